What follows belongs to an exercise in optimizing a design on an open flow for a short achievable clock period and few clock cycles; a production flow would make more cautious choices. Where RTL was checked, it was by simulation tests only, not by an equivalence proof against the original. Runs are listed by start time; runs that overlapped did not see each other's results, and the first one shown may already differ from the original design. Some runs may be left out. An edit can pass the tests and still lose a function that they never use. Only the layout flow was run in runs 1 and 2; the RTL was not checked for function there.

[flow/config.mk]
export PLATFORM = sky130hd
export DESIGN_NAME = mips
export DESIGN_NICKNAME = mips
export VERILOG_FILES = /design/flow/design.v
export SDC_FILE = /design/flow/constraint.sdc
export NUM_CORES = 4
export LEC_CHECK = 0
export CAP_MARGIN = 20
export CORE_MARGIN = 2
export CORE_UTILIZATION = 40
export PLACE_DENSITY = 0.6
export SLEW_MARGIN = 20
[flow/design.v]
`timescale 1ns / 1ps
module ALU(
    input [31:0] A,        
    input [31:0] B,        
    input [3:0] ALUOp,
    output [31:0] ALUOut
    );
	 wire signed [31:0]C = A;
	 wire signed [31:0]D = B;
	 assign ALUOut = (ALUOp == 4'b0000) ? A + B :
						  (ALUOp == 4'b0001) ? A - B :
						  (ALUOp == 4'b0010 ) ? A | B : 
						  (ALUOp == 4'b0011) ? A & B :
						  (ALUOp == 4'b0100) ? A ^ B : 
						  (ALUOp == 4'b0101) ? (~(A | B)): 
						  (ALUOp == 4'b0110) ? ((C < D) ? 32'h0000_0001 : 32'b0) :
						  (ALUOp == 4'b0111)? ((A < B) ? 32'h0000_0001 : 32'b0) : 
						  (ALUOp == 4'b1000) ? A <<B :
						  (ALUOp == 4'b1001) ? A >>B :
						  (ALUOp == 4'b1010) ? $signed($signed(A)>>>B) : 32'b0;
endmodule
`timescale 1ns / 1ps
module CMP(
    input signed [31:0] A,
    input signed [31:0] B,
    output equal,
    output great,
    output less
    );
	 assign equal = (A == B) ? 1 : 0;
	 assign great = (A >  B) ? 1 : 0;
	 assign less  = (A <  B) ? 1 : 0;
endmodule
`timescale 1ns / 1ps
module CONTROL(
    input [31:0] instr,
    output RegDst,
    output RegWrite,
    output ALUSrc,
    output MemWrite,
    output MemToReg,
    output [1:0] EXTOp,
    output [3:0] ALUOp,
	 output [2:0] DMEXTOp,
    output if_beq,
	 output if_bgez,
	 output if_bgtz,
	 output if_blez,
	 output if_bltz,
	 output if_bne,
    output if_jal,
    output if_jr,
	 output if_j,
	 output if_jalr,
	 output if_sw,
	 output if_sh,
	 output if_sb,
	 output shift_i,
	 output shift_v,
	 output start,
	 output mthi,
	 output mtlo,
	 output mfhi,
	 output mflo,
	 output mdop,
	 output [1:0] MDOp
    );
	 wire [5:0] OpCode,Func;
	 wire add,addu,And,Nor,Or,sub,subu,Xor;
	 wire addi,addiu,andi,lui,ori,xori;
	 wire beq,blez,bltz,bgez,bgtz,bne;
	 wire jal,jr,j,jalr;
	 wire slt,sltu,slti,sltiu;
	 wire sll,sllv,sra,srav,srl,srlv;
	 wire lw,lh,lhu,lb,lbu;
	 wire sw,sh,sb;
	 wire multu,mult,divu,div;
	 assign OpCode = instr[31:26];
	 assign Func2  = instr[20:16];
	 assign Func   = instr[5:0];
    assign add  = ((OpCode == 6'b0) & (Func == 6'b100000)); 
	 assign addu = ((OpCode == 6'b0) & (Func == 6'b100001));
	 assign And  = ((OpCode == 6'b0) & (Func == 6'b100100));
	 assign Nor  = ((OpCode == 6'b0) & (Func == 6'b100111));
	 assign Or   = ((OpCode == 6'b0) & (Func == 6'b100101));
	 assign sub  = ((OpCode == 6'b0) & (Func == 6'b100010));
	 assign subu = ((OpCode == 6'b0) & (Func == 6'b100011));
	 assign Xor  = ((OpCode == 6'b0) & (Func == 6'b100110));
	 assign addi = (OpCode == 6'b001000);
	 assign addiu= (OpCode == 6'b001001);
	 assign andi = (OpCode == 6'b001100);
	 assign lui  = (OpCode == 6'b001111);
	 assign ori  = (OpCode == 6'b001101);
	 assign xori = (OpCode == 6'b001110);
	 assign beq  =  (OpCode == 6'b000100);
	 assign bgez = ((OpCode == 6'b000001) & (Func2 == 5'b00001));
	 assign bgtz =  (OpCode == 6'b000111);
	 assign blez =  (OpCode == 6'b000110);
	 assign bltz = ((OpCode == 6'b000001) & (Func2 == 5'b00000));
	 assign bne  =  (OpCode == 6'b000101);
	 assign j   = (OpCode == 6'b000010);
	 assign jal = (OpCode == 6'b000011);
	 assign jr  = ((OpCode == 6'b0) & (Func == 6'b001000));
	 assign jalr= ((OpCode == 6'b0) & (Func == 6'b001001));
	 assign slt  = ((OpCode == 6'b0) & (Func == 6'b101010));
	 assign sltu = ((OpCode == 6'b0) & (Func == 6'b101011));
	 assign slti = (OpCode == 6'b001010);
	 assign sltiu= (OpCode == 6'b001011);
	 assign sll  = ((OpCode == 6'b0) & (Func == 6'b000000));
	 assign sllv = ((OpCode == 6'b0) & (Func == 6'b000100));
	 assign sra  = ((OpCode == 6'b0) & (Func == 6'b000011));
	 assign srav = ((OpCode == 6'b0) & (Func == 6'b000111));
	 assign srl  = ((OpCode == 6'b0) & (Func == 6'b000010));
	 assign srlv = ((OpCode == 6'b0) & (Func == 6'b000110));
	 assign lw  = (OpCode == 6'b100011);
	 assign lh  = (OpCode == 6'b100001);
	 assign lhu = (OpCode == 6'b100101);
	 assign lb  = (OpCode == 6'b100000);
	 assign lbu = (OpCode == 6'b100100);
	 assign sw  = (OpCode == 6'b101011);
	 assign sh  = (OpCode == 6'b101001);
	 assign sb  = (OpCode == 6'b101000);
	 assign multu = ((OpCode == 6'b0) & (Func == 6'b011001));
	 assign mult  = ((OpCode == 6'b0) & (Func == 6'b011000));
	 assign divu  = ((OpCode == 6'b0) & (Func == 6'b011011));
	 assign div   = ((OpCode == 6'b0) & (Func == 6'b011010));
	 assign mfhi  = ((OpCode == 6'b0) & (Func == 6'b010000));
	 assign mflo  = ((OpCode == 6'b0) & (Func == 6'b010010));
	 assign mthi  = ((OpCode == 6'b0) & (Func == 6'b010001));
	 assign mtlo  = ((OpCode == 6'b0) & (Func == 6'b010011));
	 assign RegDst   = add  | addu | And | Nor  | Or  | sub | subu | Xor | jalr 
						  | slt  | sltu | sll |sllv  |sra  | srl | srav |srlv | mfhi | mflo;
	 assign RegWrite = add  | addu | And | Nor  | Or  | sub | subu | Xor 
						  | addi | addiu| andi| lui  | ori | xori 
						  | jal  | jalr | slt | sltu | slti| sltiu
						  | sll  | sllv | sra | srav | srl | srlv
						  | lw   | lh   | lhu | lb   | lbu | mfhi | mflo;
	 assign ALUSrc   = addi | addiu|andi | lui  | ori | xori 
						  | lw   | lh   | lhu | lb   | lbu 
						  | sw   | sh   | sb  |slti  | sltiu;
	 assign MemWrite = sw   | sh   | sb;
	 assign MemToReg = lw   | lh   | lhu | lb   | lbu;
	 assign EXTOp[1] = lui;
	 assign EXTOp[0] = addi| addiu 
						  | beq | bgez | bgtz| blez | bltz | bne
					     | sw  | sh   | sb  | slti | sltiu
						  | lw  | lh   | lhu | lb   | lbu;
	 assign ALUOp[3] = sll | sllv | sra | srav | srl  | srlv;
	 assign ALUOp[2] = Nor | Xor  | xori| slt  | slti | sltiu | sltu;
	 assign ALUOp[1] = And | Or   | andi| ori  | slt  | slti  | sltiu | sltu | sra | srav;
	 assign ALUOp[0] = And | Nor  | sub | subu | andi | sltiu | sltu  | srl  | srlv;
	 assign DMEXTOp[2] = lh;
	 assign DMEXTOp[1] = lhu | lb;
	 assign DMEXTOp[0] = lhu | lbu;
	 assign if_beq   = beq;
	 assign if_bgez  = bgez;
	 assign if_bgtz  = bgtz;
	 assign if_blez  = blez;
	 assign if_bltz  = bltz;
	 assign if_bne   = bne;
	 assign if_jal   = jal;
	 assign if_jr    = jr;
	 assign if_j     = j;
	 assign if_jalr  = jalr;
	 assign if_sw    = sw;
	 assign if_sh    = sh;
	 assign if_sb    = sb;
	 assign shift_i  = sll  | srl  | sra;
	 assign shift_v  = sllv | srlv | srav;
	 assign start    = multu| mult | divu | div;
	 assign mdop     = multu| mult | divu | div | mtlo | mthi | mflo | mfhi;
	 assign MDOp[1]  = divu | div;
	 assign MDOp[0]  = mult | div;
endmodule
`timescale 1ns / 1ps
module DMEXT(
    input [1:0] A,
    input [31:0] Din,
    input [2:0] Op,
    output [31:0] DOut
    );
	 assign DOut = (Op == 3'b000) ? Din :
						(Op == 3'b001) ? ((A == 2'b00) ? {24'b0,Din[7:0] } :
													(A == 2'b01) ? {24'b0,Din[15:8] }:
													(A == 2'b10) ? {24'b0,Din[23:16]}:
													(A == 2'b11) ? {24'b0,Din[31:24]}: 0) :
						(Op == 3'b010) ? ((A == 2'b00) ? ((Din[7]  == 1) ? {24'hffffff,Din[7:0]  } : {24'b0,Din[7:0]  }):
													(A == 2'b01) ? ((Din[15] == 1) ? {24'hffffff,Din[15:8] }	: {24'b0,Din[15:8] }):
													(A == 2'b10) ? ((Din[23] == 1) ? {24'hffffff,Din[23:16]}	: {24'b0,Din[23:16]}):
													(A == 2'b11) ? ((Din[31] == 1) ? {24'hffffff,Din[31:24]}	: {24'b0,Din[31:24]}): 0) :
						(Op == 3'b011) ? ((A[1] == 0) ? {16'b0,Din[15:0]} : {16'b0,Din[31:16]}) :
						(Op == 3'b100) ? ((A[1] == 0) ? ((Din[15] == 1) ? {16'hffff,Din[15:0]} : {16'b0,Din[15:0]}) :
																	  ((Din[31] == 1) ? {16'hffff,Din[31:16]}: {16'b0,Din[31:16]})) : 0;
endmodule
`timescale 1ns / 1ps
module EXT(
    input [15:0] imm16,
    input [1:0] EXTOp,     
    output [31:0] ext32
    );
	 assign ext32 = (EXTOp == 2'b00) ? {16'b0,imm16} :
						 (EXTOp == 2'b01) ? ((imm16[15] == 1) ? {16'hffff,imm16} : {16'b0,imm16}) :
						 (EXTOp == 2'b10 ) ? {imm16,16'b0} : 0;
endmodule
`timescale 1ns / 1ps
module GPR(
    input clk,
    input reset,
	 input WE,
    input [4:0] RA,           
    input [4:0] RB,           
    input [4:0] RW,           
    input [31:0] WD,      	   
	 input [31:0] pc,
    output [31:0] BusA,       
    output [31:0] BusB        
    );
	 reg [31:0] gpr [31:0];
	 assign BusA = gpr[RA];     
	 assign BusB = gpr[RB];
	 integer i;
	 always @(posedge clk) begin
		if (reset) begin
			for(i = 0 ; i < 32 ; i = i + 1) begin
				gpr[i] <= 0;
			end
		end
		else begin
			if (WE) begin
				if (RW != 5'b0) begin
					gpr[RW] <= WD;
				end
			end
		end
	 end
endmodule
`timescale 1ns / 1ps
module HAZARD(
    input [4:0] D_Rs,
    input [4:0] D_Rt,
	 input       D_ALUSrc,
    input 		 D_branch,
    input		 D_jump,
    input [4:0] E_Rs,
    input [4:0] E_Rt,
    input 		 E_WriteEnable,
	 input 		 E_MemToReg,
    input [4:0] E_WriteReg,
    input [4:0] M_Rs,
    input [4:0] M_Rt,
    input 		 M_WriteEnable,
    input [4:0] M_WriteReg,
    input 		 M_MemToReg,
    input 		 W_WriteEnable,
    input [4:0] W_WriteReg,
	 input       busy,
	 input       start,
	 input       D_mdop,
	 output [1:0] ForwardAD,
    output [1:0] ForwardBD,
    output [1:0] ForwardAE,
    output [1:0] ForwardBE,
	 output ForwardBM,
    output Stall
    );
	 assign ForwardAD = (M_WriteEnable & (D_Rs != 0) & (M_WriteReg == D_Rs)) ? 2 :
							  (W_WriteEnable & (D_Rs != 0) & (W_WriteReg == D_Rs)) ? 1 : 0;
	 assign ForwardBD = (M_WriteEnable & (D_Rt != 0) & (M_WriteReg == D_Rt)) ? 2 :
							  (W_WriteEnable & (D_Rt != 0) & (W_WriteReg == D_Rt)) ? 1 : 0;
	 assign ForwardAE = (M_WriteEnable & (E_Rs != 0) & (M_WriteReg == E_Rs)) ? 2 :
							  (W_WriteEnable & (E_Rs != 0) & (W_WriteReg == E_Rs)) ? 1 : 0;
	 assign ForwardBE = (M_WriteEnable & (E_Rt != 0) & (M_WriteReg == E_Rt)) ? 2 :
							  (W_WriteEnable & (E_Rt != 0) & (W_WriteReg == E_Rt)) ? 1 : 0; 
	 assign ForwardBM = (W_WriteEnable & (M_Rt != 0) & (W_WriteReg == M_Rt)) ? 1 : 0;
	 wire Stall_load,Stall_branch,Stall_jump,Stall_md;            
	 assign Stall_load = (E_MemToReg & ((E_Rt == D_Rs) | (E_Rt == D_Rt & !D_ALUSrc)));    
	 assign Stall_branch  = (D_branch & E_WriteEnable & (E_WriteReg != 0) & (E_WriteReg == D_Rs | E_WriteReg == D_Rt)) |
									(D_branch & M_MemToReg & (M_WriteReg != 0) & (M_WriteReg == D_Rs | M_WriteReg == D_Rt));
	 assign Stall_jump    = (D_jump  & E_WriteEnable & (E_WriteReg != 0) & (E_WriteReg == D_Rs)) |
								   (D_jump  & M_MemToReg & (M_WriteReg != 0) & (M_WriteReg == D_Rs));
	 assign Stall_md      = (busy|start & D_mdop) ;
	 assign Stall = Stall_load | Stall_branch | Stall_jump | Stall_md;
endmodule
`timescale 1ns / 1ps
module MD(
    input [31:0] A,
    input [31:0] B,
	 input [31:0] WD,
	 input mthi,
	 input mtlo,
    input clk,
    input reset,
    input start,
    input [1:0] MDOp,
    output reg busy,
    output reg [31:0] hi,
	 output reg [31:0] lo
    );
	 integer cnt;
	 reg [63:0] prod;
	 reg [31:0] hi_n,lo_n;
	 reg busy_n;
	 reg [31:0] dv_quo,dv_den,dv_rem;
	 reg [32:0] dv_tmp;
	 reg dv_negq,dv_negr,dv_run;
	 always @(posedge clk) begin
		hi_n = hi;
		lo_n = lo;
		busy_n = busy;
		if(reset) begin
			hi_n = 0;
			lo_n = 0;
			cnt = 0;
    		busy_n = 0;
			dv_run = 0;
		end
		else if(dv_run) begin
			dv_tmp = {dv_rem,dv_quo[31]} - {1'b0,dv_den};
			if (!dv_tmp[32]) dv_rem = dv_tmp[31:0];
			else             dv_rem = {dv_rem[30:0],dv_quo[31]};
			dv_quo = {dv_quo[30:0],!dv_tmp[32]};
			if (cnt == 0) begin
				dv_run = 0;
				hi_n = dv_negr ? (~dv_rem + 1) : dv_rem;
				lo_n = dv_negq ? (~dv_quo + 1) : dv_quo;
			end
		end
		else if(start) begin
			case (MDOp)
				2'b00:
					begin
						cnt = 4;
						prod= A * B;
						hi_n  = prod[63:32];
						lo_n  = prod[31:0] ;
					end
				2'b01:
					begin
						cnt = 4;
						prod= $signed(A) * $signed(B);
						hi_n  = prod[63:32];
						lo_n  = prod[31:0] ;
					end
				2'b10,2'b11:
					begin
						cnt = 32;
						dv_negq = MDOp[0] & (A[31] ^ B[31]);
						dv_negr = MDOp[0] & A[31];
						dv_quo = (MDOp[0] & A[31]) ? (~A + 1) : A;
						dv_den = (MDOp[0] & B[31]) ? (~B + 1) : B;
						dv_rem = 0;
						dv_run = 1;
					end
				 default:
					begin
						hi_n = 0;
						lo_n = 0;
						cnt = 0;
						busy_n = 0;
					end
			endcase
			busy_n = 1;
		end
		else if(mthi) begin
			hi_n = WD;
		end
		else if(mtlo) begin
			lo_n = WD;
		end
	   if(cnt > 0) begin
			cnt = cnt - 1;	
		end
		else begin
			busy_n = 0;
		end
		hi   <= hi_n;
		lo   <= lo_n;
		busy <= busy_n;
	 end
endmodule
`timescale 1ns / 1ps
module MUX32_2(
    input [31:0] in0,
    input [31:0] in1,
    input sel,
    output [31:0] out
    );
	 assign out = (sel) ? in1 : in0;
endmodule
module MUX32_3(
	 input [31:0] in0,
	 input [31:0] in1,
	 input [31:0] in2,
	 input [1:0]  sel,
	 output [31:0] out
	 );
	 assign out = (sel == 0) ? in0 :
					  (sel == 1) ? in1 :
					  (sel == 2) ? in2 : 0;
endmodule
`timescale 1ns / 1ps
module NPC(
    input [31:0] pc4,
    output [31:0] npc,
    input if_beq,              
	 input if_bgez,
	 input if_bgtz,
	 input if_blez,
	 input if_bltz,
	 input if_bne,
    input if_jal,
    input if_jr,
	 input if_j,
	 input if_jalr,
	 input zero,                 
	 input great,
	 input less,
    input [31:0] jr_pc,         
	 input [31:0] offset,        
	 input [31:0] instr
    );
	 wire [31:0] b_pc,j_pc;   
	 assign b_pc = pc4 + (offset << 2);
	 assign j_pc = {pc4[31:28],instr[25:0],2'b0};
	 assign npc = (  (if_beq && zero) | (if_bgez && (zero || great)) 
					  |  (if_bgtz&& great)| (if_blez && (zero || less ))
					  |  (if_bltz&& less) | (if_bne  && !zero)         ) ? b_pc :
					  (if_jal | if_j) ? j_pc :
					  (if_jr  | if_jalr) ? jr_pc : pc4;
endmodule
`timescale 1ns / 1ps
module PC(
    input [31:0] in_pc,
    input clk,
	 input en,
    input reset,
    output reg [31:0] pc
    );
	 always  @(posedge clk) begin
		if (reset) begin
			pc <= 32'h0000_3000;
		end
		else begin
			if (en) begin
				pc <= in_pc;
			end
		end
	 end
endmodule
`timescale 1ns / 1ps
module PREG(
	 input [31:0] in,
	 input clk,
	 input reset,
	 input en,
	 output reg [31:0] out
    );
	 always @(posedge clk) begin
		if (reset) begin
			out <= 0;
		end
		else begin
			if(en) begin
				out <= in;
			end
		end
	 end
endmodule
`timescale 1ns / 1ps
module mips(
    input clk,
    input reset,
    output [31:0] i_addr,
    input  [31:0] i_data,
    output [31:0] d_addr,
    output        d_we,
    output [3:0]  d_be,
    output [31:0] d_wdata,
    input  [31:0] d_rdata,
    output        wb_en,
    output [4:0]  wb_reg,
    output [31:0] wb_data,
    output [31:0] wb_pc
    );
	 wire [31:0] in_pcF,pcF,npc,pc4F,pc4D,jr_pcD,pc8D,pc8E,pc8M,pc8W,pcM,pcW;
	 wire [31:0] instrF,instrD,instrE,instrM,instrW;
	 wire [31:0] ext32D,ext32E;
	 wire [31:0] BusAD,BusBD,BusAE,BusBE;
	 wire [31:0] srcW,WriteDataW;                     
	 wire [31:0] ALUOutE,EXOutE,EXOutM,EXOutW;
	 wire [31:0] DMOutM,DMOutW,DOutW;
	 wire [31:0] WriteMemoryM;
	 wire [31:0] ForwardValue1,ForwardValue2;    
	 wire [31:0] hiE,loE;
	 wire RegDstD,RegDstE,RegDstM,RegDstW;
	 wire RegWriteD,RegWriteE,RegWriteM,RegWriteW;                   
	 wire ALUSrcD,ALUSrcE;
	 wire MemWriteD,MemWriteE,MemWriteM,MemWriteW;
	 wire MemToRegD,MemToRegE,MemToRegM,MemToRegW;
	 wire [1:0] EXTOpD,MDOpE;
	 wire [3:0] ALUOpE;
	 wire [2:0] DMEXTOpW;
	 wire if_beqD,if_bgezD,if_bgtzD,if_blezD,if_bltzD,if_bneD,if_branchD;
	 wire if_jrD,if_jD,if_jalrD,if_jumpD;
	 wire if_jalD,if_jalE,if_jalM,if_jalW,if_jalrM,if_jalrW;
	 wire shift_iE,shift_vE;
	 wire swM,shM,sbM;
	 wire mdopD;
	 wire startE,mthiE,mtloE,mfhiE,mfloE;
	 wire PCSrcD;
	 wire zeroD,greatD,lessD;                
	 wire [4:0] RsD,RsE,RsM;
	 wire [4:0] RtD,RtE,RtM;
	 wire [4:0] WriteRegE,WriteRegM,WriteRegW;
	 wire [31:0] MFAD,MFBD,MFAE,ALUAE,MFBE,ALUBE,SRCE,MFBM;
	 wire [31:0] cmpA,cmpB;
	 wire [1:0] ForwardAD,ForwardBD;
	 wire [1:0] ForwardAE,ForwardBE;
	 wire       ForwardBM;
	 wire stall;
	 wire busyE;
	 wire const0=0,const1=1;
	 assign pc4F = pcF + 4;
	 MUX32_2 F_mpcin (.in0(pc4F),.in1(npc),.sel(PCSrcD),.out(in_pcF));
	 PC F_pc (.clk(clk),.en(!stall),.reset(reset),.in_pc(in_pcF),.pc(pcF));
	 assign i_addr = pcF;
	 assign instrF = i_data;
	 PREG F_D_IR (.clk(clk),.reset(reset),.en(!stall),.in(instrF),.out(instrD));   
	 PREG F_D_PC (.clk(clk),.reset(reset),.en(!stall),.in(pc4F),.out(pc4D));
    assign PCSrcD = (if_beqD && zeroD) | (if_bgezD && (zeroD || greatD)) 
						| (if_bgtzD&& greatD) | (if_blezD && (zeroD || lessD))
						| (if_bltzD&& lessD) | (if_bneD && !zeroD)
						| if_jalD | if_jrD | if_jD | if_jalrD;
	 assign pc8D = pc4D + 4;
	 assign RsD = instrD[25:21];
	 assign RtD = instrD[20:16];
	 assign jr_pcD = MFAD;      
	 assign cmpA = MFAD;
	 assign if_branchD = if_beqD | if_bgezD | if_bgtzD | if_blezD | if_bltzD | if_bneD;
	 assign if_jumpD = if_jrD | if_jalrD;
	 GPR D_gpr (.clk(clk),.reset(reset),.WE(RegWriteW),.RA(instrD[25:21]),.RB(instrD[20:16]),
				   .RW(WriteRegW),.WD(WriteDataW),.pc(pcW),.BusA(BusAD),.BusB(BusBD));        
	 EXT D_ext (.imm16(instrD[15:0]),.EXTOp(EXTOpD),.ext32(ext32D));
	 MUX32_3 D_mf_cmp_a (.in0(BusAD),.in1(ForwardValue1),.in2(ForwardValue2),.sel(ForwardAD),.out(MFAD));    
	 MUX32_3 D_mf_cmp_b (.in0(BusBD),.in1(ForwardValue1),.in2(ForwardValue2),.sel(ForwardBD),.out(MFBD));     
	 MUX32_2 D_ms_cmp_b (.in0(MFBD),.in1(0),.sel(if_bgezD | if_blezD),.out(cmpB));
	 CMP D_cmp (.A(cmpA),.B(cmpB),.equal(zeroD),.great(greatD),.less(lessD));
	 CONTROL D_controller (.instr(instrD),.RegDst(RegDstD),.RegWrite(RegWriteD),.ALUSrc(ALUSrcD),
								  .MemWrite(MemWriteD),.MemToReg(MemToRegD),.EXTOp(EXTOpD),
								  .if_beq(if_beqD),.if_bgez(if_bgezD),.if_bgtz(if_bgtzD),
								  .if_blez(if_blezD),.if_bltz(if_bltzD),.if_bne(if_bneD),
								  .if_jal(if_jalD),.if_jr(if_jrD),.if_j(if_jD),.if_jalr(if_jalrD),
								  .mdop(mdopD));
	 NPC D_npc (.pc4(pc4D),.npc(npc),
				  .if_beq(if_beqD),.if_bgez(if_bgezD),.if_bgtz(if_bgtzD),
				  .if_blez(if_blezD),.if_bltz(if_bltzD),.if_bne(if_bneD),
				  .if_jal(if_jalD),.if_jr(if_jrD),.if_j(if_jD),.if_jalr(if_jalrD),
				  .zero(zeroD),.great(greatD),.less(lessD),
				  .jr_pc(jr_pcD),.offset(ext32D),.instr(instrD));
	 PREG D_E_IR (.clk(clk),.reset(stall|reset),.en(const1),.in(instrD),.out(instrE));
	 PREG D_E_PC (.clk(clk),.reset(stall|reset),.en(const1),.in(pc8D),.out(pc8E));
	 PREG D_E_BusA (.clk(clk),.reset(stall|reset),.en(const1),.in(MFAD),.out(BusAE));
	 PREG D_E_BusB (.clk(clk),.reset(stall|reset),.en(const1),.in(MFBD),.out(BusBE));
	 PREG D_E_Ext  (.clk(clk),.reset(stall|reset),.en(const1),.in(ext32D),.out(ext32E));
	 assign RsE = instrE[25:21];
	 assign RtE = instrE[20:16];
	 assign WriteRegE = (if_jalE) ? 5'b11111 : 
							  (RegDstE) ? instrE[15:11] : instrE[20:16];
	 MUX32_3 E_mf_alu_a (.in0(BusAE),.in1(ForwardValue1),.in2(ForwardValue2),.sel(ForwardAE),.out(MFAE));      
	 MUX32_2 E_ms_alu_a (.in0(MFAE),.in1(MFBE),.sel(shift_iE | shift_vE),.out(ALUAE));
	 MUX32_3 E_mf_alu_b (.in0(BusBE),.in1(ForwardValue1),.in2(ForwardValue2),.sel(ForwardBE),.out(MFBE));
	 MUX32_2 E_ms1_alu_b(.in0(MFBE),.in1(ext32E),.sel(ALUSrcE),.out(SRCE));
	 assign ALUBE = (shift_iE) ? {27'b0,instrE[10:6]} : 
						 (shift_vE) ? {27'b0,MFAE[4:0]} : SRCE;
	 ALU E_alu (.A(ALUAE),.B(ALUBE),.ALUOp(ALUOpE),.ALUOut(ALUOutE));
	 MD  E_md  (.clk(clk),.reset(reset),.A(MFAE),.B(MFBE),.WD(MFAE),
				   .mthi(mthiE),.mtlo(mtloE),.start(startE),.MDOp(MDOpE),
					.busy(busyE),.hi(hiE),.lo(loE));
	 assign EXOutE = (mfhiE) ? hiE :                              
						  (mfloE) ? loE : ALUOutE;
	 CONTROL E_controller (.instr(instrE),.RegDst(RegDstE),.RegWrite(RegWriteE),.ALUSrc(ALUSrcE),
								  .MemWrite(MemWriteE),.MemToReg(MemToRegE),.ALUOp(ALUOpE),
								  .shift_i(shift_iE),.shift_v(shift_vE),.if_jal(if_jalE),
								  .start(startE),.mthi(mthiE),.mtlo(mtloE),.mfhi(mfhiE),.mflo(mfloE),.MDOp(MDOpE));
	 PREG E_M_IR (.clk(clk),.reset(reset),.en(const1),.in(instrE),.out(instrM));
	 PREG E_M_PC (.clk(clk),.reset(reset),.en(const1),.in(pc8E),.out(pc8M));
	 PREG E_M_EO (.clk(clk),.reset(reset),.en(const1),.in(EXOutE),.out(EXOutM));
	 PREG E_M_WM (.clk(clk),.reset(reset),.en(const1),.in(MFBE),.out(WriteMemoryM));
	 assign pcM = pc8M - 8;
	 assign RsM = instrM[25:21];
	 assign RtM = instrM[20:16];
	 assign WriteRegM = (if_jalM) ? 5'b11111:
							  (RegDstM) ? instrM[15:11] : instrM[20:16];
	 assign ForwardValue2 = (if_jalM | if_jalrM) ? pc8M : EXOutM;
	 MUX32_2 M_mf_dm_wd (.in0(WriteMemoryM),.in1(ForwardValue1),.sel(ForwardBM),.out(MFBM));
	 assign d_addr  = EXOutM;
	 assign d_we    = MemWriteM;
	 assign d_be    = swM ? 4'b1111 :
	                  shM ? (EXOutM[1] ? 4'b1100 : 4'b0011) :
	                  (4'b0001 << EXOutM[1:0]);
	 assign d_wdata = swM ? MFBM :
	                  shM ? {MFBM[15:0],MFBM[15:0]} : {4{MFBM[7:0]}};
	 assign DMOutM  = d_rdata;
	 CONTROL M_controller (.instr(instrM),.RegDst(RegDstM),.RegWrite(RegWriteM),
								  .MemWrite(MemWriteM),.MemToReg(MemToRegM),.if_jal(if_jalM),
								  .if_jalr(if_jalrM),.if_sw(swM),.if_sh(shM),.if_sb(sbM));
	 PREG M_W_IR (.clk(clk),.reset(reset),.en(const1),.in(instrM),.out(instrW));
	 PREG M_W_PC (.clk(clk),.reset(reset),.en(const1),.in(pc8M),.out(pc8W));
	 PREG M_W_DO (.clk(clk),.reset(reset),.en(const1),.in(DMOutM),.out(DMOutW));
	 PREG M_W_AO (.clk(clk),.reset(reset),.en(const1),.in(EXOutM),.out(EXOutW));
	 assign pcW = pc8W - 8;
	 assign WriteRegW = (if_jalW) ? 5'b11111 :
							  (RegDstW) ? instrW[15:11] : instrW[20:16];
	 assign ForwardValue1 = WriteDataW;
	 DMEXT W_dmext(.A(EXOutW[1:0]),.Din(DMOutW),.Op(DMEXTOpW),.DOut(DOutW));
    MUX32_2 W_ms_pc (.in0(EXOutW),.in1(pc8W),.sel(if_jalW | if_jalrW),.out(srcW));
	 MUX32_2 W_ms_wb (.in0(srcW),.in1(DOutW),.sel(MemToRegW),.out(WriteDataW));	
	 CONTROL W_controller (.instr(instrW),.RegWrite(RegWriteW),.RegDst(RegDstW),
								  .MemWrite(MemWriteW),.MemToReg(MemToRegW),.DMEXTOp(DMEXTOpW),
								  .if_jal(if_jalW),.if_jalr(if_jalrW));
	 assign wb_en   = RegWriteW & (WriteRegW != 5'b0);
	 assign wb_reg  = WriteRegW;
	 assign wb_data = WriteDataW;
	 assign wb_pc   = pcW;
	 HAZARD hazard (.D_Rs(RsD),.D_Rt(RtD),.D_ALUSrc(ALUSrcD),.D_branch(if_branchD),.D_jump(if_jumpD),.D_mdop(mdopD),
				       .E_Rs(RsE),.E_Rt(RtE),.E_WriteEnable(RegWriteE),.E_MemToReg(MemToRegE),.E_WriteReg(WriteRegE),
						 .M_Rs(RsM),.M_Rt(RtM),.M_WriteEnable(RegWriteM),.M_MemToReg(MemToRegM),.M_WriteReg(WriteRegM),
						 .W_WriteEnable(RegWriteW),.W_WriteReg(WriteRegW),.ForwardBM(ForwardBM),
						 .ForwardAD(ForwardAD),.ForwardBD(ForwardBD),.ForwardAE(ForwardAE),.ForwardBE(ForwardBE),
						 .Stall(stall),.busy(busyE),.start(startE));
endmodule
[flow/constraint.sdc]
create_clock -name core_clock -period 20.0 [get_ports {clk}]
set_input_delay 4.0000 -clock core_clock [delete_from_list [all_inputs] [get_ports {clk}]]
set_output_delay 4.0000 -clock core_clock [all_outputs]
set_load 0.01 [all_outputs]
[flow/run.sh]
#!/bin/bash
# synth_recipe.tcl (not shown) runs the flow's synth.tcl, then flattens the netlist and writes it again
# the make line also repeats each setting of config.mk as NAME=value (left out here)
make -C /OpenROAD-flow-scripts/flow DESIGN_CONFIG=/design/flow/config.mk WORK_HOME=/design/flow/orfs CLKGATE_MAP_FILE= SYNTH_SCRIPT=/design/flow/synth_recipe.tcl finish
==> results.cfg, run 1 <==
[drt]
dr_total_vias = 126500
drt_iter0_markers = 18070
routedWlPerCell_um = 33.98
drc = 0
dr.pass1.iters = 6
viasPerCell = 6.249
drt-total-wl_mm = 687.6
ant_nets = 0

[setup_path]
crit_top_cell = fa_1
start_kind = flop
reg2regPathDepth = 38
crit_fanout = 35
arrival_ns = 15.80
required_ns = 20.71
slowest_delay_ns = 1.16
critPathSlowestCell = mux2_2
path_class = reg2reg
end_kind = flop

[flow_run]
maxCapViolCount = 0

[synth]
synth_adder_area_share_pct = 24.21
synth_cell_types = 113
synth-seq-area-share_pct = 29.99
synth-async-reset-ratio_pct = 0
syn_area_per_cell_um2 = 10.05
synthSimpleGateAreaFrac_pct = 13.25
syn_inst = 15160
synth_compound_area_share_pct = 9.315
synth-xor-area-share_pct = 2.437
synth_mux_area_share_pct = 13.64
ys_warn_count = 5
ys_seq_elements = 1722
synth_ff_type = edfxtp_1
synth_area_um2 = 152400
yosys.area.top_type = edfxtp_1
synth_top_family_by_area = adder cells
synth_top_area_share_pct = 22.11
synth-edff-count = 1122
synth.area.top_cells = edfxtp_1 22%, fa_1 19%, mux4_2 9.6%

[global_routing]
grt_util_all_layers_pct = 34.85
grt_max_degree = 127
grt_overflow = 0
grt_first_pass_wirelength_mm = 951.3
antenna_found_initial = 47
grt_pass1_vias = 122900

[place]
gp_congestion = 1.060
portBuffers = 236
dp_hpwl_mm = 487.3

[clock_network]
cts_buffers = 182
postCtsResizedCells = 0
cts_sinks = 1722
hold_buffers = 0
path_clk_slew_ns = 0.09
clock_latency_ns = 0.92
cts_max_path_buffers = 4
cts_root_buf = clkbuf_16
cts_tree = yes
htree_num_levels = 4
post_cts_buffers = 0

[floorplan]
num_rows = 226
die_area_um2 = 385900
io_pins = 237
die_y_um = 621.2
coreArea_um2 = 379200
die_x_um = 621.2
initial_core_util_pct = 40.19

[layout]
layout_common_cells = 2252 x nor2_1, 1819 x inv_1, 1476 x fa_1
final_layout_size_suffix_gt1_share_pct = 11.65
multi_input_comb_area_um2 = 97060
register_area_um2 = 45740
layout_commonest_cell = nor2_1
fillers = 36130
nets = 17160
area_growth_pct = 10.10

[sta]
fin_crit_sh_pct = 75.45
setup_viol = 0
drv_slew = 0
worstMarginPinSlew_ns = 1.316
rsz0062_at_grt = no
skew_ns = 0.1048
hold_viol_final = 0
fin_crit_ns = 15.09
slew_headroom_pct = 11.70
fmax_mhz = 66.27
tns_ns = 0

[worst_hold_path]
min_path_type = reg2reg
hold_depth = 1

[status]
status = no timing/DRC/antenna violations
layer usage:
metal	vias up	wire length (um)	track usage (%)
met5	-	144	0
met4	16	61050	25.19
met3	2386	85740	9.753
met2	9245	295900	51.91
met1	63410	244800	43.44
li1	51410	-	-
final timing paths:
| kind | startpoint | to | slack, ns |
|---|---|---|---|
| max reg2reg | E_M_IR.out[0] | E_md.hi[28] | 4.91 |
| max | E_M_IR.out[0] | E_md.hi[28] | 4.91 |
| min | E_M_PC.out[21] | M_W_PC.out[21] | 0.43 |
| min reg2reg | E_M_PC.out[21] | M_W_PC.out[21] | 0.43 |
state kept, by name, indices dropped and copies added (netlist names), 22 cells and up, named ones only:
| signal | flops |
|---|---|
| E_M_EO.out | 32 |
| D_E_BusB.out | 32 |
| M_W_PC.out | 32 |
| D_E_IR.out | 32 |
| E_md.dv_quo | 32 |
| E_md.cnt | 32 |
| E_md.lo | 32 |
| D_E_Ext.out | 32 |
| D_E_BusA.out | 32 |
| M_W_IR.out | 22 |
| M_W_AO.out | 32 |
| E_md.hi | 32 |
| E_md.dv_den | 32 |
| E_M_PC.out | 32 |
| D_gpr.gpr | 1024 |
| M_W_DO.out | 32 |
| F_D_IR.out | 32 |
| E_M_WM.out | 32 |
| E_M_IR.out | 22 |
| D_E_PC.out | 32 |
| F_D_PC.out | 32 |
| F_pc.pc | 32 |
| E_md.dv_rem | 32 |
worst max-delay path, delay by kind of cell (launching register included):
family / cells / cell delay (ns)
AOI/OAI and AO/OA: 11 / 4.52
adders and majority gates: 9 / 4.45
and+or+nand+nor: 9 / 2.40
muxes: 2 / 2.01
buffers and inverters: 5 / 0.79
xor gates and xnor gates: 2 / 0.36
DFF: 1 / 0.33
cells by family (layout without fill, tap and decap cells):
| group | count (synthesis) | in the layout |
|---|---|---|
| AND/OR/NAND/NOR | 4675 | 4675 |
| buffers and inverters | 2860 | 2847 |
| AO/OA/AOI/OAI | 2182 | 2182 |
| adder cells (fa/ha/maj) | 2063 | 2063 |
| flip-flops | 1722 | 1722 |
| multiplexers | 1231 | 1231 |
| XOR/XNOR | 424 | 424 |
| other | 1 | 77 |
synthesized netlist by cell type (all sizes together) (53+ instances only):
library cell / instances
a211oi: 138
a21o: 139
a21oi: 526
a221oi: 53
a31oi: 69
and3: 188
buf: 208
clkbuf: 806
dfxtp: 600
edfxtp: 1122
fa: 1476
ha: 587
inv: 1842
mux2: 97
mux2i: 485
mux4: 649
nand2: 1264
nand2b: 77
nand3: 155
nand4: 66
nor2: 2267
nor2b: 198
nor3: 189
nor4: 59
o211ai: 147
o21ai: 550
or3: 64
xnor2: 302
xor2: 122
area by class of cell:
| class | count | area share [%] |
|---|---|---|
| flip-flops and latches | 1722 | 27.26 |
| clock inverters | 88 | 0.5600 |
| inverters | 1846 | 4.133 |
| multi-input cells | 10610 | 57.85 |
| well taps | 5016 | 3.741 |
| diodes | 45 | 0.06712 |
| clock buffers | 237 | 2.967 |
| repair buffers | 676 | 3.421 |
through the flow:
stage	hold slack [ns]	utilization [%]	setup WS [ns]	cells	cell area (um^2)
2_1_floorplan	0.4138	-	7.238	15190	152500
3_3_place_gp	0.4157	42.63	5.379	19860	161700
3_5_place_dp	0.4212	42.64	5.375	19870	161700
4_1_cts	0.4360	44.20	5.265	20190	167600
5_1_grt	0.4508	44.22	4.550	20190	167700
6_report	0.4260	44.25	4.909	20240	167800
Power of run 1 is not shown: the default activity estimate is doubtful for this run.
==> run 2: changes to the inputs <==
==> flow/design.v (replaced) <==
`timescale 1ns / 1ps
module mips(
    input clk,
    input reset,
    output [31:0] i_addr,
    input  [31:0] i_data,
    output [31:0] d_addr,
    output        d_we,
    output [3:0]  d_be,
    output [31:0] d_wdata,
    input  [31:0] d_rdata,
    output        wb_en,
    output [4:0]  wb_reg,
    output [31:0] wb_data,
    output [31:0] wb_pc
    );
    reg  [31:0] pcF;
    reg  [31:0] instrD, pcD, pc4D;
    reg  [31:0] gpr [1:31];
    reg  [31:0] hi, lo;
    reg  [31:0] pcE, aE_r, bE_r, immE, linkE;
    reg  [4:0]  shE, rdE;
    reg         wrE, loadE, storeE;
    reg         fAM, fAW, fBM, fBW;
    reg         e_add, e_subm, e_sum, e_and, e_or, e_xor, e_nor, e_slt, e_sltu;
    reg         e_sll, e_srl, e_sra, e_shv, e_lui, e_link, e_mfhi, e_mflo, e_bimm;
    reg         e_lb, e_lh, e_lw, e_lbu, e_lhu, e_sb, e_sh, e_sw;
    reg         e_mult, e_div, e_msgn, e_mthi, e_mtlo;
    reg  [31:0] resM, addrM, wdataM, pcM;
    reg  [3:0]  beM;
    reg  [4:0]  rdM;
    reg         wrM, loadM, weM;
    reg         m_lb, m_lh, m_lw, m_lbu, m_lhu;
    reg  [31:0] wdW, pcW;
    reg  [4:0]  rdW;
    reg         wrW;
    wire [31:0] pc4F = pcF + 32'd4;
    assign i_addr = pcF;
    wire [5:0]  op  = instrD[31:26];
    wire [5:0]  fn  = instrD[5:0];
    wire [4:0]  rsD = instrD[25:21];
    wire [4:0]  rtD = instrD[20:16];
    wire [4:0]  rdD = instrD[15:11];
    wire [15:0] immD = instrD[15:0];
    wire        isR = (op == 6'd0);
    wire d_sll   = isR & (fn == 6'h00);
    wire d_srl   = isR & (fn == 6'h02);
    wire d_sra   = isR & (fn == 6'h03);
    wire d_sllv  = isR & (fn == 6'h04);
    wire d_srlv  = isR & (fn == 6'h06);
    wire d_srav  = isR & (fn == 6'h07);
    wire d_jr    = isR & (fn == 6'h08);
    wire d_jalr  = isR & (fn == 6'h09);
    wire d_mfhi  = isR & (fn == 6'h10);
    wire d_mthi  = isR & (fn == 6'h11);
    wire d_mflo  = isR & (fn == 6'h12);
    wire d_mtlo  = isR & (fn == 6'h13);
    wire d_mult  = isR & (fn == 6'h18);
    wire d_multu = isR & (fn == 6'h19);
    wire d_div   = isR & (fn == 6'h1a);
    wire d_divu  = isR & (fn == 6'h1b);
    wire d_add   = isR & ((fn == 6'h20) | (fn == 6'h21));
    wire d_sub   = isR & ((fn == 6'h22) | (fn == 6'h23));
    wire d_and   = isR & (fn == 6'h24);
    wire d_or    = isR & (fn == 6'h25);
    wire d_xor   = isR & (fn == 6'h26);
    wire d_nor   = isR & (fn == 6'h27);
    wire d_slt   = isR & (fn == 6'h2a);
    wire d_sltu  = isR & (fn == 6'h2b);
    wire d_bltz  = (op == 6'h01) & ~rtD[0];
    wire d_bgez  = (op == 6'h01) &  rtD[0];
    wire d_j     = (op == 6'h02);
    wire d_jal   = (op == 6'h03);
    wire d_beq   = (op == 6'h04);
    wire d_bne   = (op == 6'h05);
    wire d_blez  = (op == 6'h06);
    wire d_bgtz  = (op == 6'h07);
    wire d_addi  = (op == 6'h08) | (op == 6'h09);
    wire d_slti  = (op == 6'h0a);
    wire d_sltiu = (op == 6'h0b);
    wire d_andi  = (op == 6'h0c);
    wire d_ori   = (op == 6'h0d);
    wire d_xori  = (op == 6'h0e);
    wire d_lui   = (op == 6'h0f);
    wire d_lb    = (op == 6'h20);
    wire d_lh    = (op == 6'h21);
    wire d_lw    = (op == 6'h23);
    wire d_lbu   = (op == 6'h24);
    wire d_lhu   = (op == 6'h25);
    wire d_sb    = (op == 6'h28);
    wire d_sh    = (op == 6'h29);
    wire d_sw    = (op == 6'h2b);
    wire d_load   = d_lb | d_lh | d_lw | d_lbu | d_lhu;
    wire d_store  = d_sb | d_sh | d_sw;
    wire d_shimm  = d_sll | d_srl | d_sra;
    wire d_shv    = d_sllv | d_srlv | d_srav;
    wire d_ralu   = d_add | d_sub | d_and | d_or | d_xor | d_nor | d_slt | d_sltu | d_shimm | d_shv;
    wire d_ialu   = d_addi | d_slti | d_sltiu | d_andi | d_ori | d_xori | d_lui;
    wire d_branch = d_beq | d_bne | d_blez | d_bgtz | d_bltz | d_bgez;
    wire d_mdstart = d_mult | d_multu | d_div | d_divu;
    wire d_mdop   = d_mdstart | d_mfhi | d_mflo | d_mthi | d_mtlo;
    wire use_rs = (d_ralu & ~d_shimm) | d_jr | d_jalr | d_mdstart | d_mthi | d_mtlo |
                  (d_ialu & ~d_lui) | d_load | d_store | d_branch;
    wire use_rt = d_ralu | d_mdstart | d_store | d_beq | d_bne;
    wire [4:0] dstD = d_jal ? 5'd31 :
                      (d_ralu | d_jalr | d_mfhi | d_mflo) ? rdD :
                      (d_ialu | d_load) ? rtD : 5'd0;
    wire wrD = (dstD != 5'd0);
    wire [31:0] rfA = (rsD == 5'd0) ? 32'd0 : gpr[rsD];
    wire [31:0] rfB = (rtD == 5'd0) ? 32'd0 : gpr[rtD];
    wire aM = wrM & ~loadM & (rdM == rsD);
    wire bM = wrM & ~loadM & (rdM == rtD);
    wire aW = wrW & (rdW == rsD);
    wire bW = wrW & (rdW == rtD);
    wire [31:0] aD = aM ? resM : aW ? wdW : rfA;
    wire [31:0] bD = bM ? resM : bW ? wdW : rfB;
    wire hitEa = wrE & (rdE == rsD);
    wire hitEb = wrE & (rdE == rtD);
    wire hitE  = (use_rs & hitEa) | (use_rt & hitEb);
    wire hitML = wrM & loadM & ((use_rs & (rdM == rsD)) | (use_rt & (rdM == rtD)));
    reg         m1v;             
    reg  [1:0]  dvst;            
    wire md_block = e_mult | e_div | m1v | (dvst == 2'd1) | (dvst == 2'd2);
    wire needD   = d_branch | d_jr | d_jalr;
    wire stall   = (loadE & hitE) | (needD & (hitE | hitML)) | (d_mdop & md_block);
    wire a_eq_b = (aD == bD);
    wire a_zero = (aD == 32'd0);
    wire taken  = (d_beq & a_eq_b) | (d_bne & ~a_eq_b) |
                  (d_blez & (aD[31] | a_zero)) | (d_bgtz & ~aD[31] & ~a_zero) |
                  (d_bltz & aD[31]) | (d_bgez & ~aD[31]);
    wire [31:0] btarget = pc4D + {{14{immD[15]}}, immD, 2'b00};
    wire [31:0] jtarget = {pc4D[31:28], instrD[25:0], 2'b00};
    wire [31:0] npc = taken ? btarget :
                      (d_j | d_jal) ? jtarget :
                      (d_jr | d_jalr) ? aD : pc4F;
    wire [31:0] immExt = d_lui ? {immD, 16'd0} :
                         (d_andi | d_ori | d_xori) ? {16'd0, immD} :
                         {{16{immD[15]}}, immD};
    always @(posedge clk) begin
        if (reset) begin
            pcF    <= 32'h0000_3000;
            instrD <= 32'd0;
        end else if (!stall) begin
            pcF    <= npc;
            instrD <= i_data;
            pcD    <= pcF;
            pc4D   <= pc4F;
        end
    end
    always @(posedge clk) begin
        pcE   <= pcD;
        aE_r  <= aD;
        bE_r  <= bD;
        immE  <= immExt;
        linkE <= pc4D + 32'd4;
        shE   <= instrD[10:6];
        rdE   <= dstD;
        fAM   <= hitEa;
        fBM   <= hitEb;
        fAW   <= ~hitEa & wrM & loadM & (rdM == rsD);
        fBW   <= ~hitEb & wrM & loadM & (rdM == rtD);
        e_subm <= d_sub | d_slt | d_sltu | d_slti | d_sltiu;
        e_sum  <= d_add | d_addi | d_sub;
        e_and  <= d_and | d_andi;
        e_or   <= d_or | d_ori;
        e_xor  <= d_xor | d_xori;
        e_nor  <= d_nor;
        e_slt  <= d_slt | d_slti;
        e_sltu <= d_sltu | d_sltiu;
        e_sll  <= d_sll | d_sllv;
        e_srl  <= d_srl | d_srlv;
        e_sra  <= d_sra | d_srav;
        e_shv  <= d_shv;
        e_lui  <= d_lui;
        e_link <= d_jal | d_jalr;
        e_mfhi <= d_mfhi;
        e_mflo <= d_mflo;
        e_bimm <= d_ialu | d_load | d_store;
        e_lb   <= d_lb;
        e_lh   <= d_lh;
        e_lw   <= d_lw;
        e_lbu  <= d_lbu;
        e_lhu  <= d_lhu;
        e_sb   <= d_sb;
        e_sh   <= d_sh;
        e_sw   <= d_sw;
        e_msgn <= d_mult | d_div;
        if (reset | stall) begin
            wrE    <= 1'b0;
            loadE  <= 1'b0;
            storeE <= 1'b0;
            e_mult <= 1'b0;
            e_div  <= 1'b0;
            e_mthi <= 1'b0;
            e_mtlo <= 1'b0;
        end else begin
            wrE    <= wrD;
            loadE  <= d_load;
            storeE <= d_store;
            e_mult <= d_mult | d_multu;
            e_div  <= d_div | d_divu;
            e_mthi <= d_mthi;
            e_mtlo <= d_mtlo;
        end
    end
    wire [31:0] aE = fAM ? resM : fAW ? wdW : aE_r;
    wire [31:0] bE = fBM ? resM : fBW ? wdW : bE_r;
    wire [31:0] opB = e_bimm ? immE : bE;
    wire [32:0] addsub = {1'b0, aE} + {1'b0, opB ^ {32{e_subm}}} + {32'd0, e_subm};
    wire        slt_r  = (aE[31] ^ opB[31]) ? aE[31] : addsub[31];
    wire        sltu_r = ~addsub[32];
    wire [4:0]  sa     = e_shv ? aE[4:0] : shE;
    wire [31:0] sll_r  = bE << sa;
    wire [32:0] sr_in  = {e_sra & bE[31], bE};
    wire [32:0] sr_o   = $signed(sr_in) >>> sa;
    wire [31:0] resE = ({32{e_sum}}  & addsub[31:0]) |
                       ({32{e_and}}  & (aE & opB)) |
                       ({32{e_or}}   & (aE | opB)) |
                       ({32{e_xor}}  & (aE ^ opB)) |
                       ({32{e_nor}}  & ~(aE | opB)) |
                       {31'd0, (e_slt & slt_r) | (e_sltu & sltu_r)} |
                       ({32{e_sll}}  & sll_r) |
                       ({32{e_srl | e_sra}} & sr_o[31:0]) |
                       ({32{e_lui}}  & immE) |
                       ({32{e_link}} & linkE) |
                       ({32{e_mfhi}} & hi) |
                       ({32{e_mflo}} & lo);
    wire [31:0] addrE = aE + immE;
    wire [3:0]  beE   = e_sw ? 4'b1111 :
                        e_sh ? (addrE[1] ? 4'b1100 : 4'b0011) :
                        (4'b0001 << addrE[1:0]);
    wire [31:0] wdE   = e_sw ? bE : e_sh ? {2{bE[15:0]}} : {4{bE[7:0]}};
    always @(posedge clk) begin
        resM   <= resE;
        addrM  <= addrE;
        wdataM <= wdE;
        beM    <= beE;
        pcM    <= pcE;
        rdM    <= rdE;
        m_lb   <= e_lb;
        m_lh   <= e_lh;
        m_lw   <= e_lw;
        m_lbu  <= e_lbu;
        m_lhu  <= e_lhu;
        if (reset) begin
            wrM   <= 1'b0;
            loadM <= 1'b0;
            weM   <= 1'b0;
        end else begin
            wrM   <= wrE;
            loadM <= loadE;
            weM   <= storeE;
        end
    end
    assign d_addr  = addrM;
    assign d_we    = weM;
    assign d_be    = beM;
    assign d_wdata = wdataM;
    wire [15:0] ld_h = addrM[1] ? d_rdata[31:16] : d_rdata[15:0];
    wire [7:0]  ld_b = addrM[0] ? ld_h[15:8] : ld_h[7:0];
    wire [31:0] ldv  = m_lw ? d_rdata :
                       (m_lh | m_lhu) ? {{16{m_lh & ld_h[15]}}, ld_h} :
                       {{24{m_lb & ld_b[7]}}, ld_b};
    always @(posedge clk) begin
        wdW <= loadM ? ldv : resM;
        pcW <= pcM;
        rdW <= rdM;
        if (reset) wrW <= 1'b0;
        else       wrW <= wrM;
    end
    assign wb_en   = wrW;
    assign wb_reg  = rdW;
    assign wb_data = wdW;
    assign wb_pc   = pcW;
    integer i;
    always @(posedge clk) begin
        if (reset) begin
            for (i = 1; i < 32; i = i + 1) gpr[i] <= 32'd0;
        end else if (wrW) begin
            gpr[rdW] <= wdW;
        end
    end
    reg  [31:0] mA, mB;
    reg         mS, m2v;
    reg  [31:0] pLL;
    reg  [33:0] pLH, pHL, pHH;
    wire signed [16:0] mAh = {mS & mA[31], mA[31:16]};
    wire signed [16:0] mBh = {mS & mB[31], mB[31:16]};
    wire signed [16:0] mAl = {1'b0, mA[15:0]};
    wire signed [16:0] mBl = {1'b0, mB[15:0]};
    wire [63:0] prod = {32'd0, pLL} +
                       {{14{pLH[33]}}, pLH, 16'd0} +
                       {{14{pHL[33]}}, pHL, 16'd0} +
                       {pHH[31:0], 32'd0};
    always @(posedge clk) begin
        if (e_mult) begin
            mA <= aE;
            mB <= bE;
            mS <= e_msgn;
        end
        pLL <= mA[15:0] * mB[15:0];
        pLH <= mAl * mBh;
        pHL <= mAh * mBl;
        pHH <= mAh * mBh;
        if (reset) begin
            m1v <= 1'b0;
            m2v <= 1'b0;
        end else begin
            m1v <= e_mult;
            m2v <= m1v;
        end
    end
    function [5:0] clz32(input [31:0] x);
        reg [31:0] v;
        reg [4:0]  n;
        begin
            v = x;
            n = 5'd0;
            if (v[31:16] == 16'd0) begin n[4] = 1'b1; v = {v[15:0], 16'd0}; end
            if (v[31:24] == 8'd0)  begin n[3] = 1'b1; v = {v[23:0], 8'd0};  end
            if (v[31:28] == 4'd0)  begin n[2] = 1'b1; v = {v[27:0], 4'd0};  end
            if (v[31:30] == 2'd0)  begin n[1] = 1'b1; v = {v[29:0], 2'd0};  end
            n[0] = ~v[31];
            clz32 = (x == 32'd0) ? 6'd32 : {1'b0, n};
        end
    endfunction
    reg  [31:0] dvA, dvB;        
    reg         dvNq, dvNr;      
    reg  [31:0] dvR, dvQ, dvD;
    reg  [5:0]  dvCnt;           
    wire        aNeg = e_msgn & aE[31];
    wire        bNeg = e_msgn & bE[31];
    wire [5:0]  clzA = clz32(dvA);
    wire [5:0]  clzB = clz32(dvB);
    wire [5:0]  dvS  = clzB - clzA;
    wire [32:0] dt1 = {1'b0, dvR} - {1'b0, dvD};
    wire        g1  = ~dt1[32];
    wire [31:0] r1  = g1 ? dt1[31:0] : dvR;
    wire [31:0] d1  = {1'b0, dvD[31:1]};
    wire [32:0] dt2 = {1'b0, r1} - {1'b0, d1};
    wire        g2  = ~dt2[32];
    wire [31:0] r2  = g2 ? dt2[31:0] : r1;
    always @(posedge clk) begin
        if (e_div) begin
            dvA  <= aNeg ? (~aE + 32'd1) : aE;
            dvB  <= bNeg ? (~bE + 32'd1) : bE;
            dvNq <= aNeg ^ bNeg;
            dvNr <= aNeg;
        end
        if (reset) begin
            dvst <= 2'd0;
        end else begin
            case (dvst)
                2'd0: if (e_div) dvst <= 2'd1;
                2'd1: begin
                    dvR <= dvA;
                    dvQ <= 32'd0;
                    dvD <= dvB << dvS[4:0];
                    dvCnt <= dvS + 6'd1;
                    if (clzB < clzA) dvst <= 2'd3;
                    else             dvst <= 2'd2;
                end
                2'd2: begin
                    if (dvCnt == 6'd1) begin
                        dvR   <= r1;
                        dvQ   <= {dvQ[30:0], g1};
                        dvst  <= 2'd3;
                    end else begin
                        dvR   <= r2;
                        dvQ   <= {dvQ[29:0], g1, g2};
                        dvD   <= {2'b00, dvD[31:2]};
                        dvCnt <= dvCnt - 6'd2;
                        if (dvCnt == 6'd2) dvst <= 2'd3;
                    end
                end
                2'd3: dvst <= 2'd0;
            endcase
        end
    end
    always @(posedge clk) begin
        if (reset) begin
            hi <= 32'd0;
            lo <= 32'd0;
        end else if (m2v) begin
            hi <= prod[63:32];
            lo <= prod[31:0];
        end else if (dvst == 2'd3) begin
            hi <= dvNr ? (~dvR + 32'd1) : dvR;
            lo <= dvNq ? (~dvQ + 32'd1) : dvQ;
        end else if (e_mthi) begin
            hi <= aE;
        end else if (e_mtlo) begin
            lo <= aE;
        end
    end
endmodule
--- a/flow/config.mk
+++ b/flow/config.mk
@@ -5,6 +5,7 @@
 export SDC_FILE = /design/flow/constraint.sdc
 export NUM_CORES = 4
 export LEC_CHECK = 0
+export ABC_CLOCK_PERIOD_IN_PS = 3000
 export CAP_MARGIN = 20
 export CORE_MARGIN = 2
 export CORE_UTILIZATION = 40
==> run 2 against run 1 <==
Against the previous run: register-to-register slack improved by 6.1 ns; core utilization increased by 0.24 points; maximum frequency increased by 69%; still clean; wire length decreased by 21%; die area decreased by 2.0%; final cell count decreased by 5.4%; critical path depth decreased by 5; first-iteration DRC count decreased by 36%; critical path type unchanged; non-clock buffer count decreased by 99.
==> results.cfg, run 2 <==
[layout]
largest-register = gpr
final_layout_size_suffix_gt1_share_pct = 11.08
nets = 15730
fillers = 34860
area_growth_pct = 10.81
layout_common_cells = 1413 x and2_1, 1326 x inv_1, 1319 x edfxtp_1
layout_commonest_cell = and2_1
largestRegisters = gpr (1024), pHL (34), pLH (34)
largest_register_ffs = 1024

[worst_hold_path]
min_path_type = reg2reg

[drt]
ant_nets = 0
dr_total_vias = 111300
routedWlPerCell_um = 28.51
viasPerCell = 5.812
drt_iter0_markers = 11560
dr.pass1.iters = 6
drt-total-wl_mm = 545.7
drc = 0

[synth]
synth_most_common_cell = and2_1
synth_ff_type = edfxtp_1
synth_adder_area_share_pct = 19.29
netlist_top_cells_count = 1413 x and2_1, 1329 x inv_1, 1319 x edfxtp_1
synth-seq-area-share_pct = 35.79
synth_cell_types = 90
synth-xor-area-share_pct = 3.367
synth_top_area_share_pct = 26.53
synth_mux_area_share_pct = 11.29
syn_area_per_cell_um2 = 10.59
yosys.area.top_type = edfxtp_1
synth_top_family_by_area = adder cells
ys_warn_count = 1
synth_area_um2 = 149300
syn_inst = 14100
synth.area.top_cells = edfxtp_1 27%, fa_1 13%, dfxtp_1 9.3%
synthSimpleGateAreaFrac_pct = 14.16
synth_compound_area_share_pct = 10.16
ys_seq_elements = 2010
synth-async-reset-ratio_pct = 0
synth-edff-count = 1319

[sta]
worstMarginPinSlew_ns = 1.250
setup_viol = 0
skew_ns = 0.1372
tns_ns = 0
fin_crit_sh_pct = 44.71
slew_headroom_pct = 16.53
fmax_mhz = 111.8
hold_viol_final = 0
fin_crit_ns = 8.943
rsz0062_at_grt = no
drv_slew = 0

[setup_path]
path_class = reg2reg
crit_fanout = 33
crit_top_cell = a21oi_1
end_kind = flop
start_kind = flop
arrival_ns = 9.56
critPathSlowestCell = buf_4
slowest_delay_ns = 0.49
required_ns = 20.62
reg2reg_slack_ns = 11.06

[clock_network]
cts_max_path_buffers = 4
path_clk_slew_ns = 0.06
cts_sinks = 2010
cts_root_buf = clkbuf_16
cts_buffers = 230
postCtsResizedCells = 0
post_cts_buffers = 0
cts_tree = yes
clock_latency_ns = 1.00
htree_num_levels = 4
hold_buffers = 0

[global_routing]
grt_overflow = 0
grt_max_degree = 95
grt_first_pass_wirelength_mm = 788.0
grt_util_all_layers_pct = 28.43
grt_pass1_vias = 110200
antenna_found_initial = 49

[status]
status = no timing/DRC/antenna violations

[floorplan]
io_pins = 237
coreArea_um2 = 371900
die_y_um = 615.0
die_x_um = 615.0
num_rows = 224
initial_core_util_pct = 40.15
die_area_um2 = 378200

[place]
portBuffers = 236
gp_congestion = 1.012
dp_hpwl_mm = 390.1

[flow_run]
maxCapViolCount = 0
run 2: cells by family (layout without fill, tap and decap cells):
kind of cell	after synthesis	in the layout
mux	966	966
other cells	0	21
xor+xnor	574	574
flops	2010	2010
fa+ha+maj	1709	1709
simple gates	4225	4225
buf+inv	2284	2338
compound gates	2328	2328
run 2: metal layers:
metal / up-vias / wire length, um / GRT usage [%]
li1: 48650 / - / -
met1: 56140 / 207100 / 35.35
met2: 5129 / 256500 / 46.68
met3: 1308 / 46300 / 5.184
met4: 30 / 35680 / 15.88
met5: - / 172 / 0
run 2: cell type report:
class | instances | area, um^2 | area share, %
diodes | 21 | 52.55 | 0.03176
inverters | 1331 | 4999 | 3.021
repair buffers | 577 | 5047 | 3.051
well taps | 4972 | 6221 | 3.760
flip-flops and latches | 2010 | 53490 | 32.33
clock inverters | 152 | 1642 | 0.9922
multi-input cells | 9802 | 87850 | 53.10
clock buffers | 278 | 6147 | 3.715
run 2: path summary, 6_finish.rpt:
path / startpoint / endpoint / cells past startpoint
max: dvR[0] / dvR[12] / 33
min reg2reg: e_lb / m_lb / 0
min: e_lb / m_lb / 0
max reg2reg: dvR[0] / dvR[12] / 33
run 2: stage by stage:
step	instances	utilization [%]	setup WS, ns	hold slack (ns)	instance area [um^2]
after CTS	19120	44.47	11.07	0.2723	165400
after floorplan	14100	-	12.18	0.3096	149300
after global placement	18690	42.33	11.13	0.3106	157400
final	19140	44.49	11.06	0.3094	165500
after global routing	19130	44.48	10.59	0.2926	165400
after detailed placement	18690	42.38	11.15	0.3121	157600
run 2: worst max-delay path: cells and delay by family, from the launching register on:
family | cells | cell delay, ns
AOI/OAI and AO/OA | 19 | 4.64
buffers and inverters | 5 | 1.04
adders and majority gates | 4 | 1.02
muxes | 3 | 1.00
DFF | 1 | 0.43
and+or+nand+nor | 2 | 0.43
Power of run 2 is not shown: the default activity estimate is doubtful for this run.
==> run 3: changes to the inputs <==
--- a/flow/design.v
+++ b/flow/design.v
@@ -14,8 +14,11 @@
     output [31:0] wb_data,
     output [31:0] wb_pc
     );
-    reg  [31:0] pcF;
+    reg  [31:0] pcF;             
+    reg  [31:0] pcFn;            
+    reg         rst_q;           
     reg  [31:0] instrD, pcD, pc4D;
+    reg  [31:0] rsOH, rtOH;      
     reg  [31:0] gpr [1:31];
     reg  [31:0] hi, lo;
     reg  [31:0] pcE, aE_r, bE_r, immE, linkE;
@@ -26,15 +29,19 @@
     reg         e_sll, e_srl, e_sra, e_shv, e_lui, e_link, e_mfhi, e_mflo, e_bimm;
     reg         e_lb, e_lh, e_lw, e_lbu, e_lhu, e_sb, e_sh, e_sw;
     reg         e_mult, e_div, e_msgn, e_mthi, e_mtlo;
+    reg         e_lbr, e_beq, e_bne, e_blez, e_bgtz, e_bltz, e_bgez;
     reg  [31:0] resM, addrM, wdataM, pcM;
+    reg  [1:0]  lnM;             
     reg  [3:0]  beM;
     reg  [4:0]  rdM;
     reg         wrM, loadM, weM;
     reg         m_lb, m_lh, m_lw, m_lbu, m_lhu;
-    reg  [31:0] wdW, pcW;
-    reg  [4:0]  rdW;
-    reg         wrW;
-    wire [31:0] pc4F = pcF + 32'd4;
+    reg  [31:0] wdW, pcW, wbD;
+    reg  [4:0]  rdW, wbR;
+    reg         nwrW, wbE;       
+    wire        wrW = ~nwrW;
+    wire [31:0] pcFi = ~pcFn;
+    wire [31:0] pc4F = pcFi + 32'd4;
     assign i_addr = pcF;
     wire [5:0]  op  = instrD[31:26];
     wire [5:0]  fn  = instrD[5:0];
@@ -106,8 +113,16 @@
                       (d_ralu | d_jalr | d_mfhi | d_mflo) ? rdD :
                       (d_ialu | d_load) ? rtD : 5'd0;
     wire wrD = (dstD != 5'd0);
-    wire [31:0] rfA = (rsD == 5'd0) ? 32'd0 : gpr[rsD];
-    wire [31:0] rfB = (rtD == 5'd0) ? 32'd0 : gpr[rtD];
+    reg  [31:0] rfA, rfB;
+    integer r;
+    always @* begin
+        rfA = 32'd0;
+        rfB = 32'd0;
+        for (r = 1; r < 32; r = r + 1) begin
+            rfA = rfA | ({32{rsOH[r]}} & gpr[r]);
+            rfB = rfB | ({32{rtOH[r]}} & gpr[r]);
+        end
+    end
     wire aM = wrM & ~loadM & (rdM == rsD);
     wire bM = wrM & ~loadM & (rdM == rtD);
     wire aW = wrW & (rdW == rsD);
@@ -119,10 +134,11 @@
     wire hitE  = (use_rs & hitEa) | (use_rt & hitEb);
     wire hitML = wrM & loadM & ((use_rs & (rdM == rsD)) | (use_rt & (rdM == rtD)));
     reg         m1v;             
-    reg  [1:0]  dvst;            
-    wire md_block = e_mult | e_div | m1v | (dvst == 2'd1) | (dvst == 2'd2);
-    wire needD   = d_branch | d_jr | d_jalr;
-    wire stall   = (loadE & hitE) | (needD & (hitE | hitML)) | (d_mdop & md_block);
+    reg  [2:0]  dvst;            
+    wire md_block = e_mult | e_div | m1v | m2v | (dvst == 3'd1) | (dvst == 3'd2) | (dvst == 3'd3);
+    wire needJ   = d_jr | d_jalr;
+    wire stall   = (loadE & hitE) | (needJ & (hitE | hitML)) | (d_mdop & md_block);
+    wire lateD   = d_branch & (hitE | hitML);
     wire a_eq_b = (aD == bD);
     wire a_zero = (aD == 32'd0);
     wire taken  = (d_beq & a_eq_b) | (d_bne & ~a_eq_b) |
@@ -130,21 +146,35 @@
                   (d_bltz & aD[31]) | (d_bgez & ~aD[31]);
     wire [31:0] btarget = pc4D + {{14{immD[15]}}, immD, 2'b00};
     wire [31:0] jtarget = {pc4D[31:28], instrD[25:0], 2'b00};
-    wire [31:0] npc = taken ? btarget :
+    wire [31:0] npc = (taken | lateD) ? btarget :
                       (d_j | d_jal) ? jtarget :
                       (d_jr | d_jalr) ? aD : pc4F;
     wire [31:0] immExt = d_lui ? {immD, 16'd0} :
                          (d_andi | d_ori | d_xori) ? {16'd0, immD} :
                          {{16{immD[15]}}, immD};
     always @(posedge clk) begin
+        rst_q <= reset;
         if (reset) begin
             pcF    <= 32'h0000_3000;
+            pcFn   <= ~32'h0000_3000;
             instrD <= 32'd0;
-        end else if (!stall) begin
-            pcF    <= npc;
-            instrD <= i_data;
-            pcD    <= pcF;
-            pc4D   <= pc4F;
+            rsOH   <= 32'd1;
+            rtOH   <= 32'd1;
+        end else begin
+            if (mispE) begin
+                pcF    <= linkE;
+                pcFn   <= ~linkE;
+            end else if (!stall) begin
+                pcF    <= npc;
+                pcFn   <= ~npc;
+            end
+            if (!stall) begin
+                rsOH   <= mispE ? 32'd1 : (32'd1 << i_data[25:21]);
+                rtOH   <= mispE ? 32'd1 : (32'd1 << i_data[20:16]);
+                instrD <= mispE ? 32'd0 : i_data;
+                pcD    <= pcFi;
+                pc4D   <= pc4F;
+            end
         end
     end
     always @(posedge clk) begin
@@ -185,6 +215,12 @@
         e_sh   <= d_sh;
         e_sw   <= d_sw;
         e_msgn <= d_mult | d_div;
+        e_beq  <= d_beq;
+        e_bne  <= d_bne;
+        e_blez <= d_blez;
+        e_bgtz <= d_bgtz;
+        e_bltz <= d_bltz;
+        e_bgez <= d_bgez;
         if (reset | stall) begin
             wrE    <= 1'b0;
             loadE  <= 1'b0;
@@ -193,7 +229,9 @@
             e_div  <= 1'b0;
             e_mthi <= 1'b0;
             e_mtlo <= 1'b0;
+            e_lbr  <= 1'b0;
         end else begin
+            e_lbr  <= lateD;
             wrE    <= wrD;
             loadE  <= d_load;
             storeE <= d_store;
@@ -206,6 +244,11 @@
     wire [31:0] aE = fAM ? resM : fAW ? wdW : aE_r;
     wire [31:0] bE = fBM ? resM : fBW ? wdW : bE_r;
     wire [31:0] opB = e_bimm ? immE : bE;
+    wire eqE   = (aE == bE);
+    wire zE    = (aE == 32'd0);
+    wire tkE   = (e_beq & eqE) | (e_bne & ~eqE) | (e_blez & (aE[31] | zE)) |
+                 (e_bgtz & ~aE[31] & ~zE) | (e_bltz & aE[31]) | (e_bgez & ~aE[31]);
+    wire mispE = e_lbr & ~tkE;
     wire [32:0] addsub = {1'b0, aE} + {1'b0, opB ^ {32{e_subm}}} + {32'd0, e_subm};
     wire        slt_r  = (aE[31] ^ opB[31]) ? aE[31] : addsub[31];
     wire        sltu_r = ~addsub[32];
@@ -232,7 +275,8 @@
     wire [31:0] wdE   = e_sw ? bE : e_sh ? {2{bE[15:0]}} : {4{bE[7:0]}};
     always @(posedge clk) begin
         resM   <= resE;
-        addrM  <= addrE;
+        if (loadE | storeE) addrM <= addrE;
+        lnM    <= addrE[1:0];
         wdataM <= wdE;
         beM    <= beE;
         pcM    <= pcE;
@@ -256,60 +300,112 @@
     assign d_we    = weM;
     assign d_be    = beM;
     assign d_wdata = wdataM;
-    wire [15:0] ld_h = addrM[1] ? d_rdata[31:16] : d_rdata[15:0];
-    wire [7:0]  ld_b = addrM[0] ? ld_h[15:8] : ld_h[7:0];
+    wire [15:0] ld_h = lnM[1] ? d_rdata[31:16] : d_rdata[15:0];
+    wire [7:0]  ld_b = lnM[0] ? ld_h[15:8] : ld_h[7:0];
     wire [31:0] ldv  = m_lw ? d_rdata :
                        (m_lh | m_lhu) ? {{16{m_lh & ld_h[15]}}, ld_h} :
                        {{24{m_lb & ld_b[7]}}, ld_b};
     always @(posedge clk) begin
         wdW <= loadM ? ldv : resM;
-        pcW <= pcM;
         rdW <= rdM;
-        if (reset) wrW <= 1'b0;
-        else       wrW <= wrM;
+        if (wrM) begin
+            wbD <= loadM ? ldv : resM;
+            wbR <= rdM;
+            pcW <= pcM;
+        end
+        if (reset) begin
+            nwrW <= 1'b1;
+            wbE  <= 1'b0;
+        end else begin
+            nwrW <= ~wrM;
+            wbE  <= wrM;
+        end
     end
-    assign wb_en   = wrW;
-    assign wb_reg  = rdW;
-    assign wb_data = wdW;
+    assign wb_en   = wbE;
+    assign wb_reg  = wbR;
+    assign wb_data = wbD;
     assign wb_pc   = pcW;
     integer i;
     always @(posedge clk) begin
-        if (reset) begin
+        if (rst_q) begin
             for (i = 1; i < 32; i = i + 1) gpr[i] <= 32'd0;
         end else if (wrW) begin
             gpr[rdW] <= wdW;
         end
     end
     reg  [31:0] mA, mB;
-    reg         mS, m2v;
-    reg  [31:0] pLL;
-    reg  [33:0] pLH, pHL, pHH;
-    wire signed [16:0] mAh = {mS & mA[31], mA[31:16]};
-    wire signed [16:0] mBh = {mS & mB[31], mB[31:16]};
-    wire signed [16:0] mAl = {1'b0, mA[15:0]};
-    wire signed [16:0] mBl = {1'b0, mB[15:0]};
-    wire [63:0] prod = {32'd0, pLL} +
-                       {{14{pLH[33]}}, pLH, 16'd0} +
-                       {{14{pHL[33]}}, pHL, 16'd0} +
-                       {pHH[31:0], 32'd0};
+    reg         mS, m2v, m3v;
+    wire [33:0] xA  = {{2{mS & mA[31]}}, mA};           
+    wire [34:0] yP  = {{2{mS & mB[31]}}, mB, 1'b0};     
+    reg  [63:0] pp [0:17];
+    reg  [63:0] negs;
+    reg  [2:0]  bt;
+    reg  [33:0] bx;
+    integer k;
+    always @* begin
+        negs = 64'd0;
+        for (k = 0; k < 17; k = k + 1) begin
+            bt = yP[2*k +: 3];
+            case (bt)
+                3'b001, 3'b010: bx = xA;
+                3'b101, 3'b110: bx = ~xA;
+                3'b011:         bx = {xA[32:0], 1'b0};
+                3'b100:         bx = ~{xA[32:0], 1'b0};
+                default:        bx = 34'd0;
+            endcase
+            pp[k] = {{30{bx[33]}}, bx} << (2 * k);
+            negs[2*k] = bt[2] & ~(bt[1] & bt[0]);
+        end
+        pp[17] = negs;
+    end
+    function [127:0] csa(input [63:0] a, input [63:0] b, input [63:0] c);
+        csa = {((a & b) | (a & c) | (b & c)) << 1, a ^ b ^ c};
+    endfunction
+    wire [127:0] c1a = csa(pp[0],  pp[1],  pp[2]);
+    wire [127:0] c1b = csa(pp[3],  pp[4],  pp[5]);
+    wire [127:0] c1c = csa(pp[6],  pp[7],  pp[8]);
+    wire [127:0] c1d = csa(pp[9],  pp[10], pp[11]);
+    wire [127:0] c1e = csa(pp[12], pp[13], pp[14]);
+    wire [127:0] c1f = csa(pp[15], pp[16], pp[17]);
+    wire [127:0] c2a = csa(c1a[63:0], c1a[127:64], c1b[63:0]);
+    wire [127:0] c2b = csa(c1b[127:64], c1c[63:0], c1c[127:64]);
+    wire [127:0] c2c = csa(c1d[63:0], c1d[127:64], c1e[63:0]);
+    wire [127:0] c2d = csa(c1e[127:64], c1f[63:0], c1f[127:64]);
+    wire [127:0] c3a = csa(c2a[63:0], c2a[127:64], c2b[63:0]);
+    wire [127:0] c3b = csa(c2b[127:64], c2c[63:0], c2c[127:64]);
+    wire [127:0] c4a = csa(c3a[63:0], c3a[127:64], c3b[63:0]);
+    wire [127:0] c4b = csa(c3b[127:64], c2d[63:0], c2d[127:64]);
+    reg  [63:0] s1a, s1b, s1c, s1d;
+    wire [127:0] c5a = csa(s1a, s1b, s1c);
+    wire [127:0] c6a = csa(c5a[63:0], c5a[127:64], s1d);
+    wire [32:0]  lo2 = {1'b0, c6a[31:0]} + {1'b0, c6a[95:64]};
+    reg  [31:0]  s2lo, s2a, s2b;
+    reg          s2c;
     always @(posedge clk) begin
         if (e_mult) begin
             mA <= aE;
             mB <= bE;
             mS <= e_msgn;
         end
-        pLL <= mA[15:0] * mB[15:0];
-        pLH <= mAl * mBh;
-        pHL <= mAh * mBl;
-        pHH <= mAh * mBh;
+        s1a  <= c4a[63:0];
+        s1b  <= c4a[127:64];
+        s1c  <= c4b[63:0];
+        s1d  <= c4b[127:64];
+        s2lo <= lo2[31:0];
+        s2c  <= lo2[32];
+        s2a  <= c6a[63:32];
+        s2b  <= c6a[127:96];
         if (reset) begin
             m1v <= 1'b0;
             m2v <= 1'b0;
+            m3v <= 1'b0;
         end else begin
             m1v <= e_mult;
             m2v <= m1v;
+            m3v <= m2v;
         end
     end
+    wire [31:0] prod_hi = s2a + s2b + {31'd0, s2c};
     function [5:0] clz32(input [31:0] x);
         reg [31:0] v;
         reg [4:0]  n;
@@ -326,20 +422,21 @@
     endfunction
     reg  [31:0] dvA, dvB;        
     reg         dvNq, dvNr;      
-    reg  [31:0] dvR, dvQ, dvD;
-    reg  [5:0]  dvCnt;           
+    reg  [5:0]  dvZA, dvZB;      
+    reg  [33:0] dvB3;            
+    reg  [31:0] dvR, dvQ;
+    reg  [33:0] dvD1, dvD2, dvD3;    
+    reg  [4:0]  dvCnt;           
     wire        aNeg = e_msgn & aE[31];
     wire        bNeg = e_msgn & bE[31];
-    wire [5:0]  clzA = clz32(dvA);
-    wire [5:0]  clzB = clz32(dvB);
-    wire [5:0]  dvS  = clzB - clzA;
-    wire [32:0] dt1 = {1'b0, dvR} - {1'b0, dvD};
-    wire        g1  = ~dt1[32];
-    wire [31:0] r1  = g1 ? dt1[31:0] : dvR;
-    wire [31:0] d1  = {1'b0, dvD[31:1]};
-    wire [32:0] dt2 = {1'b0, r1} - {1'b0, d1};
-    wire        g2  = ~dt2[32];
-    wire [31:0] r2  = g2 ? dt2[31:0] : r1;
+    wire [5:0]  dvS  = dvZB - dvZA;
+    wire [4:0]  dvP  = {dvS[4:1], 1'b0};      
+    wire [34:0] dt1 = {3'd0, dvR} - {1'b0, dvD1};
+    wire [34:0] dt2 = {3'd0, dvR} - {1'b0, dvD2};
+    wire [34:0] dt3 = {3'd0, dvR} - {1'b0, dvD3};
+    wire        g1  = ~dt1[34];
+    wire        g2  = ~dt2[34];
+    wire        g3  = ~dt3[34];
     always @(posedge clk) begin
         if (e_div) begin
             dvA  <= aNeg ? (~aE + 32'd1) : aE;
@@ -347,44 +444,46 @@
             dvNq <= aNeg ^ bNeg;
             dvNr <= aNeg;
         end
+        dvZA <= clz32(dvA);
+        dvZB <= clz32(dvB);
+        dvB3 <= {2'b00, dvB} + {1'b0, dvB, 1'b0};
         if (reset) begin
-            dvst <= 2'd0;
+            dvst <= 3'd0;
         end else begin
             case (dvst)
-                2'd0: if (e_div) dvst <= 2'd1;
-                2'd1: begin
-                    dvR <= dvA;
-                    dvQ <= 32'd0;
-                    dvD <= dvB << dvS[4:0];
-                    dvCnt <= dvS + 6'd1;
-                    if (clzB < clzA) dvst <= 2'd3;
-                    else             dvst <= 2'd2;
+                3'd0: if (e_div) dvst <= 3'd1;
+                3'd1: dvst <= 3'd2;
+                3'd2: begin
+                    dvR   <= dvA;
+                    dvQ   <= 32'd0;
+                    dvD1  <= {2'b00, dvB} << dvP;
+                    dvD2  <= {1'b0, dvB, 1'b0} << dvP;
+                    dvD3  <= dvB3 << dvP;
+                    dvCnt <= {1'b0, dvP[4:1]};
+                    if (dvZB < dvZA) dvst <= 3'd4;
+                    else             dvst <= 3'd3;
                 end
-                2'd2: begin
-                    if (dvCnt == 6'd1) begin
-                        dvR   <= r1;
-                        dvQ   <= {dvQ[30:0], g1};
-                        dvst  <= 2'd3;
-                    end else begin
-                        dvR   <= r2;
-                        dvQ   <= {dvQ[29:0], g1, g2};
-                        dvD   <= {2'b00, dvD[31:2]};
-                        dvCnt <= dvCnt - 6'd2;
-                        if (dvCnt == 6'd2) dvst <= 2'd3;
-                    end
+                3'd3: begin
+                    dvR   <= g3 ? dt3[31:0] : g2 ? dt2[31:0] : g1 ? dt1[31:0] : dvR;
+                    dvQ   <= {dvQ[29:0], g2 | g3, g3 | (g1 & ~g2)};
+                    dvD1  <= {2'b00, dvD1[33:2]};
+                    dvD2  <= {2'b00, dvD2[33:2]};
+                    dvD3  <= {2'b00, dvD3[33:2]};
+                    dvCnt <= dvCnt - 5'd1;
+                    if (dvCnt == 5'd0) dvst <= 3'd4;
                 end
-                2'd3: dvst <= 2'd0;
+                default: dvst <= 3'd0;
             endcase
         end
     end
     always @(posedge clk) begin
-        if (reset) begin
+        if (rst_q) begin
             hi <= 32'd0;
             lo <= 32'd0;
-        end else if (m2v) begin
-            hi <= prod[63:32];
-            lo <= prod[31:0];
-        end else if (dvst == 2'd3) begin
+        end else if (m3v) begin
+            hi <= prod_hi;
+            lo <= s2lo;
+        end else if (dvst == 3'd4) begin
             hi <= dvNr ? (~dvR + 32'd1) : dvR;
             lo <= dvNq ? (~dvQ + 32'd1) : dvQ;
         end else if (e_mthi) begin
==> flow/flow/run.sh (new file) <==
#!/bin/bash
# Standard layout, with timing repair asked to leave extra setup slack so that the
# optimiser works on the real critical paths (the SDC and clock period are unchanged).
set -euo pipefail
export SETUP_SLACK_MARGIN=14.5
bash standard.sh > standard.log 2>&1
==> flow/standard.sh (new file) <==
#!/bin/bash
# synth_recipe.tcl (not shown) runs the flow's synth.tcl, then flattens the netlist and writes it again
# the make line also repeats each setting of config.mk as NAME=value (left out here)
make -C /OpenROAD-flow-scripts/flow DESIGN_CONFIG=/design/flow/config.mk WORK_HOME=/design/flow/orfs CLKGATE_MAP_FILE= SYNTH_SCRIPT=/design/flow/synth_recipe.tcl "${@:-finish}"
removed: flow/run.sh
==> run 3 against run 2 <==
Against the previous run: the layout now fails its checks (antenna rules); core utilization up 0.48 points; final area up 1.2%; clock skew increased by 0.015 ns; synthesized cell count is 8.2% higher; highest routed layer unchanged; first-iteration DRC count is 100% higher; critical path depth fell by 32; non-clock buffer count grew 111; final cell count grew 6.0%; synthesized area up 0.22%; wire length is 35% higher; sequential cell count up 381.
==> results.cfg, run 3 <==
[clock_network]
htree_num_levels = 5
cts_max_path_buffers = 4
cts_tree = yes
clock_latency_ns = 1.03
path_clk_slew_ns = 0.06
cts_buffers = 282
cts_root_buf = clkbuf_16
cts_sinks = 2391
hold_buffers = 0

[synth]
synth-async-reset-ratio_pct = 0
synth-edff-count = 1440
syn_area_per_cell_um2 = 9.813
ys_warn_count = 2
yosys.area.top_type = edfxtp_1
synth_area_um2 = 149600
netlist_top_cells_count = 1440 x edfxtp_1, 1076 x nor2_1, 1020 x clkbuf_1
synth_cell_types = 103
synth.area.top_cells = edfxtp_1 29%, dfxtp_1 13%, fa_1 7.8%
synth_ff_type = edfxtp_1
synth-seq-area-share_pct = 41.62
ys_seq_elements = 2391
syn_inst = 15250
synth_top_area_share_pct = 28.90
synth_most_common_cell = edfxtp_1

[setup_path]
critPathTopFamily = flip-flops
required_ns = 16.00
reg2regPathDepth = 15
end_kind = primary output
crit_fanout = 7
arrival_ns = 2.03
path_depth = 1
slowest_delay_ns = 0.80
crit_chain = buf_2
path_class = reg2out
critPathSlowestCell = edfxtp_1
start_kind = flop
cp_num_buf_inv = 1

[layout]
largest-register = gpr
area_growth_pct = 11.93
layout_common_cells = 1440 x edfxtp_1, 1022 x nor2_1, 996 x and2_1
largestRegisters = gpr (992), s1a (63), s1b (58)
nets = 16070
layoutNonFillerInstCount = 20290
final_layout_size_suffix_gt1_share_pct = 9.830
layout_commonest_cell = edfxtp_1
largest_register_ffs = 992
fillers = 35150

[status]
violations = antenna rules
status = failed layout checks

[sta]
drv_slew = 0
whs_ns = 0.2800
hold_viol_final = 0
rsz0062_at_grt = yes
setup_viol = 0
skew_ns = 0.1523
slew_headroom_pct = 19.39
worstMarginPinSlew_ns = 1.209
layout_setup_ws_ns = 13.97
tns_ns = 0
fmax_mhz = 165.9
fin_crit_ns = 6.027
fin_crit_sh_pct = 30.13

[drt]
dr.pass1.iters = 11
drc = 0
drt-total-wl_mm = 737.9
routedWlPerCell_um = 36.37
ant_nets = 1
dr_total_vias = 133100
viasPerCell = 6.561
drt_iter0_markers = 23170

[place]
pre_cts_slack_ns = 13.50
portBuffers = 236
placedCellCount = 19590
dp_hpwl_mm = 493.8
gp_congestion = 1.023

[floorplan]
die_area_um2 = 379000
coreArea_um2 = 372500
die_x_um = 615.6
initial_core_util_pct = 40.17
io_pins = 237
die_y_um = 615.6
num_rows = 224

[worst_hold_path]
min_path_type = reg2reg
hold_depth = 0

[global_routing]
grt_pass1_vias = 124400
grt_util_all_layers_pct = 37.61
grt_max_degree = 86
antenna_found_initial = 98
grt_first_pass_wirelength_mm = 1005
grt_overflow = 0

[flow_run]
maxCapViolCount = 0
run 3: cell count changes in the layout (fill, tap and decap cells not counted), moves of 242 or more:
cell | before | now
o21ai_0 | 338 | 615
fa_1 | 988 | 578
mux4_2 | 566 | 2
xor2_1 | 185 | 500
nand2_1 | 1230 | 909
nor2_1 | 732 | 1022
inv_1 | 1326 | 886
a22oi_1 | 88 | 866
ha_1 | 719 | 477
and2_1 | 1413 | 996
run 3: cell families after synthesis:
logic type	Yosys count	synth area share [%]
and+or+nand+nor	4211	14.04
AOI/OAI and AO/OA	4068	18.82
DFF	2391	41.62
buffers and inverters	2178	5.613
adders and majority gates	1057	11.75
xor gates and xnor gates	1039	6.081
muxes	305	2.079
other	1	0.002506
run 3: cell type report:
cell class                      instances  area (um^2)  area share (%)
Clock inverter                        157         1814           1.083
Tap cell                             4972         6221           3.714
Timing Repair inverter                  1        5.005        0.002988
Multi-Input combinational cell      10680        80100           47.82
Antenna cell                          137        342.8          0.2047
Timing Repair Buffer                  688         5479           3.271
Clock buffer                          357         7605           4.540
Inverter                              900         3391           2.024
Sequential cell                      2391        62530           37.34
run 3: path summary, 6_finish.rpt:
check / startpoint / end / slack, ns
setup / recovery: wbR[4] / wb_reg[4] / 13.97
hold / removal: pcM[8] / pcW[8] / 0.28
setup reg to reg: rtOH[4] / pcFn[18] / 14.31
hold reg to reg: pcM[8] / pcW[8] / 0.28
run 3: metrics by stage:
step           instance area (um^2)  utilization (%)
6_report                     167500            44.97
5_1_grt                      167300            44.91
3_5_place_dp                 157200            42.19
2_1_floorplan                149700                -
3_3_place_gp                 157100            42.17
4_1_cts                      166600            44.72
run 3: per-layer routing:
layer	up-vias	wire [um]	global-route usage [%]
met5	-	538	0.03788
met4	42	81330	33.03
met3	3647	93000	12.72
met2	11040	310800	55.70
met1	64000	252300	43.37
li1	54380	-	-
run 3: repair_timing:
action / 4_1_cts / 5_1_grt
setup buffers: 7 / 28
endpoints found under the setup margin: 372 / 227
resized for setup: 865 / 68
hold endpoints to repair: 0 / 0
cloned: 2 / 3
pin swaps: 4 / 9
Testbench counts for the RTL of run 3, summed over its fixed seeds: cycles 53,569.
Power of run 3 is not shown: the default activity estimate is doubtful for this run.
==> run 4: changes to the inputs <==
--- a/flow/design.v
+++ b/flow/design.v
@@ -16,9 +16,11 @@
     );
     reg  [31:0] pcF;             
     reg  [31:0] pcFn;            
-    reg         rst_q;           
+    reg         rst_q;
     reg  [31:0] instrD, pcD, pc4D;
     reg  [31:0] rsOH, rtOH;      
+    reg         vD;              
+    reg         hEa, hEb, hMa, hMb, hWa, hWb;
     reg  [31:0] gpr [1:31];
     reg  [31:0] hi, lo;
     reg  [31:0] pcE, aE_r, bE_r, immE, linkE;
@@ -30,16 +32,23 @@
     reg         e_lb, e_lh, e_lw, e_lbu, e_lhu, e_sb, e_sh, e_sw;
     reg         e_mult, e_div, e_msgn, e_mthi, e_mtlo;
     reg         e_lbr, e_beq, e_bne, e_blez, e_bgtz, e_bltz, e_bgez;
+    reg         e_fast;          
     reg  [31:0] resM, addrM, wdataM, pcM;
-    reg  [1:0]  lnM;             
+    reg  [3:0]  ldB0;            
+    reg  [1:0]  ldB1;            
+    reg         ldW;             
+    reg  [3:0]  ldSg;            
+    reg         ldX8, ldX16;     
+    reg         nldM;            
     reg  [3:0]  beM;
     reg  [4:0]  rdM;
     reg         wrM, loadM, weM;
-    reg         m_lb, m_lh, m_lw, m_lbu, m_lhu;
-    reg  [31:0] wdW, pcW, wbD;
-    reg  [4:0]  rdW, wbR;
-    reg         nwrW, wbE;       
+    reg  [31:0] pcW, wbD, nwdW;
+    reg  [4:0]  wbR, nrdW;
+    reg         nwrW, wbE;
     wire        wrW = ~nwrW;
+    wire [31:0] wdW = ~nwdW;
+    wire [4:0]  rdW = ~nrdW;
     wire [31:0] pcFi = ~pcFn;
     wire [31:0] pc4F = pcFi + 32'd4;
     assign i_addr = pcF;
@@ -49,7 +58,7 @@
     wire [4:0]  rtD = instrD[20:16];
     wire [4:0]  rdD = instrD[15:11];
     wire [15:0] immD = instrD[15:0];
-    wire        isR = (op == 6'd0);
+    wire        isR = vD & (op == 6'd0);
     wire d_sll   = isR & (fn == 6'h00);
     wire d_srl   = isR & (fn == 6'h02);
     wire d_sra   = isR & (fn == 6'h03);
@@ -74,29 +83,29 @@
     wire d_nor   = isR & (fn == 6'h27);
     wire d_slt   = isR & (fn == 6'h2a);
     wire d_sltu  = isR & (fn == 6'h2b);
-    wire d_bltz  = (op == 6'h01) & ~rtD[0];
-    wire d_bgez  = (op == 6'h01) &  rtD[0];
-    wire d_j     = (op == 6'h02);
-    wire d_jal   = (op == 6'h03);
-    wire d_beq   = (op == 6'h04);
-    wire d_bne   = (op == 6'h05);
-    wire d_blez  = (op == 6'h06);
-    wire d_bgtz  = (op == 6'h07);
-    wire d_addi  = (op == 6'h08) | (op == 6'h09);
-    wire d_slti  = (op == 6'h0a);
-    wire d_sltiu = (op == 6'h0b);
-    wire d_andi  = (op == 6'h0c);
-    wire d_ori   = (op == 6'h0d);
-    wire d_xori  = (op == 6'h0e);
-    wire d_lui   = (op == 6'h0f);
-    wire d_lb    = (op == 6'h20);
-    wire d_lh    = (op == 6'h21);
-    wire d_lw    = (op == 6'h23);
-    wire d_lbu   = (op == 6'h24);
-    wire d_lhu   = (op == 6'h25);
-    wire d_sb    = (op == 6'h28);
-    wire d_sh    = (op == 6'h29);
-    wire d_sw    = (op == 6'h2b);
+    wire d_bltz  = vD & (op == 6'h01) & ~rtD[0];
+    wire d_bgez  = vD & (op == 6'h01) &  rtD[0];
+    wire d_j = vD & ((op == 6'h02));
+    wire d_jal = vD & ((op == 6'h03));
+    wire d_beq = vD & ((op == 6'h04));
+    wire d_bne = vD & ((op == 6'h05));
+    wire d_blez = vD & ((op == 6'h06));
+    wire d_bgtz = vD & ((op == 6'h07));
+    wire d_addi = vD & ((op == 6'h08) | (op == 6'h09));
+    wire d_slti = vD & ((op == 6'h0a));
+    wire d_sltiu = vD & ((op == 6'h0b));
+    wire d_andi = vD & ((op == 6'h0c));
+    wire d_ori = vD & ((op == 6'h0d));
+    wire d_xori = vD & ((op == 6'h0e));
+    wire d_lui = vD & ((op == 6'h0f));
+    wire d_lb = vD & ((op == 6'h20));
+    wire d_lh = vD & ((op == 6'h21));
+    wire d_lw = vD & ((op == 6'h23));
+    wire d_lbu = vD & ((op == 6'h24));
+    wire d_lhu = vD & ((op == 6'h25));
+    wire d_sb = vD & ((op == 6'h28));
+    wire d_sh = vD & ((op == 6'h29));
+    wire d_sw = vD & ((op == 6'h2b));
     wire d_load   = d_lb | d_lh | d_lw | d_lbu | d_lhu;
     wire d_store  = d_sb | d_sh | d_sw;
     wire d_shimm  = d_sll | d_srl | d_sra;
@@ -123,21 +132,27 @@
             rfB = rfB | ({32{rtOH[r]}} & gpr[r]);
         end
     end
-    wire aM = wrM & ~loadM & (rdM == rsD);
-    wire bM = wrM & ~loadM & (rdM == rtD);
-    wire aW = wrW & (rdW == rsD);
-    wire bW = wrW & (rdW == rtD);
+    wire aM = hMa & ~loadM;
+    wire bM = hMb & ~loadM;
+    wire aW = hWa;
+    wire bW = hWb;
     wire [31:0] aD = aM ? resM : aW ? wdW : rfA;
     wire [31:0] bD = bM ? resM : bW ? wdW : rfB;
-    wire hitEa = wrE & (rdE == rsD);
-    wire hitEb = wrE & (rdE == rtD);
+    wire hitEa = hEa;
+    wire hitEb = hEb;
     wire hitE  = (use_rs & hitEa) | (use_rt & hitEb);
-    wire hitML = wrM & loadM & ((use_rs & (rdM == rsD)) | (use_rt & (rdM == rtD)));
-    reg         m1v;             
+    wire hitML = loadM & ((use_rs & hMa) | (use_rt & hMb));
+    reg         m1v, m2v, m3v;           
+    reg         m1h, m2h, m3h, m1l, m2l, m3l;    
     reg  [2:0]  dvst;            
-    wire md_block = e_mult | e_div | m1v | m2v | (dvst == 3'd1) | (dvst == 3'd2) | (dvst == 3'd3);
+    reg         dvh, dvl;        
+    wire dvRun  = (dvst == 3'd1) | (dvst == 3'd2) | (dvst == 3'd3);
+    wire hiPend = e_mult | e_div | (m1v & m1h) | (m2v & m2h) | (dvRun & dvh);
+    wire loPend = e_mult | e_div | (m1v & m1l) | (m2v & m2l) | (dvRun & dvl);
     wire needJ   = d_jr | d_jalr;
-    wire stall   = (loadE & hitE) | (needJ & (hitE | hitML)) | (d_mdop & md_block);
+    wire jfast   = e_fast & hitEa;
+    wire stall   = (loadE & hitE) | (needJ & ((hitE & ~e_fast) | hitML)) |
+                   (d_mfhi & hiPend) | (d_mflo & loPend);
     wire lateD   = d_branch & (hitE | hitML);
     wire a_eq_b = (aD == bD);
     wire a_zero = (aD == 32'd0);
@@ -148,19 +163,42 @@
     wire [31:0] jtarget = {pc4D[31:28], instrD[25:0], 2'b00};
     wire [31:0] npc = (taken | lateD) ? btarget :
                       (d_j | d_jal) ? jtarget :
-                      (d_jr | d_jalr) ? aD : pc4F;
+                      (d_jr | d_jalr) ? (jfast ? fastE : aD) : pc4F;
     wire [31:0] immExt = d_lui ? {immD, 16'd0} :
                          (d_andi | d_ori | d_xori) ? {16'd0, immD} :
                          {{16{immD[15]}}, immD};
     always @(posedge clk) begin
         rst_q <= reset;
-        if (reset) begin
+        if (rst_q) begin
             pcF    <= 32'h0000_3000;
             pcFn   <= ~32'h0000_3000;
             instrD <= 32'd0;
             rsOH   <= 32'd1;
             rtOH   <= 32'd1;
+            vD     <= 1'b0;
+            hEa    <= 1'b0;
+            hEb    <= 1'b0;
+            hMa    <= 1'b0;
+            hMb    <= 1'b0;
+            hWa    <= 1'b0;
+            hWb    <= 1'b0;
         end else begin
+            if (stall) begin
+                hEa <= 1'b0;
+                hEb <= 1'b0;
+                hMa <= hEa;
+                hMb <= hEb;
+                hWa <= hMa;
+                hWb <= hMb;
+            end else begin
+                hEa <= wrD & (dstD == i_data[25:21]);
+                hEb <= wrD & (dstD == i_data[20:16]);
+                hMa <= wrE & (rdE == i_data[25:21]);
+                hMb <= wrE & (rdE == i_data[20:16]);
+                hWa <= wrM & (rdM == i_data[25:21]);
+                hWb <= wrM & (rdM == i_data[20:16]);
+                vD  <= ~mispE;
+            end
             if (mispE) begin
                 pcF    <= linkE;
                 pcFn   <= ~linkE;
@@ -169,9 +207,9 @@
                 pcFn   <= ~npc;
             end
             if (!stall) begin
-                rsOH   <= mispE ? 32'd1 : (32'd1 << i_data[25:21]);
-                rtOH   <= mispE ? 32'd1 : (32'd1 << i_data[20:16]);
-                instrD <= mispE ? 32'd0 : i_data;
+                rsOH   <= 32'd1 << i_data[25:21];
+                rtOH   <= 32'd1 << i_data[20:16];
+                instrD <= i_data;
                 pcD    <= pcFi;
                 pc4D   <= pc4F;
             end
@@ -187,8 +225,8 @@
         rdE   <= dstD;
         fAM   <= hitEa;
         fBM   <= hitEb;
-        fAW   <= ~hitEa & wrM & loadM & (rdM == rsD);
-        fBW   <= ~hitEb & wrM & loadM & (rdM == rtD);
+        fAW   <= ~hitEa & hMa & loadM;
+        fBW   <= ~hitEb & hMb & loadM;
         e_subm <= d_sub | d_slt | d_sltu | d_slti | d_sltiu;
         e_sum  <= d_add | d_addi | d_sub;
         e_and  <= d_and | d_andi;
@@ -215,13 +253,14 @@
         e_sh   <= d_sh;
         e_sw   <= d_sw;
         e_msgn <= d_mult | d_div;
+        e_fast <= d_and | d_andi | d_or | d_ori | d_xor | d_xori | d_nor | d_lui;
         e_beq  <= d_beq;
         e_bne  <= d_bne;
         e_blez <= d_blez;
         e_bgtz <= d_bgtz;
         e_bltz <= d_bltz;
         e_bgez <= d_bgez;
-        if (reset | stall) begin
+        if (rst_q | stall) begin
             wrE    <= 1'b0;
             loadE  <= 1'b0;
             storeE <= 1'b0;
@@ -244,6 +283,11 @@
     wire [31:0] aE = fAM ? resM : fAW ? wdW : aE_r;
     wire [31:0] bE = fBM ? resM : fBW ? wdW : bE_r;
     wire [31:0] opB = e_bimm ? immE : bE;
+    wire [31:0] fastE = ({32{e_and}}  & (aE & opB)) |
+                        ({32{e_or}}   & (aE | opB)) |
+                        ({32{e_xor}}  & (aE ^ opB)) |
+                        ({32{e_nor}}  & ~(aE | opB)) |
+                        ({32{e_lui}}  & immE);
     wire eqE   = (aE == bE);
     wire zE    = (aE == 32'd0);
     wire tkE   = (e_beq & eqE) | (e_bne & ~eqE) | (e_blez & (aE[31] | zE)) |
@@ -275,45 +319,50 @@
     wire [31:0] wdE   = e_sw ? bE : e_sh ? {2{bE[15:0]}} : {4{bE[7:0]}};
     always @(posedge clk) begin
         resM   <= resE;
-        if (loadE | storeE) addrM <= addrE;
-        lnM    <= addrE[1:0];
+        addrM  <= addrE;
+        ldB0   <= {4{e_lw}} & 4'b0001 |
+                  {4{e_lh | e_lhu}} & (addrE[1] ? 4'b0100 : 4'b0001) |
+                  {4{e_lb | e_lbu}} & (4'b0001 << addrE[1:0]);
+        ldB1   <= {2{e_lw}} & 2'b01 |
+                  {2{e_lh | e_lhu}} & (addrE[1] ? 2'b10 : 2'b01);
+        ldW    <= e_lw;
+        ldSg   <= {4{e_lh}} & (addrE[1] ? 4'b1000 : 4'b0010) |
+                  {4{e_lb}} & (4'b0001 << addrE[1:0]);
+        ldX8   <= e_lb;
+        ldX16  <= e_lb | e_lh;
+        nldM   <= ~loadE;
         wdataM <= wdE;
         beM    <= beE;
         pcM    <= pcE;
         rdM    <= rdE;
-        m_lb   <= e_lb;
-        m_lh   <= e_lh;
-        m_lw   <= e_lw;
-        m_lbu  <= e_lbu;
-        m_lhu  <= e_lhu;
-        if (reset) begin
+        if (rst_q) begin
             wrM   <= 1'b0;
             loadM <= 1'b0;
-            weM   <= 1'b0;
         end else begin
             wrM   <= wrE;
             loadM <= loadE;
-            weM   <= storeE;
         end
+        if (reset | rst_q) weM <= 1'b0;
+        else               weM <= storeE;
     end
     assign d_addr  = addrM;
     assign d_we    = weM;
     assign d_be    = beM;
     assign d_wdata = wdataM;
-    wire [15:0] ld_h = lnM[1] ? d_rdata[31:16] : d_rdata[15:0];
-    wire [7:0]  ld_b = lnM[0] ? ld_h[15:8] : ld_h[7:0];
-    wire [31:0] ldv  = m_lw ? d_rdata :
-                       (m_lh | m_lhu) ? {{16{m_lh & ld_h[15]}}, ld_h} :
-                       {{24{m_lb & ld_b[7]}}, ld_b};
+    wire        ld_s  = |(ldSg & {d_rdata[31], d_rdata[23], d_rdata[15], d_rdata[7]});
+    wire [7:0]  ld_b0 = ({8{ldB0[0]}} & d_rdata[7:0])   | ({8{ldB0[1]}} & d_rdata[15:8]) |
+                        ({8{ldB0[2]}} & d_rdata[23:16]) | ({8{ldB0[3]}} & d_rdata[31:24]);
+    wire [7:0]  ld_b1 = ({8{ldB1[0]}} & d_rdata[15:8])  | ({8{ldB1[1]}} & d_rdata[31:24]) |
+                        {8{ldX8 & ld_s}};
+    wire [15:0] ld_hi = ({16{ldW}} & d_rdata[31:16]) | {16{ldX16 & ld_s}};
+    wire [31:0] wbv   = ({32{nldM}} & resM) | {ld_hi, ld_b1, ld_b0};
     always @(posedge clk) begin
-        wdW <= loadM ? ldv : resM;
-        rdW <= rdM;
-        if (wrM) begin
-            wbD <= loadM ? ldv : resM;
-            wbR <= rdM;
-            pcW <= pcM;
-        end
-        if (reset) begin
+        nwdW <= ~wbv;
+        nrdW <= ~rdM;
+        wbD  <= wbv;
+        wbR  <= rdM;
+        pcW  <= pcM;
+        if (reset | rst_q) begin
             nwrW <= 1'b1;
             wbE  <= 1'b0;
         end else begin
@@ -334,7 +383,7 @@
         end
     end
     reg  [31:0] mA, mB;
-    reg         mS, m2v, m3v;
+    reg         mS;
     wire [33:0] xA  = {{2{mS & mA[31]}}, mA};           
     wire [34:0] yP  = {{2{mS & mB[31]}}, mB, 1'b0};     
     reg  [63:0] pp [0:17];
@@ -382,11 +431,9 @@
     reg  [31:0]  s2lo, s2a, s2b;
     reg          s2c;
     always @(posedge clk) begin
-        if (e_mult) begin
-            mA <= aE;
-            mB <= bE;
-            mS <= e_msgn;
-        end
+        mA <= aE;
+        mB <= bE;
+        mS <= e_msgn;
         s1a  <= c4a[63:0];
         s1b  <= c4a[127:64];
         s1c  <= c4b[63:0];
@@ -395,7 +442,13 @@
         s2c  <= lo2[32];
         s2a  <= c6a[63:32];
         s2b  <= c6a[127:96];
-        if (reset) begin
+        m1h <= 1'b1;
+        m1l <= 1'b1;
+        m2h <= m1h & ~e_mthi;
+        m2l <= m1l & ~e_mtlo;
+        m3h <= m2h & ~e_mthi;
+        m3l <= m2l & ~e_mtlo;
+        if (rst_q) begin
             m1v <= 1'b0;
             m2v <= 1'b0;
             m3v <= 1'b0;
@@ -447,31 +500,42 @@
         dvZA <= clz32(dvA);
         dvZB <= clz32(dvB);
         dvB3 <= {2'b00, dvB} + {1'b0, dvB, 1'b0};
-        if (reset) begin
+        if (e_div) begin
+            dvh <= 1'b1;
+            dvl <= 1'b1;
+        end else begin
+            if (e_mthi) dvh <= 1'b0;
+            if (e_mtlo) dvl <= 1'b0;
+        end
+        case (dvst)
+            3'd2: begin
+                dvR   <= dvA;
+                dvQ   <= 32'd0;
+                dvD1  <= {2'b00, dvB} << dvP;
+                dvD2  <= {1'b0, dvB, 1'b0} << dvP;
+                dvD3  <= dvB3 << dvP;
+                dvCnt <= {1'b0, dvP[4:1]};
+            end
+            3'd3: begin
+                dvR   <= g3 ? dt3[31:0] : g2 ? dt2[31:0] : g1 ? dt1[31:0] : dvR;
+                dvQ   <= {dvQ[29:0], g2 | g3, g3 | (g1 & ~g2)};
+                dvD1  <= {2'b00, dvD1[33:2]};
+                dvD2  <= {2'b00, dvD2[33:2]};
+                dvD3  <= {2'b00, dvD3[33:2]};
+                dvCnt <= dvCnt - 5'd1;
+            end
+            default: ;
+        endcase
+        if (rst_q | e_mult) begin
             dvst <= 3'd0;
+        end else if (e_div) begin
+            dvst <= 3'd1;
         end else begin
             case (dvst)
-                3'd0: if (e_div) dvst <= 3'd1;
+                3'd0: dvst <= 3'd0;
                 3'd1: dvst <= 3'd2;
-                3'd2: begin
-                    dvR   <= dvA;
-                    dvQ   <= 32'd0;
-                    dvD1  <= {2'b00, dvB} << dvP;
-                    dvD2  <= {1'b0, dvB, 1'b0} << dvP;
-                    dvD3  <= dvB3 << dvP;
-                    dvCnt <= {1'b0, dvP[4:1]};
-                    if (dvZB < dvZA) dvst <= 3'd4;
-                    else             dvst <= 3'd3;
-                end
-                3'd3: begin
-                    dvR   <= g3 ? dt3[31:0] : g2 ? dt2[31:0] : g1 ? dt1[31:0] : dvR;
-                    dvQ   <= {dvQ[29:0], g2 | g3, g3 | (g1 & ~g2)};
-                    dvD1  <= {2'b00, dvD1[33:2]};
-                    dvD2  <= {2'b00, dvD2[33:2]};
-                    dvD3  <= {2'b00, dvD3[33:2]};
-                    dvCnt <= dvCnt - 5'd1;
-                    if (dvCnt == 5'd0) dvst <= 3'd4;
-                end
+                3'd2: dvst <= (dvZB < dvZA) ? 3'd4 : 3'd3;
+                3'd3: if (dvCnt == 5'd0) dvst <= 3'd4;
                 default: dvst <= 3'd0;
             endcase
         end
@@ -480,16 +544,19 @@
         if (rst_q) begin
             hi <= 32'd0;
             lo <= 32'd0;
-        end else if (m3v) begin
-            hi <= prod_hi;
-            lo <= s2lo;
-        end else if (dvst == 3'd4) begin
-            hi <= dvNr ? (~dvR + 32'd1) : dvR;
-            lo <= dvNq ? (~dvQ + 32'd1) : dvQ;
-        end else if (e_mthi) begin
-            hi <= aE;
-        end else if (e_mtlo) begin
-            lo <= aE;
+        end else begin
+            if (e_mthi)
+                hi <= aE;
+            else if (m3v & m3h)
+                hi <= prod_hi;
+            else if ((dvst == 3'd4) & dvh)
+                hi <= dvNr ? (~dvR + 32'd1) : dvR;
+            if (e_mtlo)
+                lo <= aE;
+            else if (m3v & m3l)
+                lo <= s2lo;
+            else if ((dvst == 3'd4) & dvl)
+                lo <= dvNq ? (~dvQ + 32'd1) : dvQ;
         end
     end
 endmodule
==> run 4 against run 3 <==
Against the previous run: the run now finishes clean; via count rose by 0.33%; global-route usage decreased by 0.31 points; first-iteration DRC count up 0.36%; hold slack gained 0.016 ns; maximum frequency increased by 4.6%; synthesized area shrank 2.1%; final cell count down 0.99%; critical endpoint is now pcF[9]; largest cell class unchanged; highest routed layer unchanged.
==> results.cfg, run 4 <==
[status]
status = no timing/DRC/antenna violations

[drt]
dr_total_vias = 133600
routedLengthMet1_mm = 255.1
ant_nets = 0
routedWlPerCell_um = 35.79
drt_iter0_markers = 23250
drc = 0
dr.pass1.iters = 13
wl_met2_mm = 286.1
drt-total-wl_mm = 719.0
viasPerCell = 6.649
maxUsedRoutingLayer = met5
wl_met3_mm = 104.5

[setup_path]
crit_fanout = 20
required_ns = 20.81
path_class = reg2reg
end_kind = flop
start_kind = flop
arrival_ns = 6.58

[sta]
drv_slew = 0
fmax_mhz = 173.5
hold_viol_final = 0
skew_ns = 0.1225
tns_ns = 0
rsz0062_at_grt = yes
fin_crit_sh_pct = 28.81
worstMarginPinSlew_ns = 1.333
fin_crit_ns = 5.763
slew_headroom_pct = 10.22
setup_viol = 0

[floorplan]
coreArea_um2 = 365300
die_y_um = 609.3
die_area_um2 = 371200
die_x_um = 609.3
num_rows = 222
io_pins = 237
initial_core_util_pct = 40.12

[layout]
largest-register = gpr
final_layout_size_suffix_gt1_share_pct = 9.551
register_area_um2 = 61230
area_growth_pct = 11.80
layout_common_cells = 1925 x nor2_1, 1274 x edfxtp_1, 990 x nand2_1
fin_area_um2 = 163800
layout_commonest_cell = nor2_1
fillers = 34690
largest_register_ffs = 992
nets = 16090
largestRegisters = gpr (992), s1a (63), s1b (58)
multi_input_comb_area_um2 = 77870

[worst_hold_path]
min_path_type = reg2reg

[synth]
synth_area_um2 = 146600
synth_top_area_share_pct = 26.10
syn_inst = 15260
netlist_top_cells_count = 1943 x nor2_1, 1274 x edfxtp_1, 1132 x dfxtp_1
synth.area.top_cells = edfxtp_1 26%, dfxtp_1 15%, fa_1 7.9%
ys_warn_count = 2
yosys.area.top_type = edfxtp_1
synth_most_common_cell = nor2_1
synth-seq-area-share_pct = 41.57
synth-async-reset-ratio_pct = 0
synth_cell_types = 99
ys_seq_elements = 2406
syn_area_per_cell_um2 = 9.604
synth_ff_type = edfxtp_1
synth-edff-count = 1274

[clock_network]
cts_buffers = 278
cts_sinks = 2406
cts_max_path_buffers = 4
cts_tree = yes
clock_latency_ns = 1.02
path_clk_slew_ns = 0.06
hold_buffers = 0
htree_num_levels = 5
cts_root_buf = clkbuf_16

[global_routing]
grt_first_pass_wirelength_mm = 983.5
grt_pass1_vias = 122900
grt_overflow = 0
grt_max_degree = 100
grt_util_all_layers_pct = 37.30
antenna_found_initial = 65

[place]
dp_hpwl_mm = 476.1
gp_congestion = 1.066
portBuffers = 236
placed_area_um2 = 154100

[flow_run]
maxCapViolCount = 0
## run 4: cell count changes after synthesis, sizes merged, moves of 166 or more
cell / before / now
nor2: 1080 / 1943
edfxtp: 1440 / 1274
a221oi: 313 / 487
dfxtp: 951 / 1132
and2: 999 / 84
a22oi: 866 / 534
## run 4: critical path, cell delays in order (launching register included)
cell and delay [ns]:
dfxtp_2 0.88, buf_4 0.70, a22o_1 0.24, a221oi_1 0.05
nand4_1 0.16, o31a_1 0.64, nor4_2 0.13, nand4_1 0.15
a21oi_1 0.11, a41oi_1 0.44, nor2_2 0.15, a21oi_1 0.49
and3_2 0.41, buf_4 0.38, mux2_4 0.35, a221o_1 0.25
## run 4: worst paths after layout
check	from	end	slack, ns	cells after the start
worst max-delay path	rsOH[29]	pcF[9]	14.24	15
worst min-delay path	pcM[15]	pcW[15]	0.30	0
worst max register to register	rsOH[29]	pcF[9]	14.24	15
worst min register to register	pcM[15]	pcW[15]	0.30	0
## run 4: cells by family after synthesis
| family | synth area share (%) |
|---|---|
| other | 0.002559 |
| multiplexers | 2.489 |
| buffers and inverters | 5.910 |
| AO/OA/AOI/OAI | 19.19 |
| adder cells (fa/ha/maj) | 11.99 |
| XOR/XNOR | 6.317 |
| AND/OR/NAND/NOR | 12.54 |
| flip-flops | 41.57 |
## run 4: metrics by stage
step                      utilization, %  setup slack [ns]  std cells  hold slack (ns)
final                              44.86             14.24      20090           0.2958
after global routing               44.83             14.45      20040           0.3020
after CTS                          44.76             14.42      20010           0.2906
after detailed placement           42.19             14.03      19490           0.3121
after global placement             42.19             14.02      19490           0.3114
after floorplan                        -             14.89      15260           0.3096
## run 4: per-layer routing
metal | GRT usage (%) | vias to the layer above
met2 | 52.28 | 11740
met1 | 45.75 | 64140
met4 | 28.52 | 36
met3 | 14.62 | 3590
li1 | - | 54050
met5 | 1.020 | -
## run 4: timing repair
| item | CTS | global route |
|---|---|---|
| setup endpoints to repair | 286 | 104 |
| gates resized for setup | 732 | 52 |
| cloned | 6 | 0 |
| setup buffers | 11 | 0 |
| pin swaps | 1 | 0 |
## run 4: final cells by class
class / count / area share (%)
multi-input combinational: 10610 / 47.53
antenna: 79 / 0.1207
tap: 4816 / 3.678
inverter: 989 / 2.269
timing repair buffer: 684 / 3.356
clock buffer: 371 / 4.753
sequential: 2406 / 37.37
clock inverter: 129 / 0.9286
Testbench counts for the RTL of run 4, summed over its fixed seeds: cycles 51,532.
Power of run 4 is not shown: the default activity estimate is doubtful for this run.
==> run 5: changes to the inputs <==
--- a/flow/design.v
+++ b/flow/design.v
@@ -43,8 +43,8 @@
     reg  [3:0]  beM;
     reg  [4:0]  rdM;
     reg         wrM, loadM, weM;
-    reg  [31:0] pcW, wbD, nwdW;
-    reg  [4:0]  wbR, nrdW;
+    reg  [31:0] pcW, nwdW, pcT, wbD;
+    reg  [4:0]  nrdW, wbR;
     reg         nwrW, wbE;
     wire        wrW = ~nwrW;
     wire [31:0] wdW = ~nwdW;
@@ -146,9 +146,10 @@
     reg         m1h, m2h, m3h, m1l, m2l, m3l;    
     reg  [2:0]  dvst;            
     reg         dvh, dvl;        
-    wire dvRun  = (dvst == 3'd1) | (dvst == 3'd2) | (dvst == 3'd3);
-    wire hiPend = e_mult | e_div | (m1v & m1h) | (m2v & m2h) | (dvRun & dvh);
-    wire loPend = e_mult | e_div | (m1v & m1l) | (m2v & m2l) | (dvRun & dvl);
+    wire dvBlock = (dvst == 3'd1) | ((dvst == 3'd2) & ~(dvZB < dvZA)) |
+                   ((dvst == 3'd3) & (dvCnt != 5'd0));
+    wire hiPend = e_mult | e_div | (m1v & m1h) | (dvBlock & dvh);
+    wire loPend = e_mult | e_div | (m1v & m1l) | (dvBlock & dvl);
     wire needJ   = d_jr | d_jalr;
     wire jfast   = e_fast & hitEa;
     wire stall   = (loadE & hitE) | (needJ & ((hitE & ~e_fast) | hitML)) |
@@ -310,8 +311,8 @@
                        ({32{e_srl | e_sra}} & sr_o[31:0]) |
                        ({32{e_lui}}  & immE) |
                        ({32{e_link}} & linkE) |
-                       ({32{e_mfhi}} & hi) |
-                       ({32{e_mflo}} & lo);
+                       ({32{e_mfhi}} & hiE) |
+                       ({32{e_mflo}} & loE);
     wire [31:0] addrE = aE + immE;
     wire [3:0]  beE   = e_sw ? 4'b1111 :
                         e_sh ? (addrE[1] ? 4'b1100 : 4'b0011) :
@@ -359,21 +360,22 @@
     always @(posedge clk) begin
         nwdW <= ~wbv;
         nrdW <= ~rdM;
-        wbD  <= wbv;
-        wbR  <= rdM;
         pcW  <= pcM;
+        wbD  <= wdW;
+        wbR  <= rdW;
+        pcT  <= pcW;
         if (reset | rst_q) begin
             nwrW <= 1'b1;
             wbE  <= 1'b0;
         end else begin
             nwrW <= ~wrM;
-            wbE  <= wrM;
+            wbE  <= wrW;
         end
     end
     assign wb_en   = wbE;
     assign wb_reg  = wbR;
     assign wb_data = wbD;
-    assign wb_pc   = pcW;
+    assign wb_pc   = pcT;
     integer i;
     always @(posedge clk) begin
         if (rst_q) begin
@@ -459,6 +461,10 @@
         end
     end
     wire [31:0] prod_hi = s2a + s2b + {31'd0, s2c};
+    wire [31:0] dvHi    = dvNr ? (~dvR + 32'd1) : dvR;
+    wire [31:0] dvLo    = dvNq ? (~dvQ + 32'd1) : dvQ;
+    wire [31:0] hiE     = (m3v & m3h) ? prod_hi : ((dvst == 3'd4) & dvh) ? dvHi : hi;
+    wire [31:0] loE     = (m3v & m3l) ? s2lo : ((dvst == 3'd4) & dvl) ? dvLo : lo;
     function [5:0] clz32(input [31:0] x);
         reg [31:0] v;
         reg [4:0]  n;
@@ -550,13 +556,13 @@
             else if (m3v & m3h)
                 hi <= prod_hi;
             else if ((dvst == 3'd4) & dvh)
-                hi <= dvNr ? (~dvR + 32'd1) : dvR;
+                hi <= dvHi;
             if (e_mtlo)
                 lo <= aE;
             else if (m3v & m3l)
                 lo <= s2lo;
             else if ((dvst == 3'd4) & dvl)
-                lo <= dvNq ? (~dvQ + 32'd1) : dvQ;
+                lo <= dvLo;
         end
     end
 endmodule
==> flow/flow/run.sh (replaced) <==
#!/bin/bash
# Standard layout with two changes to how it is optimised (the SDC, clock period and
# constraints are unchanged):
#  - timing repair is asked to leave extra setup slack, so that it works on the real
#    critical paths instead of stopping at the relaxed clock;
#  - the port buffers are buf_4 cells instead of the default delay-buffer cell.
set -euo pipefail
export SETUP_SLACK_MARGIN=15.2
export BUFFER_PORTS_ARGS="-buffer_cell sky130_fd_sc_hd__buf_4"
bash standard.sh > standard.log 2>&1
--- a/flow/config.mk
+++ b/flow/config.mk
@@ -8,6 +8,6 @@
 export ABC_CLOCK_PERIOD_IN_PS = 3000
 export CAP_MARGIN = 20
 export CORE_MARGIN = 2
-export CORE_UTILIZATION = 40
-export PLACE_DENSITY = 0.6
+export CORE_UTILIZATION = 35
+export PLACE_DENSITY = 0.5
 export SLEW_MARGIN = 20
==> run 5 against run 4 <==
Against the previous run: setup slack better by 0.12 ns; non-clock buffer count is 98 higher; still clean on timing, DRC and antenna; critical endpoint is now d_wdata[1]; final area is 3.1% higher.
==> results.cfg, run 5 <==
[status]
status = no timing/DRC/antenna violations

[synth]
synth_area_um2 = 146600
synth_cell_types = 105
synth_top_area_share_pct = 26.09
ys_warn_count = 2
synth.area.top_cells = edfxtp_1 26%, dfxtp_1 16%, fa_1 7.9%
syn_area_per_cell_um2 = 9.580
ys_seq_elements = 2438
netlist_top_cells_count = 1845 x nor2_1, 1274 x edfxtp_1, 1167 x nand2_1
synth-seq-area-share_pct = 41.99
syn_inst = 15300
synth-edff-count = 1274
yosys.area.top_type = edfxtp_1
synth_most_common_cell = nor2_1
synth_ff_type = edfxtp_1
synth-async-reset-ratio_pct = 0

[drt]
routedWlPerCell_um = 38.26
viasPerCell = 6.434
ant_nets = 0
dr_total_vias = 134400
dr.pass1.iters = 13
drc = 0
drt-total-wl_mm = 799.4
drt_iter0_markers = 21630

[flow_run]
maxCapViolCount = 0

[layout]
largestRegisters = gpr (992), s1a (63), s1b (58)
layout_common_cells = 1827 x nor2_1, 1274 x edfxtp_1, 1095 x nand2_1
nets = 16250
largest_register_ffs = 992
final_layout_size_suffix_gt1_share_pct = 12.96
layout_commonest_cell = nor2_1
largest-register = gpr
fillers = 41000
area_growth_pct = 15.18

[place]
portBuffers = 236
gp_congestion = 1.038
dp_hpwl_mm = 531.4

[setup_path]
start_kind = flop
r2r_start = rtOH[24]
path_class = reg2out
critPathSlowestCell = dfxtp_4
required_ns = 16.00
startpoint = wdataM[1]
crit_chain = buf_12, buf_16, buf_6
slowest_delay_ns = 0.35
end_kind = primary output
crit_fanout = 2
arrival_ns = 1.64

[clock_network]
clock_latency_ns = 1.02
hold_buffers = 0
cts_max_path_buffers = 4
htree_num_levels = 5
cts_sinks = 2438
cts_root_buf = clkbuf_16
cts_buffers = 289
path_clk_slew_ns = 0.06
cts_tree = yes

[global_routing]
grt_max_degree = 128
grt_overflow = 0
grt_first_pass_wirelength_mm = 1071
antenna_found_initial = 55
grt_pass1_vias = 125400
grt_util_all_layers_pct = 36.18

[sta]
skew_ns = 0.1211
worstMarginPinSlew_ns = 1.351
drv_slew = 0
fmax_mhz = 177.2
setup_viol = 0
rsz0062_at_grt = yes
slew_headroom_pct = 9.409
tns_ns = 0
fin_crit_ns = 5.643
hold_viol_final = 0
fin_crit_sh_pct = 28.21

[floorplan]
die_y_um = 651.2
coreArea_um2 = 416900
initial_core_util_pct = 35.17
die_area_um2 = 424100
num_rows = 237
die_x_um = 651.2
io_pins = 237

[worst_hold_path]
min_path_type = reg2reg
min_from = e_lw
==> run 5: changes by cell type in the layout (fill, tap and decap cells not counted), moves of 46 or more <==
cell             change
a221oi_1            -62
a22oi_1             +74
buf_12              +46
buf_2              -102
buf_6              +197
clkdlybuf4s50_1     -65
dfxtp_1             -96
dfxtp_2             +61
dfxtp_4             +67
mux2i_1             -87
nand2_1            +105
nand4_1             -47
nor2_1              -98
o21ai_0             +48
==> run 5: timing repair <==
item                       CTS  global route
hold endpoints to repair     0             0
buffers inserted            59            46
pin swaps                   20            42
setup endpoints to repair  600           441
resized for setup          641           335
gates cloned                13             8
==> run 5: area by class of cell <==
class                      instances  area (um^2)  share of cell area, %
clock buffer                     385         8056                  4.771
clock inverter                   140         1466                 0.8683
timing repair buffer             782         7958                  4.712
tap                             5497         6878                  4.073
inverter                         980         3707                  2.195
antenna                           37        92.59                0.05483
sequential                      2438        62190                  36.83
multi-input combinational      10630        78530                  46.50
==> run 5: worst max-delay path: cells and delay by family, from the launching register on <==
family / cells / cell delay (ns)
flops: 1 / 0.35
buf+inv: 3 / 0.39
==> run 5: cell families after synthesis <==
logic type | after synthesis | share of synthesized area [%]
AO/OA/AOI/OAI | 4136 | 19.75
XOR/XNOR | 1060 | 6.332
adder cells (fa/ha/maj) | 1057 | 11.99
buffers and inverters | 2242 | 5.871
flip-flops | 2438 | 41.99
multiplexers | 274 | 1.901
other | 1 | 0.002558
AND/OR/NAND/NOR | 4096 | 12.16
==> run 5: path summary, 6_finish.rpt <==
path / cells past startpoint / end / slack, ns
worst max-delay path: 3 / d_wdata[1] / 14.36
worst min-delay path: 0 / ldW / 0.31
worst max register to register: 16 / pcF[28] / 14.99
worst min register to register: 0 / ldW / 0.31
==> run 5: layer usage <==
layer  wire length [um]  vias to the layer above  global-route usage (%)
li1                   -                    54370                       -
met1             288400                    65670                   43.64
met2             327900                    10810                   52.47
met3              98270                     3554                   11.99
met4              84080                       26                   29.25
met5                746                        -                  0.5093
==> run 5: stage by stage <==
stage / utilization, % / cell area (um^2) / worst slack (ns) / cells / hold slack [ns]
2_1_floorplan: - / 146900 / 15.09 / 15300 / 0.3096
3_3_place_gp: 37.06 / 154500 / 14.11 / 20200 / 0.3125
3_5_place_dp: 37.07 / 154600 / 14.13 / 20200 / 0.3121
4_1_cts: 40.03 / 166900 / 14.31 / 20800 / 0.3147
5_1_grt: 40.48 / 168800 / 14.32 / 20860 / 0.3186
6_report: 40.51 / 168900 / 14.36 / 20890 / 0.3075
Testbench counts for the RTL of run 5, summed over its fixed seeds: cycles 51,418.
Power of run 5 is not shown: the default activity estimate is doubtful for this run.

-- afterwards: timing with drivers on the ports --
No port has a modelled driver above. Below, the same layouts with a new extraction and two added sets of constraints.
Step 1 sets driving cells, clkbuf_16 on the clock port and buf_2 on the other inputs (assumed; they add their load-dependent delay and slew).
Step 2 also shifts input and output timing later by t, the mid clock arrival at the registers, as if the neighbouring blocks saw the same clock.
a / b / c = ideal / step 1 / step 2; a / b = the first two.
run	t, ns	setup slack, ns	clock arrival spread, ns	slew at the worst register clock pin (ns)	cell pins on the clock port's net
run 1	0.967	4.909 / 4.909 / 4.909	0.106 / 0.106	0.09 / 0.09	1
run 2	1.048	11.057 / 11.057 / 11.057	0.140 / 0.140	0.07 / 0.07	1
run 3	1.089	13.974 / 13.863 / 13.604	0.196 / 0.196	0.07 / 0.07	1
run 4	1.050	14.237 / 14.237 / 13.989	0.156 / 0.157	0.07 / 0.07	1
run 5	1.077	14.357 / 14.243 / 14.273	0.138 / 0.137	0.07 / 0.07	1
For run 3, which loses most, drivers alone change the setup slack by -0.111 ns; drivers and shift together by -0.370 ns.
